Source: an optimization exercise on an open RTL-to-GDS flow (aim: small area). Production flows keep margins and buffers that such runs may drop.
Function was checked by simulation only, so behaviour that the tests miss may differ from the original.
Order is by start time. A run may have started before the one above it ended, and the first run may already hold edits.
The series may have gaps, and a smaller design here may also do less where the tests do not look.
In runs 9 and 12 to 14 the design's own scripts or RTL, not TritonCTS, make the clock network.
The flow treats the clock pin as an ideal source. Dropping or thinning the clock tree relies on that and would not hold on a real chip.
No activity file was given, so power comes from the tool's default toggle rates.

==> design/flow/design.v <==
`timescale			    1ns/1ns
`default_nettype        none
module EF_PWM32(
    input wire          clk,
    input wire          rst_n,
    output wire         pwmA,
    output wire         pwmB,
    input wire [31:0]   cmpA,
    input wire [31:0]   cmpB,
    input wire [31:0]   top,
    input wire [ 3:0]   clkdiv,
    input wire          cntr_mode,
    input wire          enA,
    input wire          enB,
    input wire          invA,
    input wire          invB,
    input wire          en,
    input wire [1:0]    pwmA_e0a,
    input wire [1:0]    pwmA_e1a,
    input wire [1:0]    pwmA_e2a,
    input wire [1:0]    pwmA_e3a,
    input wire [1:0]    pwmA_e4a,
    input wire [1:0]    pwmA_e5a,
    input wire [1:0]    pwmB_e0a,
    input wire [1:0]    pwmB_e1a,
    input wire [1:0]    pwmB_e2a,
    input wire [1:0]    pwmB_e3a,
    input wire [1:0]    pwmB_e4a,
    input wire [1:0]    pwmB_e5a,
    input wire          cntr_we,
    input wire [31:0]   cntr_wdata,
    output wire [31:0]  cntr_value
);
    reg [ 3:0] clkdiv_ctr;
    always @(posedge clk or negedge rst_n)
        if(!rst_n)
            clkdiv_ctr <= 4'b0;
        else 
            if(en)
                clkdiv_ctr <= clkdiv_ctr + 4'b1;
    wire clkdiv2 = clkdiv[0] & (clkdiv_ctr[0] == 1'b1);
    wire clkdiv4 = clkdiv[1] & (clkdiv_ctr[1:0] == 2'b11);
    wire clkdiv8 = clkdiv[2] & (clkdiv_ctr[2:0] == 3'b111);
    wire clkdiv16 = clkdiv[3] & (clkdiv_ctr[3:0] == 4'b1111);
    reg clken;
    always @(posedge clk or negedge rst_n)
        if(!rst_n)
            clken <= 1'b0;
        else
            clken <= en & (clkdiv2 | clkdiv4 | clkdiv8 | clkdiv16);
    reg [31:0] cntr;
    reg dir;
    wire cmp_top    = (cntr == top);
    wire cmp_zero   = (cntr == 32'd0);
    wire cmp_a      = (cntr == cmpA);
    wire cmp_b      = (cntr == cmpB);
    wire cmp_au     = cmp_a & ~dir;
    wire cmp_ad     = cmp_a & dir;
    wire cmp_bu     = cmp_b & ~dir;
    wire cmp_bd     = cmp_b & dir;
    always @(posedge clk or negedge rst_n)
        if(!rst_n) dir <= 1'b0;
        else if(cmp_zero) dir <= 1'b0;
        else if(cmp_top) dir <= 1'b1;
    always @(posedge clk or negedge rst_n)
        if(!rst_n) cntr <= 32'b0;
        else 
            if (cntr_we)
                cntr <= cntr_wdata;
            else if (clken) 
                if(cntr_mode) cntr <= dir ? cntr - 32'b1 : cntr + 32'b1;
                else 
                    if(cmp_top) cntr <= 32'd0; 
                    else cntr <= cntr + 32'b1;
    reg pwm_a, pwm_b;
    always @(posedge clk or negedge rst_n)
        if(!rst_n) 
            pwm_a <= 1'b0;
        else if(clken & enA) begin
            if(cmp_zero)
                case (pwmA_e0a)
                    2'b01: pwm_a <= 1'b1;
                    2'b10: pwm_a <= 1'b0;
                    2'b11: pwm_a <= ~pwm_a; 
                endcase
            else if(cmp_au)
                case (pwmA_e1a)
                    2'b01: pwm_a <= 1'b1;
                    2'b10: pwm_a <= 1'b0;
                    2'b11: pwm_a <= ~pwm_a; 
                endcase
            else if(cmp_bu)
                case (pwmA_e2a)
                    2'b01: pwm_a <= 1'b1;
                    2'b10: pwm_a <= 1'b0;
                    2'b11: pwm_a <= ~pwm_a; 
                endcase
            else if(cmp_top)
                case (pwmA_e3a)
                    2'b01: pwm_a <= 1'b1;
                    2'b10: pwm_a <= 1'b0;
                    2'b11: pwm_a <= ~pwm_a; 
                endcase
            else if(cmp_bd)
                case (pwmA_e4a)
                    2'b01: pwm_a <= 1'b1;
                    2'b10: pwm_a <= 1'b0;
                    2'b11: pwm_a <= ~pwm_a; 
                endcase
            else if(cmp_ad)
                case (pwmA_e5a)
                    2'b01: pwm_a <= 1'b1;
                    2'b10: pwm_a <= 1'b0;
                    2'b11: pwm_a <= ~pwm_a; 
                endcase
        end
    always @(posedge clk or negedge rst_n)
        if(!rst_n) pwm_b <= 1'b0;
        else if(clken & enB) begin
            if(cmp_zero)
                case (pwmB_e0a)
                    2'b01: pwm_b <= 1'b1;
                    2'b10: pwm_b <= 1'b0;
                    2'b11: pwm_b <= ~pwm_b; 
                endcase
            else if(cmp_au)
                case (pwmB_e1a)
                    2'b01: pwm_b <= 1'b1;
                    2'b10: pwm_b <= 1'b0;
                    2'b11: pwm_b <= ~pwm_b; 
                endcase
            else if(cmp_bu)
                case (pwmB_e2a)
                    2'b01: pwm_b <= 1'b1;
                    2'b10: pwm_b <= 1'b0;
                    2'b11: pwm_b <= ~pwm_b; 
                endcase
            else if(cmp_top)
                case (pwmB_e3a)
                    2'b01: pwm_b <= 1'b1;
                    2'b10: pwm_b <= 1'b0;
                    2'b11: pwm_b <= ~pwm_b; 
                endcase
            else if(cmp_bd)
                case (pwmB_e4a)
                    2'b01: pwm_b <= 1'b1;
                    2'b10: pwm_b <= 1'b0;
                    2'b11: pwm_b <= ~pwm_b; 
                endcase
            else if(cmp_ad)
                case (pwmB_e5a)
                    2'b01: pwm_b <= 1'b1;
                    2'b10: pwm_b <= 1'b0;
                    2'b11: pwm_b <= ~pwm_b; 
                endcase
        end
        assign cntr_value = cntr;
        assign pwmA = invA ? ~pwm_a : pwm_a;
        assign pwmB = invB ? ~pwm_b : pwm_b;
endmodule
`timescale			1ns/1ns
`default_nettype	none
module EF_PWM32_apb (
	output	wire 		pwmA,
	output	wire 		pwmB,
	input	wire 		PCLK,
	input	wire 		PRESETn,
	input	wire [31:0]	PADDR,
	input	wire 		PWRITE,
	input	wire 		PSEL,
	input	wire 		PENABLE,
	input	wire [31:0]	PWDATA,
	output	wire [31:0]	PRDATA,
	output	wire 		PREADY
);
	localparam[15:0] CMPA_REG_ADDR = 16'h0000;
	localparam[15:0] CMPB_REG_ADDR = 16'h0004;
	localparam[15:0] TOP_REG_ADDR = 16'h0008;
	localparam[15:0] CLKDIV_REG_ADDR = 16'h000c;
	localparam[15:0] CONTROL_REG_ADDR = 16'h0010;
	localparam[15:0] GENA_REG_ADDR = 16'h0014;
	localparam[15:0] GENB_REG_ADDR = 16'h0018;
	localparam[15:0] CNTR_REG_ADDR = 16'h001c;
	reg	[31:0]	CMPA_REG;
	reg	[31:0]	CMPB_REG;
	reg	[31:0]	TOP_REG;
	reg	[3:0]	CLKDIV_REG;
	reg	[5:0]	CONTROL_REG;
	reg	[11:0]	GENA_REG;
	reg	[11:0]	GENB_REG;
	wire[31:0]	cmpA	= CMPA_REG[31:0];
	wire[31:0]	cmpB	= CMPB_REG[31:0];
	wire[31:0]	top	= TOP_REG[31:0];
	wire[3:0]	clkdiv	= CLKDIV_REG[3:0];
	wire		en	= CONTROL_REG[0:0];
	wire		enA	= CONTROL_REG[1:1];
	wire		enB	= CONTROL_REG[2:2];
	wire		invA	= CONTROL_REG[3:3];
	wire		invB	= CONTROL_REG[4:4];
	wire		cntr_mode	= CONTROL_REG[5:5];
	wire[1:0]	pwmA_e0a	= GENA_REG[1:0];
	wire[1:0]	pwmA_e1a	= GENA_REG[3:2];
	wire[1:0]	pwmA_e2a	= GENA_REG[5:4];
	wire[1:0]	pwmA_e3a	= GENA_REG[7:6];
	wire[1:0]	pwmA_e4a	= GENA_REG[9:8];
	wire[1:0]	pwmA_e5a	= GENA_REG[11:10];
	wire[1:0]	pwmB_e0a	= GENB_REG[1:0];
	wire[1:0]	pwmB_e1a	= GENB_REG[3:2];
	wire[1:0]	pwmB_e2a	= GENB_REG[5:4];
	wire[1:0]	pwmB_e3a	= GENB_REG[7:6];
	wire[1:0]	pwmB_e4a	= GENB_REG[9:8];
	wire[1:0]	pwmB_e5a	= GENB_REG[11:10];
	wire		apb_valid	= PSEL & PENABLE;
	wire		apb_we	= PWRITE & apb_valid;
	wire		apb_re	= ~PWRITE & apb_valid;
	wire		_clk_	= PCLK;
	wire		_rst_	= ~PRESETn;
	wire		cntr_we	= apb_we & (PADDR[15:0]==CNTR_REG_ADDR);
	wire[31:0]	cntr_value;
	EF_PWM32 inst_to_wrap (
		.clk(_clk_),
		.rst_n(~_rst_),
		.pwmA(pwmA),
		.pwmB(pwmB),
		.cmpA(cmpA),
		.cmpB(cmpB),
		.top(top),
		.clkdiv(clkdiv),
		.cntr_mode(cntr_mode),
		.enA(enA),
		.enB(enB),
		.en(en),
		.invA(invA),
		.invB(invB),
		.pwmA_e0a(pwmA_e0a),
		.pwmA_e1a(pwmA_e1a),
		.pwmA_e2a(pwmA_e2a),
		.pwmA_e3a(pwmA_e3a),
		.pwmA_e4a(pwmA_e4a),
		.pwmA_e5a(pwmA_e5a),
		.pwmB_e0a(pwmB_e0a),
		.pwmB_e1a(pwmB_e1a),
		.pwmB_e2a(pwmB_e2a),
		.pwmB_e3a(pwmB_e3a),
		.pwmB_e4a(pwmB_e4a),
		.pwmB_e5a(pwmB_e5a),
		.cntr_we(cntr_we),
		.cntr_wdata(PWDATA),
		.cntr_value(cntr_value)
	);
	always @(posedge PCLK or negedge PRESETn) if(~PRESETn) CMPA_REG <= 0; else if(apb_we & (PADDR[15:0]==CMPA_REG_ADDR)) CMPA_REG <= PWDATA[32-1:0];
	always @(posedge PCLK or negedge PRESETn) if(~PRESETn) CMPB_REG <= 0; else if(apb_we & (PADDR[15:0]==CMPB_REG_ADDR)) CMPB_REG <= PWDATA[32-1:0];
	always @(posedge PCLK or negedge PRESETn) if(~PRESETn) TOP_REG <= 0; else if(apb_we & (PADDR[15:0]==TOP_REG_ADDR)) TOP_REG <= PWDATA[32-1:0];
	always @(posedge PCLK or negedge PRESETn) if(~PRESETn) CLKDIV_REG <= 0; else if(apb_we & (PADDR[15:0]==CLKDIV_REG_ADDR)) CLKDIV_REG <= PWDATA[4-1:0];
	always @(posedge PCLK or negedge PRESETn) if(~PRESETn) CONTROL_REG <= 0; else if(apb_we & (PADDR[15:0]==CONTROL_REG_ADDR)) CONTROL_REG <= PWDATA[6-1:0];
	always @(posedge PCLK or negedge PRESETn) if(~PRESETn) GENA_REG <= 0; else if(apb_we & (PADDR[15:0]==GENA_REG_ADDR)) GENA_REG <= PWDATA[12-1:0];
	always @(posedge PCLK or negedge PRESETn) if(~PRESETn) GENB_REG <= 0; else if(apb_we & (PADDR[15:0]==GENB_REG_ADDR)) GENB_REG <= PWDATA[12-1:0];
	assign	PRDATA = 
			(PADDR[15:0] == CMPA_REG_ADDR) ? CMPA_REG :
			(PADDR[15:0] == CMPB_REG_ADDR) ? CMPB_REG :
			(PADDR[15:0] == TOP_REG_ADDR) ? TOP_REG :
			(PADDR[15:0] == CLKDIV_REG_ADDR) ? CLKDIV_REG :
			(PADDR[15:0] == CONTROL_REG_ADDR) ? CONTROL_REG :
			(PADDR[15:0] == GENA_REG_ADDR) ? GENA_REG :
			(PADDR[15:0] == GENB_REG_ADDR) ? GENB_REG :
			(PADDR[15:0] == CNTR_REG_ADDR) ? cntr_value :
			32'hDEADBEEF;
	assign PREADY = 1'b1;
endmodule
==> design/flow/run.sh <==
#!/bin/bash
# synth_recipe.tcl (not shown) runs the flow's synth.tcl, then flattens the netlist and writes it again
# the make line also repeats each setting of config.mk as NAME=value (left out here)
make -C /OpenROAD-flow-scripts/flow DESIGN_CONFIG=/design/flow/config.mk WORK_HOME=/design/flow/orfs CLKGATE_MAP_FILE= SYNTH_SCRIPT=/design/flow/synth_recipe.tcl finish
==> design/flow/config.mk <==
export PLATFORM = sky130hd
export DESIGN_NAME = EF_PWM32_apb
export DESIGN_NICKNAME = EF_PWM32_apb
export VERILOG_FILES = /design/flow/design.v
export SDC_FILE = /design/flow/constraint.sdc
export NUM_CORES = 4
export LEC_CHECK = 0
export ABC_AREA = 1
export CAP_MARGIN = 20
export CORE_MARGIN = 2
export CORE_UTILIZATION = 40
export SLEW_MARGIN = 20
==> design/flow/constraint.sdc <==
create_clock -name core_clock -period 10.0 [get_ports {PCLK}]
set_input_delay 2.0000 -clock core_clock [delete_from_list [all_inputs] [get_ports {PCLK}]]
set_output_delay 2.0000 -clock core_clock [all_outputs]
set_load 0.01 [all_outputs]
==> qor.yml, run 1 <==
synthesis:
  seq_area_frac_synth_pct: 34.1
  ys_types: 51
  synth_area_per_cell_um2: 6.57
  synth_flop_cell: "dfrtp_1"
  yosys.area.top_type: "dfrtp_1"
  netlist_area_um2: 12500
  synthTopCellsByCount: "nand2_1, o21ai_0, inv_1"
  yosysMostFrequentCell: "nand2_1"
  synthArstFlopShare_pct: 100
  synth_top_area_share_pct: 34.1
  synth-seq-cells: 170
  ys_top_cells_by_area: "dfrtp_1, nand2_1, o21ai_0"
  netlist_instances: 1902
  syn_nets: 2000
  ys_warn_count: 2
  synth-edff-count: 0
global_route:
  antenna_found_initial: 1
  grt_pass1_vias: 11800
  grt_pass1_wl_um: 69200
  grt_max_degree: 97
  grt.total_usage_pct: 27.1
  grt_overflow_total: 0
route:
  vias: 12800
  drtIter0Drc: 1312
  dr.pass1.iters: 5
  viasPerCell: 5.50
  ant_nets: 0
  drc: 0
  wl_um: 44100
  wl_per_cell_um: 18.9
floorplanning:
  fp-row-count: 64
  die_w_um: 181
  start_util_pct: 40.7
  core_area_um2: 30700
  die-area_um2: 32700
  dieHeight_um: 181
  io_pins: 104
placement:
  place_congestion: 0.980
  io_buffer_count: 86
  dpl_worst_slack_ps: 2330
  dp_hpwl_um: 32600
setup_path:
  crit_fanout: 25
  cp.arrival_ps: 5690
  required_ps: 8000
  crit_type: "in -> out"
  crit_path_end_kind: "output port"
  cp-start-kind: "primary input"
clock_network:
  clk_pin_slew_worst_paths_ps: 70
  insertion_delay_ps: 450
  clockBufferDepth: 2
  post-cts-setup-buffers: 0
  numCtsBuffers: 17
  cts-root-buf: "clkbuf_16"
  clock-sinks: 170
  cts_hold_buf: 0
  cts_tree: "done"
  htree_levels: 4
  cts_resized: 0
sta:
  setup_viol: 0
  relSlewSlack_pct: 22.5
  fin_crit_sh_pct: 76.9
  final.setup.worst_slack_ps: 2310
  max_freq_ghz: 0.130
  final_max_slew_viol_count: 0
  setup_tns_ps: 0
  tightest_slew_ps: 1160
  hold_viol_final: 0
  period_needed_ps: 7690
  rsz0062_at_grt: "no"
  fin_skew_ps: 14.6
status:
  status: "complete, no violations"
power_and_ir_drop:
  pwr_density_cell_nw_per_um2: 101
  p_leak_nw: 6.84
  vdd_ir_drop_max_uv: 119
finish:
  syn2layout_area_growth_pct: 13.0
  nets: 2025
  layout-drive-gt1-share_pct: 5.47
flow_run:
  cap_violations: 0
hold_path:
  hp-class: "reg -> reg"
## final cells by class
class	count	area, µm²
fill	3208	16500
multi-input combinational	1400	6920
sequential	170	4250
timing repair buffer	96	961
inverter	242	913
tap	396	495
clock buffer	19	443
clock inverter	12	138
antenna	1	2.50
## layer usage
layer	share of wire (%)	wire length, µm	GRT usage [%]	up-vias
li1	-	-	-	6201
met1	47	20800	40.2	6063
met2	43	18800	40.5	513
met3	7.7	3380	4.66	71
met4	2.5	1110	7.81	0
met5	0	0	0	-
## registers in the layout (all words and copies together), names as in the netlist
register,flops
CLKDIV_REG,4
CMPA_REG,32
CMPB_REG,32
CONTROL_REG,6
GENA_REG,12
GENB_REG,12
TOP_REG,32
inst_to_wrap.clkdiv_ctr,4
inst_to_wrap.clken,1
inst_to_wrap.cntr,32
inst_to_wrap.dir,1
inst_to_wrap.pwm_a,1
inst_to_wrap.pwm_b,1
## kinds of logic (layout without fill, tap and decap cells)
family,Yosys count,count (layout),share of synthesized area (%)
AO/OA/AOI/OAI,378,378,17.6
XOR/XNOR,32,32,2.24
adder cells (fa/ha/maj),29,29,2.90
buffers and inverters,332,369,10.7
flip-flops,170,170,34.1
multiplexers,1,1,0.0801
other,1,2,0.0300
AND/OR/NAND/NOR,959,959,32.3
## final timing paths
| path | start | depth (start not counted) | to | slack, ps |
|---|---|---|---|---|
| worst max-delay path | PADDR[2] | 8 | PRDATA[2] | 2310 |
| worst min-delay path | inst_to_wrap.clkdiv_ctr[3] | 1 | inst_to_wrap.clkdiv_ctr[3] | 480 |
| worst max register to register | inst_to_wrap.cntr[24] | 13 | inst_to_wrap.cntr[24] | 7040 |
| worst min register to register | inst_to_wrap.clkdiv_ctr[3] | 1 | inst_to_wrap.clkdiv_ctr[3] | 480 |
| max in group asynchronous | PRESETn | 2 | TOP_REG[16] | 7090 |
| min in group asynchronous | PRESETn | 1 | inst_to_wrap.clkdiv_ctr[2] | 1660 |
## placed cells by master, fill, tap and decap left out, types with 29 or more instances in the layout
master and instances:
nand2_1 629, o21ai_0 229, inv_1 221, dfrtp_1 170, nor2_1 153, clkdlybuf4s50_1 85
nand3_1 73, a21oi_1 34, nand4_1 33, ha_1 29
## metrics by stage
step / utilization, % / hold slack [ps] / cell area, µm² / std cells / total power, mW
2_1_floorplan: - / 446 / 12500 / 1902 / 0.713
3_3_place_gp: 44.0 / 475 / 13500 / 2302 / 0.756
3_5_place_dp: 44.1 / 475 / 13500 / 2303 / 0.756
4_1_cts: 46.0 / 490 / 14100 / 2334 / 1.44
5_1_grt: 46.0 / 528 / 14100 / 2335 / 1.47
6_report: 46.0 / 483 / 14100 / 2336 / 1.43
## power breakdown
part / switching [mW] / internal [mW]
Sequential: 0.000114 / 0.687
Clock: 0.309 / 0.377
Combinational: 0.0334 / 0.0209
Total: 0.343 / 1.09
## worst max-delay path, cell delays in order
cell             delay (ps)
clkdlybuf4s50_1         680
inv_2                   180
nor3_1                  400
nand3_2                 660
inv_1                   690
a21oi_1                 140
a22oi_1                 330
clkdlybuf4s50_1         610
==> run 2: changes to the inputs <==
==> design/flow/design.v (replaced) <==
`timescale			    1ns/1ns
`default_nettype        none
module EF_PWM32(
    input wire          clk,
    input wire          rst_n,
    output wire         pwmA,
    output wire         pwmB,
    input wire [31:0]   cmpA,
    input wire [31:0]   cmpB,
    input wire [31:0]   top,
    input wire [ 3:0]   clkdiv,
    input wire          cntr_mode,
    input wire          enA,
    input wire          enB,
    input wire          invA,
    input wire          invB,
    input wire          en,
    input wire [11:0]   genA,
    input wire [11:0]   genB,
    input wire          cntr_we,
    input wire [31:0]   cntr_wdata,
    output wire [31:0]  cntr_value
);
    reg [3:0] pc;
    always @(posedge clk or negedge rst_n)
        if (!rst_n)  pc <= 4'b0;
        else if (en) pc <= pc + 4'b1;
    wire tick_n = pc[0] & (clkdiv[0] | (pc[1] & (clkdiv[1] | (pc[2] & (clkdiv[2] | (pc[3] & clkdiv[3]))))));
    reg clken;
    always @(posedge clk or negedge rst_n)
        if (!rst_n) clken <= 1'b0;
        else        clken <= en & tick_n;
    reg  [31:0] cntr;
    reg         dir;
    wire cmp_top  = (cntr == top);
    wire cmp_zero = ~|cntr;
    wire cmp_a    = (cntr == cmpA);
    wire cmp_b    = (cntr == cmpB);
    always @(posedge clk or negedge rst_n)
        if (!rst_n)        dir <= 1'b0;
        else if (cmp_zero) dir <= 1'b0;
        else if (cmp_top)  dir <= 1'b1;
    wire down = cntr_mode & dir;
    reg [31:0] carry;
    integer i;
    always @* begin
        carry[0] = clken;
        for (i = 1; i < 32; i = i + 1)
            carry[i] = carry[i-1] & (cntr[i-1] ^ down);
    end
    wire clr = clken & ~cntr_mode & cmp_top;
    wire [31:0] cnext = (cntr ^ carry) & {32{~clr}};
    always @(posedge clk or negedge rst_n)
        if (!rst_n)       cntr <= 32'b0;
        else if (cntr_we) cntr <= cntr_wdata;
        else              cntr <= cnext;
    wire e0 = cmp_zero;
    wire e1 = ~e0 & cmp_a & ~dir;
    wire e2 = ~e0 & ~e1 & cmp_b & ~dir;
    wire e3 = ~e0 & ~e1 & ~e2 & cmp_top;
    wire e4 = ~e0 & ~e1 & ~e2 & ~e3 & cmp_b & dir;
    wire e5 = ~e0 & ~e1 & ~e2 & ~e3 & ~e4 & cmp_a & dir;
    wire [1:0] actA = {2{clken & enA}} & (
        ({2{e0}} & genA[1:0]) | ({2{e1}} & genA[3:2]) | ({2{e2}} & genA[5:4]) |
        ({2{e3}} & genA[7:6]) | ({2{e4}} & genA[9:8]) | ({2{e5}} & genA[11:10]));
    wire [1:0] actB = {2{clken & enB}} & (
        ({2{e0}} & genB[1:0]) | ({2{e1}} & genB[3:2]) | ({2{e2}} & genB[5:4]) |
        ({2{e3}} & genB[7:6]) | ({2{e4}} & genB[9:8]) | ({2{e5}} & genB[11:10]));
    reg pwm_a, pwm_b;
    always @(posedge clk or negedge rst_n)
        if (!rst_n) begin
            pwm_a <= 1'b0;
            pwm_b <= 1'b0;
        end else begin
            pwm_a <= actA[0] ? ~(actA[1] & pwm_a) : (~actA[1] & pwm_a);
            pwm_b <= actB[0] ? ~(actB[1] & pwm_b) : (~actB[1] & pwm_b);
        end
    assign cntr_value = cntr;
    assign pwmA = pwm_a ^ invA;
    assign pwmB = pwm_b ^ invB;
endmodule
`timescale			1ns/1ns
`default_nettype	none
module EF_PWM32_apb (
	output	wire 		pwmA,
	output	wire 		pwmB,
	input	wire 		PCLK,
	input	wire 		PRESETn,
	input	wire [31:0]	PADDR,
	input	wire 		PWRITE,
	input	wire 		PSEL,
	input	wire 		PENABLE,
	input	wire [31:0]	PWDATA,
	output	wire [31:0]	PRDATA,
	output	wire 		PREADY
);
	reg	[31:0]	CMPA_REG;
	reg	[31:0]	CMPB_REG;
	reg	[31:0]	TOP_REG;
	reg	[3:0]	CLKDIV_REG;
	reg	[5:0]	CONTROL_REG;
	reg	[11:0]	GENA_REG;
	reg	[11:0]	GENB_REG;
	wire	[31:0]	cntr_value;
	wire		addr_ok	= ~|PADDR[15:5] & ~|PADDR[1:0];
	wire	[7:0]	sel	= {8{addr_ok}} & (8'b1 << PADDR[4:2]);
	wire		apb_we	= PSEL & PENABLE & PWRITE;
	wire	[7:0]	we	= {8{apb_we}} & sel;
	EF_PWM32 inst_to_wrap (
		.clk(PCLK),
		.rst_n(PRESETn),
		.pwmA(pwmA),
		.pwmB(pwmB),
		.cmpA(CMPA_REG),
		.cmpB(CMPB_REG),
		.top(TOP_REG),
		.clkdiv(CLKDIV_REG),
		.cntr_mode(CONTROL_REG[5]),
		.enA(CONTROL_REG[1]),
		.enB(CONTROL_REG[2]),
		.en(CONTROL_REG[0]),
		.invA(CONTROL_REG[3]),
		.invB(CONTROL_REG[4]),
		.genA(GENA_REG),
		.genB(GENB_REG),
		.cntr_we(we[7]),
		.cntr_wdata(PWDATA),
		.cntr_value(cntr_value)
	);
	always @(posedge PCLK or negedge PRESETn) if(~PRESETn) CMPA_REG <= 0; else if(we[0]) CMPA_REG <= PWDATA;
	always @(posedge PCLK or negedge PRESETn) if(~PRESETn) CMPB_REG <= 0; else if(we[1]) CMPB_REG <= PWDATA;
	always @(posedge PCLK or negedge PRESETn) if(~PRESETn) TOP_REG <= 0; else if(we[2]) TOP_REG <= PWDATA;
	always @(posedge PCLK or negedge PRESETn) if(~PRESETn) CLKDIV_REG <= 0; else if(we[3]) CLKDIV_REG <= PWDATA[3:0];
	always @(posedge PCLK or negedge PRESETn) if(~PRESETn) CONTROL_REG <= 0; else if(we[4]) CONTROL_REG <= PWDATA[5:0];
	always @(posedge PCLK or negedge PRESETn) if(~PRESETn) GENA_REG <= 0; else if(we[5]) GENA_REG <= PWDATA[11:0];
	always @(posedge PCLK or negedge PRESETn) if(~PRESETn) GENB_REG <= 0; else if(we[6]) GENB_REG <= PWDATA[11:0];
	assign	PRDATA =
			({32{sel[0]}} & CMPA_REG) |
			({32{sel[1]}} & CMPB_REG) |
			({32{sel[2]}} & TOP_REG) |
			({32{sel[3]}} & {28'd0, CLKDIV_REG}) |
			({32{sel[4]}} & {26'd0, CONTROL_REG}) |
			({32{sel[5]}} & {20'd0, GENA_REG}) |
			({32{sel[6]}} & {20'd0, GENB_REG}) |
			({32{sel[7]}} & cntr_value) |
			({32{~addr_ok}} & 32'hDEADBEEF);
	assign PREADY = 1'b1;
endmodule
==> qor.yml, run 2 <==
floorplanning:
  start_util_pct: 40.6  # was 40.7%
  die-area_um2: 25800  # was 32700 µm²
  io_pins: 104  # unchanged
  core_area_um2: 24200  # was 30700 µm²
  die_w_um: 161  # was 181 µm
  dieHeight_um: 161  # was 181 µm
  fp-row-count: 57  # was 64
clock_network:
  clockBufferDepth: 2  # unchanged
  post-cts-setup-buffers: 0  # unchanged
  clock-sinks: 170  # unchanged
  numCtsBuffers: 17  # unchanged
  cts-root-buf: "clkbuf_16"  # unchanged
  htree_levels: 4  # unchanged
  clk_pin_slew_worst_paths_ps: 70  # about the same
  cts_resized: 0  # unchanged
  cts_hold_buf: 0  # unchanged
  cts_tree: "done"  # unchanged
  insertion_delay_ps: 440  # was 450 ps
power_and_ir_drop:
  vdd_ir_drop_max_uv: 99.0  # was 119 µV
  pwr_density_cell_nw_per_um2: 123  # was 101 nW/µm²
  power_switching_share_pct: 22.3  # was 24.0%
  intPower_mw: 1.10  # was 1.09 mW
  p_switching_uw: 316  # was 343 µW
  pwr-share-comb_pct: 3.6  # was 3.8%
  p_leak_nw: 5.22  # was 6.84 nW
  seqPwrFrac_pct: 48.7  # was 48.1%
  clkPwrFrac_pct: 47.7  # was 48.1%
route:
  drtIter0Drc: 869  # was 1312
  drc: 0  # unchanged
  dr.pass1.iters: 5  # unchanged
  ant_nets: 0  # unchanged
  vias: 9202  # was 12800
  wl_um: 31000  # was 44100 µm
  wl_per_cell_um: 18.5  # was 18.9 µm
  viasPerCell: 5.49  # was 5.50
global_route:
  antenna_found_initial: 0  # was 1
  grt_pass1_wl_um: 48900  # was 69200 µm
  grt_overflow_total: 0  # unchanged
  grt_pass1_vias: 8482  # was 11800
  grt_max_degree: 104  # was 97
  grt.total_usage_pct: 24.6  # was 27.1%
synthesis:
  seq_area_frac_synth_pct: 43.3  # was 34.1%
  synth-seq-cells: 170  # unchanged
  synth-edff-count: 0  # unchanged
  synth_top_area_share_pct: 43.3  # was 34.1%
  synthTopCellsByCount: "nand2_1, o21ai_0, dfrtp_1"  # was nand2_1, o21ai_0, inv_1
  ys_warn_count: 2  # unchanged
  synth_flop_cell: "dfrtp_1"  # unchanged
  netlist_area_um2: 9820  # was 12500 µm²
  yosys.area.top_type: "dfrtp_1"  # unchanged
  ys_types: 47  # was 51
  yosysMostFrequentCell: "nand2_1"  # unchanged
  syn_nets: 1360  # was 2000
  netlist_instances: 1290  # was 1902
  ys_top_cells_by_area: "dfrtp_1, nand2_1, o21ai_0"  # unchanged
  synthArstFlopShare_pct: 100  # unchanged
  synth_area_per_cell_um2: 7.61  # was 6.57 µm²
finish:
  layout-drive-gt1-share_pct: 6.36  # was 5.47%
  antennaDiodeCount: 0  # was 1
  mostFrequentLayoutCells: "nand2_1, o21ai_0, dfrtp_1"  # was nand2_1, o21ai_0, inv_1
  nFillCells: 2442  # was 3208
  nets: 1409  # was 2025
  final_common_cell: "nand2_1"  # unchanged
  syn2layout_area_growth_pct: 17.2  # was 13.0%
status:
  status: "complete, no violations"  # unchanged
sta:
  whs_ps: 484  # was 483 ps
  fin_skew_ps: 13.1  # was 14.6 ps
  fin_crit_sh_pct: 76.1  # was 76.9%
  period_needed_ps: 7610  # was 7690 ps
  final_max_slew_viol_count: 0  # unchanged
  tightest_slew_ps: 1140  # was 1160 ps
  setup_tns_ps: 0  # unchanged
  hold_viol_final: 0  # unchanged
  setup_viol: 0  # unchanged
  rsz0062_at_grt: "no"  # unchanged
  relSlewSlack_pct: 24.2  # was 22.5%
  max_freq_ghz: 0.131  # was 0.130 GHz
hold_path:
  hold_path_depth: 1  # unchanged
  hp-class: "reg -> reg"  # unchanged
placement:
  place_congestion: 0.904  # was 0.980
  dp_hpwl_um: 21100  # was 32600 µm
  io_buffer_count: 86  # unchanged
setup_path:
  required_ps: 8000  # about the same
  rr_worst_depth: 15  # was 13
  crit_path_end_kind: "output port"  # unchanged
  crit_type: "in -> out"  # unchanged
  cp-start-kind: "primary input"  # unchanged
  reg2reg_slack_ps: 6520  # was 7040 ps
  crit_fanout: 26  # was 25
  cp.arrival_ps: 5610  # was 5690 ps
flow_run:
  cap_violations: 0  # unchanged
==> run 2: layer usage <==
layer  up-vias  global-route usage [%]  part of all wire (%)
li1       4397                       -                     -
met1      4393                    35.0                    44
met2       359                    38.2                    46
met3        53                    3.87                   7.0
met4         0                    8.19                   2.6
met5         -                       0                     0
==> run 2: stage by stage <==
step | power, mW | util, % | instances | setup slack (ps) | instance area [µm²]
3_3_place_gp | 0.751 | 45.0 | 1643 | 2440 | 10900
3_5_place_dp | 0.751 | 45.0 | 1643 | 2440 | 10900
4_1_cts | 1.42 | 47.5 | 1675 | 2430 | 11500
6_report | 1.41 | 47.6 | 1676 | 2390 | 11500
5_1_grt | 1.45 | 47.6 | 1676 | 2160 | 11500
2_1_floorplan | 0.710 | - | 1290 | 4430 | 9820
==> run 2: final timing paths <==
path,endpoint,from
worst min-delay path,inst_to_wrap.pc[3],inst_to_wrap.pc[3]
worst max-delay path,PRDATA[10],PADDR[12]
min in group asynchronous,inst_to_wrap.cntr[26],PRESETn
max in group asynchronous,inst_to_wrap.cntr[3],PRESETn
worst min register to register,inst_to_wrap.pc[3],inst_to_wrap.pc[3]
worst max register to register,inst_to_wrap.cntr[29],CONTROL_REG[5]
==> run 2: area by class of cell <==
cell class	count	area [µm²]	share of cell area [%]
multi-input cells	918	4790	41.6
flip-flops and latches	170	4250	37.0
repair buffers	97	965	8.38
inverters	135	507	4.40
clock buffers	22	474	4.12
well taps	324	405	3.52
clock inverters	10	118	1.02
==> run 2: logic make-up after synthesis <==
logic type,Yosys count,synth area share (%)
and+or+nand+nor,524,23.4
AOI/OAI and AO/OA,323,18.9
buffers and inverters,202,8.05
DFF,170,43.3
xor gates and xnor gates,68,6.07
adders and majority gates,1,0.127
other,1,0.0382
muxes,1,0.115
==> run 2: power by group through the flow <==
stage | logic [mW] | clock network [mW] | registers [mW]
after floorplan | 0.00878 | 0 | 0.701
after global placement | 0.0503 | 0 | 0.701
after detailed placement | 0.0504 | 0 | 0.701
after CTS | 0.0507 | 0.681 | 0.688
after global routing | 0.0569 | 0.708 | 0.687
final | 0.0505 | 0.674 | 0.688
==> run 2: critical path, cell delays in order <==
cell and delay (ps):
clkdlybuf4s50_1 390, nor2_1 100, nand2_1 60, nor4_1 180
nand2_1 80, buf_4 270, nor2_1 250, nand2_1 70
buf_4 210, inv_1 840, a22oi_1 300, o2111ai_1 230
clkdlybuf4s50_1 590
==> run 3: changes to the inputs <==
==> design/flow/flow/run.sh (new file) <==
#!/bin/bash
# Standard ORFS layout with three changes to how it is made:
#  - an area-oriented ABC script for the combinational logic (registers are
#    mapped by the standard synthesis unchanged),
#  - port buffers of the smallest buffer cell,
#  - clock tree without dummy loads, built from small clock buffers.
set -euo pipefail
W=$PWD
rm -rf "$W/scripts_copy"
cp -r "$FLOW_HOME/scripts" "$W/scripts_copy"
cp "$W/flow/abc_area.script" "$W/scripts_copy/abc_area.script"
export SCRIPTS_DIR="$W/scripts_copy"
export BUFFER_PORTS_ARGS="-buffer_cell sky130_fd_sc_hd__buf_1"
export CTS_ARGS="-sink_clustering_enable -repair_clock_nets -dont_use_dummy_load -buf_list {sky130_fd_sc_hd__clkbuf_2 sky130_fd_sc_hd__clkbuf_4 sky130_fd_sc_hd__clkbuf_8}"
bash standard.sh > "$W/flow.log" 2>&1
==> design/flow/flow/abc_area.script (new file) <==
strash
dch
map -a
mfs2
strash
dch
map -a
mfs2
strash
dch
map -a
topo
==> design/flow/standard.sh (new file) <==
#!/bin/bash
# synth_recipe.tcl (not shown) runs the flow's synth.tcl, then flattens the netlist and writes it again
# the make line also repeats each setting of config.mk as NAME=value (left out here)
make -C /OpenROAD-flow-scripts/flow DESIGN_CONFIG=/design/flow/config.mk WORK_HOME=/design/flow/orfs CLKGATE_MAP_FILE= SYNTH_SCRIPT=/design/flow/synth_recipe.tcl "${@:-finish}"
removed: design/flow/run.sh
==> qor.yml, run 3 <==
synthesis:
  synthArstFlopShare_pct: 100  # unchanged
  netlist_instances: 1076  # was 1290
  synth_area_per_cell_um2: 8.35  # was 7.61 µm²
  synth_flop_cell: "dfrtp_1"  # unchanged
  ys_types: 31  # was 47
  ys_top_cells_by_area: "dfrtp_1, o21ai_0, nand2_1"  # was dfrtp_1, nand2_1, o21ai_0
  seq_area_frac_synth_pct: 47.4  # was 43.3%
  yosys.area.top_type: "dfrtp_1"  # unchanged
  ys_warn_count: 2  # unchanged
  synthTopCellsByCount: "nand2_1, o21ai_0, dfrtp_1"  # unchanged
  syn_nets: 1146  # was 1360
  yosysMostFrequentCell: "nand2_1"  # unchanged
  synth-edff-count: 0  # unchanged
  synth_top_area_share_pct: 47.4  # was 43.3%
  netlist_area_um2: 8980  # was 9820 µm²
  synth-seq-cells: 170  # unchanged
floorplanning:
  die-area_um2: 23700  # was 25800 µm²
  fp-row-count: 54  # was 57
  core_area_um2: 22000  # was 24200 µm²
  dieHeight_um: 154  # was 161 µm
  start_util_pct: 40.9  # was 40.6%
  die_w_um: 154  # was 161 µm
  io_pins: 104  # unchanged
global_route:
  grt_max_degree: 69  # was 104
  grt.total_usage_pct: 27.4  # was 24.6%
  grt_overflow_total: 0  # unchanged
  grt_pass1_wl_um: 49300  # was 48900 µm
  grt_pass1_vias: 8208  # was 8482
  antenna_found_initial: 0  # unchanged
sta:
  period_needed_ps: 7070  # was 7610 ps
  setup_tns_ps: 0  # unchanged
  max_freq_ghz: 0.142  # was 0.131 GHz
  tightest_slew_ps: 1120  # was 1140 ps
  relSlewSlack_pct: 24.8  # was 24.2%
  final_max_slew_viol_count: 0  # unchanged
  rsz0062_at_grt: "no"  # unchanged
  fin_skew_ps: 54.5  # was 13.1 ps
  whs_ps: 488  # was 484 ps
  fin_crit_sh_pct: 70.7  # was 76.1%
  hold_viol_final: 0  # unchanged
  setup_viol: 0  # unchanged
route:
  drc: 0  # unchanged
  viasPerCell: 5.91  # was 5.49
  drtIter0Drc: 838  # was 869
  wl_um: 31700  # was 31000 µm
  vias: 8692  # was 9202
  ant_nets: 0  # unchanged
  dr.pass1.iters: 5  # unchanged
  wl_per_cell_um: 21.5  # was 18.5 µm
setup_path:
  reg2reg_slack_ps: 5250  # was 6520 ps
  rr_worst_depth: 34  # was 15
  r2r_end: "inst_to_wrap.cntr[31]"  # was inst_to_wrap.cntr[29]
  cp-start-kind: "primary input"  # unchanged
  crit_path_end_kind: "output port"  # unchanged
  crit_fanout: 22  # was 26
  required_ps: 8000  # about the same
  crit_type: "in -> out"  # unchanged
  timing.rr.start: "inst_to_wrap.dir"  # was CONTROL_REG[5]
  cp.arrival_ps: 5070  # was 5610 ps
clock_network:
  clk_pin_slew_worst_paths_ps: 120  # was 70 ps
  clockBufferDepth: 2  # unchanged
  post-cts-setup-buffers: 0  # unchanged
  cts_resized: 0  # unchanged
  cts-root-buf: "clkbuf_8"  # was clkbuf_16
  cts_tree: "done"  # unchanged
  htree_levels: 4  # unchanged
  clock-sinks: 170  # unchanged
  insertion_delay_ps: 490  # was 440 ps
  numCtsBuffers: 17  # unchanged
  cts_hold_buf: 0  # unchanged
hold_path:
  worstHoldStart: "inst_to_wrap.pc[2]"  # was inst_to_wrap.pc[3]
  hold_path_depth: 1  # unchanged
  hp-class: "reg -> reg"  # unchanged
  min_to: "inst_to_wrap.pc[2]"  # was inst_to_wrap.pc[3]
flow_run:
  cap_violations: 0  # unchanged
finish:
  syn2layout_area_growth_pct: 11.3  # was 17.2%
  final_util_pct: 45.5  # was 47.6%
  antennaDiodeCount: 0  # unchanged
  layout-drive-gt1-share_pct: 3.36  # was 6.36%
  mostFrequentLayoutCells: "nand2_1, o21ai_0, dfrtp_1"  # unchanged
  nFillCells: 2236  # was 2442
  nets: 1263  # was 1409
  final_common_cell: "nand2_1"  # unchanged
placement:
  place_congestion: 0.988  # was 0.904
  io_buffer_count: 86  # unchanged
  dp_hpwl_um: 22400  # was 21100 µm
power_and_ir_drop:
  vdd_ir_drop_max_uv: 56.5  # was 99.0 µV
  pwr_density_cell_nw_per_um2: 111  # was 123 nW/µm²
  fin_total_pwr_mw: 1.11  # was 1.41 mW
  p_leak_nw: 4.03  # was 5.22 nW
status:
  status: "complete, no violations"  # unchanged
## run 3: cell count changes in the layout (fill, tap and decap cells not counted), moves of 15 or more
| cell | change |
|---|---|
| o22ai_1 | +26 |
| clkinv_1 | +112 |
| a22oi_1 | +27 |
| nand3_1 | -42 |
| inv_1 | -129 |
| nand2_1 | -79 |
| clkbuf_16 | -17 |
| or2_2 | -15 |
| buf_1 | +85 |
| nor2_1 | -24 |
| clkdlybuf4s50_1 | -85 |
## run 3: cells by family after synthesis
kind of cell / synth area share [%]
and+or+nand+nor: 15.9
adders and majority gates: 0.139
buffers and inverters: 4.89
DFF: 47.4
other: 0.0418
AOI/OAI and AO/OA: 25.8
xor gates and xnor gates: 5.85
## run 3: layout make-up
cell class | count | area (µm²) | share of cell area, %
clock buffers | 17 | 234 | 2.34
flip-flops and latches | 170 | 4250 | 42.6
inverters | 115 | 432 | 4.32
repair buffers | 99 | 424 | 4.24
well taps | 280 | 350 | 3.51
multi-input cells | 790 | 4300 | 43.0
## run 3: worst max-delay path: stages
cell	delay (ps)
buf_1	80
nor3_1	50
nand4_1	80
buf_4	350
nor2_1	230
nand2_1	390
clkinv_1	690
buf_4	480
a221oi_1	300
o2111ai_1	210
buf_1	180
## run 3: metrics by stage
step / cells / cell area, µm² / setup slack, ps
after detailed placement: 1454 / 9750 / 3050
after global placement: 1454 / 9750 / 3060
after floorplan: 1076 / 8980 / 3860
after global routing: 1471 / 9990 / 2760
final: 1471 / 9990 / 2930
after CTS: 1471 / 9990 / 3050
## run 3: metal layers
| layer | global-route usage [%] | up-vias | routed length [µm] |
|---|---|---|---|
| met5 | 0 | - | 0 |
| met4 | 8.86 | 0 | 814 |
| met3 | 5.02 | 61 | 2520 |
| met2 | 41.7 | 392 | 14300 |
| met1 | 39.7 | 4174 | 14100 |
| li1 | - | 4065 | - |
## run 3: how the worst max path moves through the flow
| stage | from | cells past startpoint | end |
|---|---|---|---|
| final | PADDR[1] | 11 | PRDATA[3] |
| after global routing | PADDR[12] | 11 | PRDATA[3] |
| after CTS | PADDR[12] | 11 | PRDATA[5] |
| after detailed placement | PADDR[8] | 11 | PRDATA[5] |
| after global placement | PADDR[8] | 11 | PRDATA[3] |
| after floorplan | PADDR[12] | 7 | PRDATA[12] |
## run 3: where the power goes
group          leakage (nW)  total (mW)  internal (mW)  switching, mW
Clock                 0.122       0.383          0.151          0.233
Combinational          1.53      0.0365        0.00711         0.0294
Sequential             2.38       0.687          0.687       0.000111
Total                  4.03        1.11          0.845          0.262
==> run 4: changes to the inputs <==
--- a/design/flow/config.mk
+++ b/design/flow/config.mk
@@ -8,5 +8,5 @@
 export ABC_AREA = 1
 export CAP_MARGIN = 20
 export CORE_MARGIN = 2
-export CORE_UTILIZATION = 40
+export CORE_UTILIZATION = 75
 export SLEW_MARGIN = 20
==> qor.yml, run 4 <==
clock_network:
  numCtsBuffers: 17  # unchanged
  clk_pin_slew_worst_paths_ps: 70  # was 120 ps
  cts-root-buf: "clkbuf_8"  # unchanged
  post-cts-setup-buffers: 0  # unchanged
  cts_resized: 0  # unchanged
  htree_levels: 4  # unchanged
  insertion_delay_ps: 490  # about the same
  cts_tree: "done"  # unchanged
  clock-sinks: 170  # unchanged
  clockBufferDepth: 2  # unchanged
  cts_hold_buf: 0  # unchanged
sta:
  period_needed_ps: 7400  # was 7070 ps
  tightest_slew_ps: 1160  # was 1120 ps
  hold_viol_final: 0  # unchanged
  fin_skew_ps: 34.7  # was 54.5 ps
  rsz0062_at_grt: "no"  # unchanged
  relSlewSlack_pct: 22.1  # was 24.8%
  final_max_slew_viol_count: 0  # unchanged
  max_freq_ghz: 0.135  # was 0.142 GHz
  setup_tns_ps: 0  # unchanged
  setup_viol: 0  # unchanged
  fin_crit_sh_pct: 74.0  # was 70.7%
setup_path:
  crit_type: "in -> out"  # unchanged
  cp.arrival_ps: 5400  # was 5070 ps
  cp-start-kind: "primary input"  # unchanged
  crit_path_end_kind: "output port"  # unchanged
  crit_fanout: 25  # was 22
  required_ps: 8000  # about the same
  reg2reg_slack_ps: 4290  # was 5250 ps
synthesis:
  synth-edff-count: 0  # unchanged
  seq_area_frac_synth_pct: 47.4  # unchanged
  synth_top_area_share_pct: 47.4  # unchanged
  synthTopCellsByCount: "nand2_1, o21ai_0, dfrtp_1"  # unchanged
  ys_top_cells_by_area: "dfrtp_1, o21ai_0, nand2_1"  # unchanged
  yosys.area.top_type: "dfrtp_1"  # unchanged
  synth_area_per_cell_um2: 8.35  # unchanged
  synth_flop_cell: "dfrtp_1"  # unchanged
  yosysMostFrequentCell: "nand2_1"  # unchanged
  netlist_area_um2: 8980  # unchanged
  syn_nets: 1146  # unchanged
  ys_types: 31  # unchanged
  synthArstFlopShare_pct: 100  # unchanged
  synth-seq-cells: 170  # unchanged
  netlist_instances: 1076  # unchanged
  ys_warn_count: 2  # unchanged
finish:
  final_util_pct: 84.8  # was 45.5%
  mostFrequentLayoutCells: "nand2_1, o21ai_0, dfrtp_1"  # unchanged
  nets: 1259  # was 1263
  syn2layout_area_growth_pct: 9.15  # was 11.3%
  antennaDiodeCount: 0  # unchanged
  layout-drive-gt1-share_pct: 3.03  # was 3.36%
  final_common_cell: "nand2_1"  # unchanged
  nFillCells: 659  # was 2236
global_route:
  grt_pass1_vias: 9125  # was 8208
  grt_overflow_total: 0  # unchanged
  grt_pass1_wl_um: 48800  # was 49300 µm
  grt_max_degree: 75  # was 69
  grt.total_usage_pct: 49.8  # was 27.4%
  antenna_found_initial: 0  # unchanged
power_and_ir_drop:
  pwr_density_cell_nw_per_um2: 112  # was 111 nW/µm²
  p_leak_nw: 4.04  # was 4.03 nW
  fin_total_pwr_mw: 1.10  # was 1.11 mW
  vdd_ir_drop_max_uv: 105  # was 56.5 µV
placement:
  place_congestion: 1.02  # was 0.988
  dp_hpwl_um: 20800  # was 22400 µm
  io_buffer_count: 86  # unchanged
floorplanning:
  die_w_um: 113  # was 154 µm
  die-area_um2: 12900  # was 23700 µm²
  fp-row-count: 39  # was 54
  dieHeight_um: 113  # was 154 µm
  start_util_pct: 77.6  # was 40.9%
  io_pins: 104  # unchanged
  core_area_um2: 11600  # was 22000 µm²
route:
  vias: 9802  # was 8692
  wl_um: 31600  # was 31700 µm
  drtIter0Drc: 2254  # was 838
  ant_nets: 0  # unchanged
  drc: 0  # unchanged
  wl_per_cell_um: 23.8  # was 21.5 µm
  viasPerCell: 7.37  # was 5.91
  dr.pass1.iters: 11  # was 5
flow_run:
  cap_violations: 0  # unchanged
status:
  status: "complete, no violations"  # unchanged
hold_path:
  hp-class: "reg -> reg"  # unchanged
-- run 4: layer usage --
metal	up-vias	global-route usage (%)	part of all wire, %
li1	4064	-	-
met1	4415	65.6	33
met4	0	25.0	7.3
met3	298	15.9	17
met2	1025	75.4	43
met5	-	0	0
-- run 4: worst paths after layout --
path,from,to,cells after the start
worst min-delay path,GENA_REG[5],GENA_REG[5],2
max in group asynchronous,PRESETn,inst_to_wrap.cntr[20],2
worst max register to register,inst_to_wrap.dir,inst_to_wrap.cntr[30],31
min in group asynchronous,PRESETn,CMPA_REG[23],1
worst min register to register,GENA_REG[5],GENA_REG[5],2
worst max-delay path,PADDR[12],PRDATA[0],10
-- run 4: power by group --
part	internal (mW)	switching (mW)	total, mW
Clock	0.150	0.225	0.375
Combinational	0.00711	0.0296	0.0367
Sequential	0.687	0.000116	0.687
Total	0.844	0.255	1.10
-- run 4: layout make-up --
type	instances	area [µm²]	area share, %
timing repair buffer	95	394	4.02
inverter	115	432	4.40
sequential	170	4250	43.4
clock buffer	17	234	2.39
multi-input combinational	790	4310	44.0
tap	143	179	1.83
-- run 4: kinds of logic after synthesis --
family / Yosys count / share of synthesized area, %
and+or+nand+nor: 341 / 15.9
xor gates and xnor gates: 60 / 5.85
AOI/OAI and AO/OA: 387 / 25.8
adders and majority gates: 1 / 0.139
other: 1 / 0.0418
buffers and inverters: 116 / 4.89
DFF: 170 / 47.4
-- run 4: through the flow --
step	instance area [µm²]	cells	hold WS, ps	worst slack, ps
after floorplan	8980	1076	444	3860
after global routing	9800	1330	529	2640
final	9800	1330	500	2600
after CTS	9790	1330	499	2990
after global placement	9550	1313	464	3120
after detailed placement	9550	1313	481	3120
-- run 4: critical path: stages --
cell and delay (ps):
buf_1 80, nor4_1 50, nand4_1 80, buf_4 360
nor2_1 250, nand2_1 460, clkinv_1 1060, a32oi_1 650
nand4_1 210, buf_1 190
==> run 5: changes to the inputs <==
--- a/design/flow/config.mk
+++ b/design/flow/config.mk
@@ -8,5 +8,5 @@
 export ABC_AREA = 1
 export CAP_MARGIN = 20
 export CORE_MARGIN = 2
-export CORE_UTILIZATION = 75
+export CORE_UTILIZATION = 60
 export SLEW_MARGIN = 20
==> qor.yml, run 5 <==
clock_network:
  post-cts-setup-buffers: 0  # unchanged
  cts_resized: 0  # unchanged
  clockBufferDepth: 2  # unchanged
  insertion_delay_ps: 480  # was 490 ps
  cts_tree: "done"  # unchanged
  numCtsBuffers: 17  # unchanged
  clock-sinks: 170  # unchanged
  htree_levels: 4  # unchanged
  cts-root-buf: "clkbuf_8"  # unchanged
  clk_pin_slew_worst_paths_ps: 100  # was 70 ps
  cts_hold_buf: 0  # unchanged
global_route:
  grt_pass1_wl_um: 46700  # was 48800 µm
  grt_overflow_total: 0  # unchanged
  top_usage_layer: "met1"  # was met2
  grt_use_met1_pct: 55.8  # was 65.6%
  grt_pass1_vias: 8126  # was 9125
  grt.met3_usage_pct: 12.3  # was 15.9%
  gr-usage-met2_pct: 54.5  # was 75.4%
  antenna_found_initial: 0  # unchanged
  grt_max_degree: 80  # was 75
  grt.total_usage_pct: 38.3  # was 49.8%
setup_path:
  r2r_end: "inst_to_wrap.cntr[31]"  # was inst_to_wrap.cntr[30]
  required_ps: 8000  # about the same
  crit_fanout: 29  # was 25
  crit_type: "in -> out"  # unchanged
  startpoint: "PADDR[12]"  # unchanged
  cp.arrival_ps: 4980  # was 5400 ps
  cp-start-kind: "primary input"  # unchanged
  rr_worst_depth: 31  # unchanged
  timing.rr.start: "inst_to_wrap.dir"  # unchanged
  reg2reg_slack_ps: 4540  # was 4290 ps
  crit_path_end_kind: "output port"  # unchanged
synthesis:
  synth-edff-count: 0  # unchanged
  netlist_instances: 1076  # unchanged
  syn_nets: 1146  # unchanged
  synth_top_family_by_area: "compound AO/OA/AOI/OAI gates"  # unchanged
  synth-seq-cells: 170  # unchanged
  synthArstFlopShare_pct: 100  # unchanged
  synth_compound_area_share_pct: 25.8  # unchanged
  ys_warn_count: 2  # unchanged
  yosysMostFrequentCell: "nand2_1"  # unchanged
  ys_top_cells_by_area: "dfrtp_1, o21ai_0, nand2_1"  # unchanged
  synth_flop_cell: "dfrtp_1"  # unchanged
  yosys.area_share.simple_pct: 15.9  # unchanged
  synthXorXnorAreaFrac_pct: 5.85  # unchanged
  ys_types: 31  # unchanged
  netlist_area_um2: 8980  # unchanged
  synth_top_area_share_pct: 47.4  # unchanged
  synthAdderAreaFrac_pct: 0.139  # unchanged
  synthMuxAreaShare_pct: 0  # unchanged
  synthTopCellsByCount: "nand2_1, o21ai_0, dfrtp_1"  # unchanged
  synth_area_per_cell_um2: 8.35  # unchanged
  seq_area_frac_synth_pct: 47.4  # unchanged
  yosys.area.top_type: "dfrtp_1"  # unchanged
route:
  wl_per_cell_um: 22.0  # was 23.8 µm
  viasPerCell: 6.53  # was 7.37
  ant_nets: 0  # unchanged
  wl_um: 30200  # was 31600 µm
  drtIter0Drc: 1296  # was 2254
  dr.pass1.iters: 6  # was 11
  drc: 0  # unchanged
  vias: 8961  # was 9802
finish:
  syn2layout_area_growth_pct: 10.3  # was 9.15%
  layout-drive-gt1-share_pct: 3.28  # was 3.03%
  mostFrequentLayoutCells: "nand2_1, o21ai_0, dfrtp_1"  # unchanged
  final_common_cell: "nand2_1"  # unchanged
  antennaDiodeCount: 0  # unchanged
  nets: 1261  # was 1259
power_and_ir_drop:
  p_leak_nw: 4.05  # was 4.04 nW
  intPower_uw: 845  # was 844 µW
  pwr_density_cell_nw_per_um2: 111  # was 112 nW/µm²
  power_switching_share_pct: 23.0  # was 23.2%
  seqPwrFrac_pct: 62.6  # was 62.5%
  pwr-share-comb_pct: 3.4  # was 3.3%
  clkPwrFrac_pct: 34.0  # was 34.1%
  vdd_ir_drop_max_uv: 108  # was 105 µV
  p_switching_uw: 253  # was 255 µW
sta:
  period_needed_ps: 6980  # was 7400 ps
  tightest_slew_ps: 849  # was 1160 ps
  fin_crit_sh_pct: 69.8  # was 74.0%
  rsz0062_at_grt: "no"  # unchanged
  hold_viol_final: 0  # unchanged
  final.setup.worst_slack_ps: 3020  # was 2600 ps
  final_max_slew_viol_count: 0  # unchanged
  setup_viol: 0  # unchanged
  fin_skew_ps: 31.1  # was 34.7 ps
  setup_tns_ps: 0  # unchanged
  relSlewSlack_pct: 43.4  # was 22.1%
  max_freq_ghz: 0.143  # was 0.135 GHz
status:
  status: "complete, no violations"  # unchanged
floorplanning:
  die-area_um2: 16000  # was 12900 µm²
  io_pins: 104  # unchanged
  start_util_pct: 61.6  # was 77.6%
  die_w_um: 126  # was 113 µm
  fp-row-count: 44  # was 39
  dieHeight_um: 126  # was 113 µm
  core_area_um2: 14600  # was 11600 µm²
hold_path:
  min_to: "inst_to_wrap.pc[3]"  # was GENA_REG[5]
  worstHoldStart: "inst_to_wrap.pc[3]"  # was GENA_REG[5]
  hp-class: "reg -> reg"  # unchanged
  hold_path_depth: 1  # was 2
placement:
  dp_hpwl_um: 20700  # was 20800 µm
  dpl_worst_slack_ps: 2880  # was 3120 ps
  place_congestion: 0.976  # was 1.02
  io_buffer_count: 86  # unchanged
flow_run:
  cap_violations: 0  # unchanged
[run 5: cell counts after synthesis]
Identical to the previous run, type by type.
[run 5: layout make-up]
cell class                      count  area, µm²
Sequential cell                   170       4250
Tap cell                          184        230
Fill cell                        1257       4690
Inverter                          115        432
Timing Repair Buffer               97        449
Clock buffer                       17        234
Multi-Input combinational cell    790       4300
[run 5: worst max path at each step]
stage | endpoint | slack, ps | depth (start not counted)
after floorplan | PRDATA[12] | 3860 | 7
after global placement | PRDATA[20] | 2870 | 10
after detailed placement | PRDATA[20] | 2880 | 10
after CTS | PRDATA[20] | 2860 | 10
after global routing | PRDATA[3] | 2870 | 10
final | PRDATA[3] | 3020 | 10
[run 5: logic make-up (layout without fill, tap and decap cells)]
logic type	Yosys count	count (layout)
flops	170	170
compound gates	387	387
buf+inv	116	229
other cells	1	1
fa+ha+maj	1	1
xor+xnor	60	60
simple gates	341	341
[run 5: worst max-delay path, stage by stage]
cell and delay [ps]:
buf_1 70, nor4_1 260, nand4_1 120, buf_4 280
nor2_1 500, nand2_1 460, inv_2 680, a221oi_1 230
o2111ai_1 180, buf_1 190
[run 5: through the flow]
step | instances | util (%) | instance area [µm²] | power, mW | hold slack (ps)
floorplan | 1076 | - | 8980 | 0.710 | 444
global placement | 1354 | 65.8 | 9600 | 0.736 | 463
detailed placement | 1354 | 65.9 | 9610 | 0.737 | 472
CTS | 1371 | 67.5 | 9840 | 1.10 | 491
global route | 1373 | 67.9 | 9900 | 1.13 | 518
finish | 1373 | 67.9 | 9900 | 1.10 | 490
[run 5: routing by layer]
layer	up-vias	routed length [µm]	share of wire, %
li1	4066	-	-
met1	4175	12300	41
met2	615	12900	43
met3	105	3910	13
met4	0	1110	3.7
met5	-	0	0
[run 5: power by group through the flow]
stage | clock (mW) | sequential, mW | combinational (mW)
after floorplan | 0 | 0.701 | 0.00885
after global placement | 0 | 0.701 | 0.0357
after detailed placement | 0 | 0.701 | 0.0360
after CTS | 0.374 | 0.687 | 0.0361
after global routing | 0.402 | 0.687 | 0.0419
final | 0.374 | 0.687 | 0.0369
==> run 6: changes to the inputs <==
==> design/flow/flow/abc_area.script (replaced) <==
strash
dch
amap
mfs2
strash
dch
amap
mfs2
strash
dch
amap
mfs2
strash
dch
amap
topo
--- a/design/flow/config.mk
+++ b/design/flow/config.mk
@@ -8,5 +8,6 @@
 export ABC_AREA = 1
 export CAP_MARGIN = 20
 export CORE_MARGIN = 2
-export CORE_UTILIZATION = 60
+export CORE_UTILIZATION = 50
+export GPL_TIMING_DRIVEN = 0
 export SLEW_MARGIN = 20
==> qor.yml, run 6 <==
sta:
  whs_ps: 504  # was 490 ps
  rsz0062_at_grt: "no"  # unchanged
  setup_tns_ps: 0  # unchanged
  final_max_slew_viol_count: 0  # unchanged
  relSlewSlack_pct: 32.4  # was 43.4%
  final.setup.worst_slack_ps: 601  # was 3020 ps
  hold_viol_final: 0  # unchanged
  setup_viol: 0  # unchanged
  fin_skew_ps: 36.2  # was 31.1 ps
  max_freq_ghz: 0.106  # was 0.143 GHz
  period_needed_ps: 9400  # was 6980 ps
  fin_crit_sh_pct: 94.0  # was 69.8%
  tightest_slew_ps: 1010  # was 849 ps
floorplanning:
  dieHeight_um: 136  # was 126 µm
  start_util_pct: 50.9  # was 61.6%
  fp-row-count: 48  # was 44
  io_pins: 104  # unchanged
  die_w_um: 136  # was 126 µm
  die-area_um2: 18600  # was 16000 µm²
  core_area_um2: 17200  # was 14600 µm²
synthesis:
  synthArstFlopShare_pct: 100  # unchanged
  netlist_instances: 998  # was 1076
  synth-edff-count: 0  # unchanged
  yosys.area.top_type: "dfrtp_1"  # unchanged
  synth_top_family_by_area: "compound AO/OA/AOI/OAI gates"  # unchanged
  synth_compound_area_share_pct: 33.0  # was 25.8%
  syn_nets: 1068  # was 1146
  ys_warn_count: 2  # unchanged
  ys_top_cells_by_area: "dfrtp_1, o22ai_1, clkinv_1"  # was dfrtp_1, o21ai_0, nand2_1
  yosysMostFrequentCell: "o22ai_1"  # was nand2_1
  synth_area_per_cell_um2: 8.79  # was 8.35 µm²
  ys_types: 37  # was 31
  netlist_area_um2: 8770  # was 8980 µm²
  synth-seq-cells: 170  # unchanged
  synthTopCellsByCount: "o22ai_1, clkinv_1, dfrtp_1"  # was nand2_1, o21ai_0, dfrtp_1
  seq_area_frac_synth_pct: 48.5  # was 47.4%
  synthAdderAreaFrac_pct: 0.143  # was 0.139%
  synth_flop_cell: "dfrtp_1"  # unchanged
  yosys.area_share.simple_pct: 9.23  # was 15.9%
  synthMuxAreaShare_pct: 0  # unchanged
  synthXorXnorAreaFrac_pct: 0  # was 5.85%
  synth_top_area_share_pct: 48.5  # was 47.4%
finish:
  final_common_cell: "o22ai_1"  # was nand2_1
  layout-drive-gt1-share_pct: 4.91  # was 3.28%
  mostFrequentLayoutCells: "o22ai_1, clkinv_1, dfrtp_1"  # was nand2_1, o21ai_0, dfrtp_1
  syn2layout_area_growth_pct: 14.2  # was 10.3%
  final_cells: 1346  # was 1373
  antennaDiodeCount: 0  # unchanged
  nets: 1193  # was 1261
power_and_ir_drop:
  pwr-share-comb_pct: 9.0  # was 3.4%
  p_leak_nw: 3.41  # was 4.05 nW
  intPower_uw: 885  # was 845 µW
  vdd_ir_drop_max_uv: 97.9  # was 108 µV
  seqPwrFrac_pct: 59.7  # was 62.6%
  fin_total_pwr_mw: 1.23  # was 1.10 mW
  p_switching_uw: 340  # was 253 µW
  pwr_density_cell_nw_per_um2: 122  # was 111 nW/µm²
  power_switching_share_pct: 27.8  # was 23.0%
  clkPwrFrac_pct: 31.3  # was 34.0%
placement:
  io_buffer_count: 86  # unchanged
  placed_cells: 1329  # was 1354
  dpl_worst_slack_ps: 516  # was 2880 ps
  place_congestion: 1.01  # was 0.976
  dp_hpwl_um: 26600  # was 20700 µm
hold_path:
  hp-class: "reg -> reg"  # unchanged
global_route:
  grt.total_usage_pct: 40.7  # was 38.3%
  grt_max_degree: 38  # was 80
  grt_pass1_wl_um: 55000  # was 46700 µm
  antenna_found_initial: 0  # unchanged
  grt_pass1_vias: 8785  # was 8126
  grt_overflow_total: 0  # unchanged
clock_network:
  cts-root-buf: "clkbuf_8"  # unchanged
  post-cts-setup-buffers: 0  # unchanged
  clk_pin_slew_worst_paths_ps: 80  # was 100 ps
  htree_levels: 4  # unchanged
  cts_tree: "done"  # unchanged
  cts_hold_buf: 0  # unchanged
  numCtsBuffers: 17  # unchanged
  cts_resized: 0  # unchanged
  clock-sinks: 170  # unchanged
  insertion_delay_ps: 490  # was 480 ps
  clockBufferDepth: 2  # unchanged
setup_path:
  path_cells: "buf_1, nor4_1, nand3_1, nor3_2, clkinv_1, or2_0, nor3_2, buf_4, clkinv_1, o22ai_1, a2111oi_0, o2111ai_1, buf_1"  # was buf_1, nor4_1, nand4_1, buf_4, nor2_1, nand2_1, inv_2, a221oi_1, o2111ai_1, buf_1
  cp-start-kind: "primary input"  # unchanged
  crit_type: "in -> out"  # unchanged
  crit_path_end_kind: "output port"  # unchanged
  critPathSlowestCell: "clkinv_1"  # was inv_2
  cp.arrival_ps: 7400  # was 4980 ps
  path_buf_inv: 5  # was 4
  required_ps: 8000  # about the same
  crit_fanout: 20  # was 29
  cp_slowest_stage_delay_ps: 1020  # was 680 ps
  cp_top_family: "buffers and inverters"  # was simple AND/OR/NAND/NOR gates
route:
  drc: 0  # unchanged
  dr.pass1.iters: 6  # unchanged
  dr.max_layer_used: "met4"  # unchanged
  vias: 9470  # was 8961
  dr_wl_met2_um: 16000  # was 12900 µm
  viasPerCell: 7.04  # was 6.53
  ant_nets: 0  # unchanged
  wl_per_cell_um: 27.4  # was 22.0 µm
  wl_met1_um: 14800  # was 12300 µm
  wl_met3_um: 4720  # was 3910 µm
  drtIter0Drc: 1374  # was 1296
  wl_um: 36800  # was 30200 µm
flow_run:
  cap_violations: 0  # unchanged
status:
  status: "complete, no violations"  # unchanged
[run 6: changes by cell type in the layout (fill, tap and decap cells not counted), sizes merged, moves of 15 or more]
cell	before	now
a21oi	48	18
xnor2	35	0
nor2	51	72
nor3	4	20
o21ai	183	74
nand2	226	36
a22oi	61	21
o221ai	11	31
clkinv	114	210
o211ai	15	0
xor2	25	0
o22ai	41	232
[run 6: layout make-up]
cell class,instances,area (µm²)
Fill cell,1626,7220
Sequential cell,170,4250
Multi-Input combinational cell,617,3800
Inverter,210,792
Timing Repair Buffer,106,653
Tap cell,225,282
Clock buffer,17,234
Buffer,1,7.51
[run 6: power groups by stage]
| stage | Combinational [mW] | Sequential (mW) | Clock, mW |
|---|---|---|---|
| global route | 0.117 | 0.732 | 0.410 |
| floorplan | 0.0522 | 0.731 | 0 |
| CTS | 0.108 | 0.729 | 0.382 |
| finish | 0.110 | 0.731 | 0.384 |
| detailed placement | 0.108 | 0.742 | 0 |
| global placement | 0.0978 | 0.742 | 0 |
[run 6: routing by layer]
metal	GRT usage [%]	up-vias
met5	0	-
met4	15.6	0
met3	11.7	102
met2	58.4	708
met1	58.2	4561
li1	-	4099
[run 6: through the flow]
step           utilization (%)  instance area, µm²
2_1_floorplan                -                8770
3_3_place_gp              54.4                9380
3_5_place_dp              56.7                9780
4_1_cts                   58.1               10000
5_1_grt                   58.1               10000
6_report                  58.1               10000
[run 6: logic make-up (layout without fill, tap and decap cells)]
group           count (synthesis)  after routing
fa+ha+maj                       1              1
simple gates                  177            177
compound gates                438            438
flops                         170            170
other cells                     1              1
buf+inv                       211            334
[run 6: final timing paths]
check                                        endpoint  slack (ps)  cells past startpoint               start
worst min-delay path               inst_to_wrap.pc[2]         500                      1  inst_to_wrap.pc[2]
worst max-delay path                        PRDATA[0]         600                     13           PADDR[10]
worst min register to register     inst_to_wrap.pc[2]         500                      1  inst_to_wrap.pc[2]
min in group asynchronous                CMPB_REG[24]        1340                      1             PRESETn
worst max register to register  inst_to_wrap.cntr[31]        2630                     36      CONTROL_REG[5]
max in group asynchronous                 CMPB_REG[6]        7790                      4             PRESETn
[run 6: worst reg2reg max path: cells and delay by family (launching register included)]
family	cells	cell delay [ps]
AOI/OAI and AO/OA	13	2110
buffers and inverters	14	2160
DFF	1	430
and+or+nand+nor	9	2560
==> run 7: changes to the inputs <==
--- a/design/flow/config.mk
+++ b/design/flow/config.mk
@@ -6,8 +6,7 @@
 export NUM_CORES = 4
 export LEC_CHECK = 0
 export ABC_AREA = 1
-export CAP_MARGIN = 20
+export CAP_MARGIN = 5
 export CORE_MARGIN = 2
 export CORE_UTILIZATION = 50
-export GPL_TIMING_DRIVEN = 0
-export SLEW_MARGIN = 20
+export SLEW_MARGIN = 5
==> qor.yml, run 7 <==
status:
  status: "complete, no violations"  # unchanged
finish:
  final_common_cell: "o22ai_1"  # unchanged
  nets: 1195  # was 1193
  final_util_pct: 56.9  # was 58.1%
  layout-drive-gt1-share_pct: 4.27  # was 4.91%
  antennaDiodeCount: 0  # unchanged
  nFillCells: 1673  # was 1626
  syn2layout_area_growth_pct: 11.9  # was 14.2%
  mostFrequentLayoutCells: "o22ai_1, clkinv_1, dfrtp_1"  # unchanged
route:
  dr.pass1.iters: 7  # was 6
  viasPerCell: 6.99  # was 7.04
  drtIter0Drc: 1273  # was 1374
  vias: 9428  # was 9470
  wl_per_cell_um: 27.0  # was 27.4 µm
  wl_um: 36400  # was 36800 µm
  drc: 0  # unchanged
  ant_nets: 0  # unchanged
sta:
  setup_tns_ps: 0  # unchanged
  rsz0062_at_grt: "no"  # unchanged
  tightest_slew_ps: 972  # was 1010 ps
  fin_skew_ps: 30.8  # was 36.2 ps
  final_max_slew_viol_count: 0  # unchanged
  hold_viol_final: 0  # unchanged
  setup_viol: 0  # unchanged
  relSlewSlack_pct: 35.2  # was 32.4%
  fin_crit_sh_pct: 77.8  # was 94.0%
  max_freq_ghz: 0.129  # was 0.106 GHz
  period_needed_ps: 7780  # was 9400 ps
flow_run:
  cap_violations: 0  # unchanged
synthesis:
  synthArstFlopShare_pct: 100  # unchanged
  netlist_area_um2: 8770  # unchanged
  syn_nets: 1068  # unchanged
  synth-edff-count: 0  # unchanged
  synthTopCellsByCount: "o22ai_1, clkinv_1, dfrtp_1"  # unchanged
  synth_area_per_cell_um2: 8.79  # unchanged
  ys_top_cells_by_area: "dfrtp_1, o22ai_1, clkinv_1"  # unchanged
  ys_warn_count: 2  # unchanged
  synth_top_area_share_pct: 48.5  # unchanged
  synth_flop_cell: "dfrtp_1"  # unchanged
  synth-seq-cells: 170  # unchanged
  yosys.area.top_type: "dfrtp_1"  # unchanged
  seq_area_frac_synth_pct: 48.5  # unchanged
  yosysMostFrequentCell: "o22ai_1"  # unchanged
  netlist_instances: 998  # unchanged
  ys_types: 37  # unchanged
power_and_ir_drop:
  p_leak_nw: 3.35  # was 3.41 nW
  vdd_ir_drop_max_uv: 98.2  # was 97.9 µV
  pwr_density_cell_nw_per_um2: 124  # was 122 nW/µm²
floorplanning:
  core_area_um2: 17200  # unchanged
  die-area_um2: 18600  # unchanged
  die_w_um: 136  # unchanged
  io_pins: 104  # unchanged
  fp-row-count: 48  # unchanged
  dieHeight_um: 136  # unchanged
  start_util_pct: 50.9  # unchanged
clock_network:
  clock-sinks: 170  # unchanged
  post-cts-setup-buffers: 0  # unchanged
  clk_pin_slew_worst_paths_ps: 90  # was 80 ps
  insertion_delay_ps: 480  # was 490 ps
  numCtsBuffers: 17  # unchanged
  cts_resized: 0  # unchanged
  cts-root-buf: "clkbuf_8"  # unchanged
  clockBufferDepth: 2  # unchanged
  cts_hold_buf: 0  # unchanged
  cts_tree: "done"  # unchanged
  htree_levels: 4  # unchanged
placement:
  io_buffer_count: 86  # unchanged
  dp_hpwl_um: 25400  # was 26600 µm
  place_congestion: 1.01  # about the same
global_route:
  grt_pass1_vias: 8408  # was 8785
  grt_max_degree: 71  # was 38
  antenna_found_initial: 0  # unchanged
  grt_pass1_wl_um: 53300  # was 55000 µm
  grt.total_usage_pct: 39.6  # was 40.7%
  grt_overflow_total: 0  # unchanged
hold_path:
  hp-class: "reg -> reg"  # unchanged
setup_path:
  crit_fanout: 20  # unchanged
  required_ps: 8000  # about the same
  crit_path_end_kind: "output port"  # unchanged
  crit_type: "in -> out"  # unchanged
  cp.arrival_ps: 5780  # was 7400 ps
  cp-start-kind: "primary input"  # unchanged
-- run 7: report_power, final --
group / leakage [nW] / internal (mW) / switching (mW)
Clock: 0.122 / 0.150 / 0.230
Combinational: 1.45 / 0.0307 / 0.0728
Sequential: 1.78 / 0.700 / 0.0309
Total: 3.35 / 0.881 / 0.334
-- run 7: worst max-delay path, stage by stage --
cell and delay, ps:
buf_1 70, nor4_1 280, nand3_1 110, nor3_1 150, buf_4 210, clkinv_1 70, buf_4 230, or2_0 370
nor3_2 150, buf_4 370, clkinv_1 810, o22ai_1 510, a2111oi_0 120, o2111ai_1 120, buf_1 190
-- run 7: path summary, 6_finish.rpt --
kind	startpoint	endpoint	slack, ps	depth (start not counted)
worst min register to register	inst_to_wrap.pc[2]	inst_to_wrap.pc[2]	510	1
worst min-delay path	inst_to_wrap.pc[2]	inst_to_wrap.pc[2]	510	1
max in group asynchronous	PRESETn	GENB_REG[0]	6930	2
min in group asynchronous	PRESETn	inst_to_wrap.cntr[24]	1610	1
worst max register to register	CONTROL_REG[5]	inst_to_wrap.cntr[31]	2940	37
worst max-delay path	PADDR[10]	PRDATA[0]	2220	15
-- run 7: final cells by class --
class                           count  area [µm²]  share of cell area, %
Inverter                          210         788                   8.03
Multi-Input combinational cell    617        3760                   38.3
Timing Repair Buffer              109         499                   5.09
Clock buffer                       17         234                   2.38
Sequential cell                   170        4250                   43.3
Tap cell                          225         282                   2.87
-- run 7: per-layer routing --
| metal | track usage, % | wire length, µm | share of wire, % | vias up |
|---|---|---|---|---|
| li1 | - | - | - | 4112 |
| met1 | 58.1 | 15100 | 42 | 4503 |
| met2 | 57.5 | 15500 | 43 | 703 |
| met3 | 9.73 | 4490 | 12 | 110 |
| met4 | 12.8 | 1270 | 3.5 | 0 |
| met5 | 0 | 0 | 0 | - |
-- run 7: logic make-up after synthesis --
group,after synthesis,share of synthesized area (%)
flops,170,48.5
compound gates,438,33.0
buf+inv,211,9.07
simple gates,177,9.23
other cells,1,0.0428
fa+ha+maj,1,0.143
-- run 7: per-stage QoR --
stage / hold WS [ps] / instance area (µm²) / std cells / setup WS, ps / power [mW]
4_1_cts: 512 / 9810 / 1348 / 2400 / 1.21
3_3_place_gp: 484 / 9580 / 1331 / 2430 / 0.844
3_5_place_dp: 496 / 9580 / 1331 / 2410 / 0.843
6_report: 514 / 9810 / 1348 / 2220 / 1.22
5_1_grt: 519 / 9810 / 1348 / 2040 / 1.25
2_1_floorplan: 457 / 8770 / 998 / 2190 / 0.783
==> run 8: changes to the inputs <==
--- a/design/flow/config.mk
+++ b/design/flow/config.mk
@@ -6,7 +6,7 @@
 export NUM_CORES = 4
 export LEC_CHECK = 0
 export ABC_AREA = 1
-export CAP_MARGIN = 5
+export CAP_MARGIN = 20
 export CORE_MARGIN = 2
 export CORE_UTILIZATION = 50
-export SLEW_MARGIN = 5
+export SLEW_MARGIN = 20
==> qor.yml, run 8 <==
power_and_ir_drop:
  fin_total_pwr_mw: 1.22  # unchanged
  p_leak_nw: 3.35  # unchanged
  vdd_ir_drop_max_uv: 98.2  # unchanged
  pwr_density_cell_nw_per_um2: 124  # unchanged
clock_network:
  post-cts-setup-buffers: 0  # unchanged
  clk_pin_slew_worst_paths_ps: 90  # about the same
  clock-sinks: 170  # unchanged
  cts_hold_buf: 0  # unchanged
  clockBufferDepth: 2  # unchanged
  cts_resized: 0  # unchanged
  numCtsBuffers: 17  # unchanged
  cts-root-buf: "clkbuf_8"  # unchanged
  htree_levels: 4  # unchanged
  cts_tree: "done"  # unchanged
  insertion_delay_ps: 480  # about the same
global_route:
  grt_pass1_wl_um: 53300  # unchanged
  grt_overflow_total: 0  # unchanged
  grt_pass1_vias: 8408  # unchanged
  grt_use_met1_pct: 58.1  # unchanged
  antenna_found_initial: 0  # unchanged
  grt.total_usage_pct: 39.6  # unchanged
  gr-usage-met2_pct: 57.5  # unchanged
  top_usage_layer: "met1"  # unchanged
  grt.met3_usage_pct: 9.73  # unchanged
  grt_max_degree: 71  # unchanged
setup_path:
  endpoint: "PRDATA[0]"  # unchanged
  cp_slowest_stage_delay_ps: 810  # about the same
  r2r_end: "inst_to_wrap.cntr[31]"  # unchanged
  cp-start-kind: "primary input"  # unchanged
  reg2reg_slack_ps: 2940  # about the same
  rr_worst_depth: 37  # unchanged
  critPathSlowestCell: "clkinv_1"  # unchanged
  crit_top_cell: "buf_4"  # unchanged
  timing.rr.start: "CONTROL_REG[5]"  # unchanged
  crit_type: "in -> out"  # unchanged
  crit_path_end_kind: "output port"  # unchanged
  cp.arrival_ps: 5780  # about the same
  cp_top_family: "buffers and inverters"  # unchanged
  crit_fanout: 20  # unchanged
  path_cells: "buf_1, nor4_1, nand3_1, nor3_1, buf_4, clkinv_1, buf_4, or2_0, nor3_2, buf_4, clkinv_1, o22ai_1, a2111oi_0, o2111ai_1, buf_1"  # unchanged
  startpoint: "PADDR[10]"  # unchanged
  path_buf_inv: 7  # unchanged
  cp.depth: 15  # unchanged
  required_ps: 8000  # about the same
finish:
  antennaDiodeCount: 0  # unchanged
  mostFrequentLayoutCells: "o22ai_1, clkinv_1, dfrtp_1"  # unchanged
  layout-drive-gt1-share_pct: 4.27  # unchanged
  syn2layout_area_growth_pct: 11.9  # unchanged
  stdcell_area_um2: 9810  # unchanged
  final_cells: 1348  # unchanged
  nets: 1195  # unchanged
  final_common_cell: "o22ai_1"  # unchanged
  final_util_pct: 56.9  # unchanged
route:
  wl_um: 36400  # unchanged
  dr.pass1.iters: 7  # unchanged
  wl_per_cell_um: 27.0  # unchanged
  drc: 0  # unchanged
  viasPerCell: 6.99  # unchanged
  vias: 9428  # unchanged
  ant_nets: 0  # unchanged
  drtIter0Drc: 1273  # unchanged
sta:
  relSlewSlack_pct: 35.2  # unchanged
  whs_ps: 514  # unchanged
  fin_crit_sh_pct: 77.8  # unchanged
  final_max_slew_viol_count: 0  # unchanged
  setup_viol: 0  # unchanged
  fin_skew_ps: 30.8  # unchanged
  rsz0062_at_grt: "no"  # unchanged
  final.setup.worst_slack_ps: 2220  # unchanged
  period_needed_ps: 7780  # unchanged
  setup_tns_ps: 0  # unchanged
  tightest_slew_ps: 972  # unchanged
  max_freq_ghz: 0.129  # unchanged
  hold_viol_final: 0  # unchanged
synthesis:
  yosysMostFrequentCell: "o22ai_1"  # unchanged
  netlist_area_um2: 8770  # unchanged
  yosys.area.top_type: "dfrtp_1"  # unchanged
  netlist_instances: 998  # unchanged
  synth-edff-count: 0  # unchanged
  ys_top_cells_by_area: "dfrtp_1, o22ai_1, clkinv_1"  # unchanged
  ys_types: 37  # unchanged
  synthTopCellsByCount: "o22ai_1, clkinv_1, dfrtp_1"  # unchanged
  synth-seq-cells: 170  # unchanged
  syn_nets: 1068  # unchanged
  synth_top_area_share_pct: 48.5  # unchanged
  synthArstFlopShare_pct: 100  # unchanged
  seq_area_frac_synth_pct: 48.5  # unchanged
  synth_area_per_cell_um2: 8.79  # unchanged
  synth_flop_cell: "dfrtp_1"  # unchanged
  ys_warn_count: 2  # unchanged
status:
  status: "complete, no violations"  # unchanged
floorplanning:
  fp-row-count: 48  # unchanged
  start_util_pct: 50.9  # unchanged
  die_w_um: 136  # unchanged
  core_area_um2: 17200  # unchanged
  die-area_um2: 18600  # unchanged
  dieHeight_um: 136  # unchanged
  io_pins: 104  # unchanged
hold_path:
  hold_path_depth: 1  # unchanged
  hp-class: "reg -> reg"  # unchanged
placement:
  place_congestion: 1.01  # unchanged
  dp_hpwl_um: 25400  # unchanged
  dpl_worst_slack_ps: 2410  # unchanged
  io_buffer_count: 86  # unchanged
  placed_cells: 1331  # unchanged
  place_area_um2: 9580  # unchanged
flow_run:
  cap_violations: 0  # unchanged
run 8: cell counts after synthesis:
No cell type changed its count.
run 8: worst min-delay path by stage:
stage | startpoint | endpoint | slack, ps
4_1_cts | inst_to_wrap.pwm_b | inst_to_wrap.pwm_b | 510
2_1_floorplan | inst_to_wrap.pc[2] | inst_to_wrap.pc[2] | 460
3_5_place_dp | inst_to_wrap.pc[3] | inst_to_wrap.pc[3] | 500
6_report | inst_to_wrap.pc[2] | inst_to_wrap.pc[2] | 510
5_1_grt | inst_to_wrap.pc[2] | inst_to_wrap.pc[2] | 520
3_3_place_gp | inst_to_wrap.pc[2] | inst_to_wrap.pc[2] | 480
run 8: where the power goes:
part	internal, mW	total [mW]	switching (mW)
sequential	0.700	0.731	0.0309
clock	0.150	0.381	0.230
combinational	0.0307	0.104	0.0728
total	0.881	1.22	0.334
run 8: per-layer routing:
metal / up-vias / wire [µm]
met5: - / 0
met4: 0 / 1270
met3: 110 / 4490
met2: 703 / 15500
met1: 4503 / 15100
li1: 4112 / -
run 8: area by class of cell:
class                   instances  area (µm²)
fillers                      1673        7420
flip-flops and latches        170        4250
multi-input cells             617        3760
inverters                     210         788
repair buffers                109         499
well taps                     225         282
clock buffers                  17         234
run 8: cell families after synthesis:
kind of cell / count (synthesis) / synth area share (%)
buffers and inverters: 211 / 9.07
adder cells (fa/ha/maj): 1 / 0.143
flip-flops: 170 / 48.5
AND/OR/NAND/NOR: 177 / 9.23
AO/OA/AOI/OAI: 438 / 33.0
other: 1 / 0.0428
==> run 9: changes to the inputs <==
==> design/flow/flow/run.sh (replaced) <==
#!/bin/bash
# Standard ORFS layout with these changes to how it is made:
#  - an area-oriented ABC script for the combinational logic (registers are
#    mapped by the standard synthesis unchanged),
#  - port buffers of the smallest buffer cell,
#  - a two-level clock tree built by flow/mycts.tcl (one root buffer, a grid
#    of equal-size register groups each driven by one leaf buffer) in place
#    of TritonCTS; the rest of the CTS step (legalisation, repair) is kept.
set -euo pipefail
W=$PWD
rm -rf "$W/scripts_copy"
cp -r "$FLOW_HOME/scripts" "$W/scripts_copy"
cp "$W/flow/abc_area.script" "$W/scripts_copy/abc_area.script"
sed -i 's|^log_cmd clock_tree_synthesis {\*}$cts_args|source $::env(MYCTS_TCL)|' "$W/scripts_copy/cts.tcl"
grep -q 'MYCTS_TCL' "$W/scripts_copy/cts.tcl"
export SCRIPTS_DIR="$W/scripts_copy"
export BUFFER_PORTS_ARGS="-buffer_cell sky130_fd_sc_hd__buf_1"
export MYCTS_TCL="$W/flow/mycts.tcl"
export MYCTS_CLK=PCLK
export MYCTS_ROWS=5
export MYCTS_COLS=4
export MYCTS_LEAF=sky130_fd_sc_hd__clkbuf_4
export MYCTS_ROOT=sky130_fd_sc_hd__clkbuf_16
bash standard.sh > "$W/flow.log" 2>&1
==> design/flow/flow/mycts.tcl (new file) <==
# Two-level clock tree built by hand: the clock port drives one root buffer,
# which drives MYCTS_ROWS x MYCTS_COLS leaf buffers; each leaf drives a
# compact, equal-size group of the registers (grid partition by location).
proc mycts_build {} {
  set rows $::env(MYCTS_ROWS)
  set cols $::env(MYCTS_COLS)
  set leaf_cell $::env(MYCTS_LEAF)
  set root_cell $::env(MYCTS_ROOT)
  set db [ord::get_db]
  set block [ord::get_db_block]
  set clk [$block findNet $::env(MYCTS_CLK)]
  set sinks {}
  foreach it [$clk getITerms] {
    set inst [$it getInst]
    set loc [$inst getLocation]
    lappend sinks [list $it [lindex $loc 0] [lindex $loc 1]]
  }
  set n [llength $sinks]
  puts "mycts: $n sinks, $rows x $cols leaves of $leaf_cell, root $root_cell"
  set lm [$db findMaster $leaf_cell]
  set rm [$db findMaster $root_cell]
  # root buffer and net
  set rootnet [odb::dbNet_create $block clknet_root]
  $rootnet setSigType CLOCK
  set root [odb::dbInst_create $block $rm clkbuf_root]
  # split by y into rows, then each row by x
  set byy [lsort -integer -index 2 $sinks]
  set k 0
  set lx {}; set ly {}
  for {set r 0} {$r < $rows} {incr r} {
    set a [expr {($r * $n) / $rows}]
    set b [expr {(($r + 1) * $n) / $rows - 1}]
    set row [lsort -integer -index 1 [lrange $byy $a $b]]
    set m [llength $row]
    for {set c 0} {$c < $cols} {incr c} {
      set a2 [expr {($c * $m) / $cols}]
      set b2 [expr {(($c + 1) * $m) / $cols - 1}]
      set grp [lrange $row $a2 $b2]
      if {[llength $grp] == 0} continue
      set sx 0; set sy 0
      foreach s $grp { incr sx [lindex $s 1]; incr sy [lindex $s 2] }
      set cx [expr {$sx / [llength $grp]}]
      set cy [expr {$sy / [llength $grp]}]
      set net [odb::dbNet_create $block clknet_leaf_$k]
      $net setSigType CLOCK
      set buf [odb::dbInst_create $block $lm clkbuf_leaf_$k]
      $buf setLocation $cx $cy
      $buf setPlacementStatus PLACED
      [$buf findITerm A] connect $rootnet
      [$buf findITerm X] connect $net
      foreach s $grp {
        set it [lindex $s 0]
        $it disconnect
        $it connect $net
      }
      lappend lx $cx; lappend ly $cy
      incr k
    }
  }
  set sx 0; set sy 0
  foreach x $lx { incr sx $x }
  foreach y $ly { incr sy $y }
  $root setLocation [expr {$sx / $k}] [expr {$sy / $k}]
  $root setPlacementStatus PLACED
  [$root findITerm A] connect $clk
  [$root findITerm X] connect $rootnet
  puts "mycts: built $k leaf buffers"
}
mycts_build
set_propagated_clock [all_clocks]
==> qor.yml, run 9 <==
synthesis:
  ys_warn_count: 2  # unchanged
  ys_types: 37  # unchanged
  seq_area_frac_synth_pct: 48.5  # unchanged
  netlist_instances: 998  # unchanged
  yosysMostFrequentCell: "o22ai_1"  # unchanged
  synth_area_per_cell_um2: 8.79  # unchanged
  synth_flop_cell: "dfrtp_1"  # unchanged
  syn_nets: 1068  # unchanged
  netlist_area_um2: 8770  # unchanged
  synth-edff-count: 0  # unchanged
  synth_top_area_share_pct: 48.5  # unchanged
  synthArstFlopShare_pct: 100  # unchanged
  ys_top_cells_by_area: "dfrtp_1, o22ai_1, clkinv_1"  # unchanged
  synth-seq-cells: 170  # unchanged
  synthTopCellsByCount: "o22ai_1, clkinv_1, dfrtp_1"  # unchanged
  yosys.area.top_type: "dfrtp_1"  # unchanged
clock_network:
  cts_hold_buf: 0  # unchanged
  cts_resized: 0  # unchanged
  post-cts-setup-buffers: 0  # unchanged
  insertion_delay_ps: 440  # was 480 ps
  clk_pin_slew_worst_paths_ps: 80  # was 90 ps
route:
  ant_nets: 0  # unchanged
  wl_per_cell_um: 26.9  # was 27.0 µm
  dr.pass1.iters: 6  # was 7
  drc: 0  # unchanged
  vias: 9388  # was 9428
  viasPerCell: 6.94  # was 6.99
  drtIter0Drc: 1208  # was 1273
  wl_um: 36300  # was 36400 µm
global_route:
  grt.total_usage_pct: 38.9  # was 39.6%
  antenna_found_initial: 0  # unchanged
  grt_use_met1_pct: 58.3  # was 58.1%
  grt.met3_usage_pct: 6.97  # was 9.73%
  gr-usage-met2_pct: 57.1  # was 57.5%
  top_usage_layer: "met1"  # unchanged
  grt_pass1_vias: 8460  # was 8408
  grt_pass1_wl_um: 53500  # was 53300 µm
  grt_max_degree: 71  # unchanged
  grt_overflow_total: 0  # unchanged
status:
  status: "complete, no violations"  # unchanged
finish:
  final_util_pct: 56.6  # was 56.9%
  multi_input_area_um2: 3760  # unchanged
  layout-drive-gt1-share_pct: 4.61  # was 4.27%
  mostFrequentLayoutCells: "o22ai_1, clkinv_1, dfrtp_1"  # unchanged
  nets: 1199  # was 1195
  nFillCells: 1682  # was 1673
  ff_latch_area_um2: 4250  # unchanged
  antennaDiodeCount: 0  # unchanged
  syn2layout_area_growth_pct: 11.2  # was 11.9%
  final_common_cell: "o22ai_1"  # unchanged
sta:
  period_needed_ps: 7770  # was 7780 ps
  relSlewSlack_pct: 32.5  # was 35.2%
  whs_ps: 512  # was 514 ps
  final_max_slew_viol_count: 0  # unchanged
  fin_skew_ps: 24.6  # was 30.8 ps
  tightest_slew_ps: 1010  # was 972 ps
  setup_viol: 0  # unchanged
  setup_tns_ps: 0  # unchanged
  hold_viol_final: 0  # unchanged
  fin_crit_sh_pct: 77.7  # was 77.8%
  max_freq_ghz: 0.129  # about the same
  rsz0062_at_grt: "no"  # unchanged
power_and_ir_drop:
  fin_total_pwr_mw: 1.18  # was 1.22 mW
  p_leak_nw: 3.33  # was 3.35 nW
  pwr_density_cell_nw_per_um2: 121  # was 124 nW/µm²
  vdd_ir_drop_max_uv: 122  # was 98.2 µV
floorplanning:
  core_area_um2: 17200  # unchanged
  fp-row-count: 48  # unchanged
  io_pins: 104  # unchanged
  die_w_um: 136  # unchanged
  start_util_pct: 50.9  # unchanged
  dieHeight_um: 136  # unchanged
  die-area_um2: 18600  # unchanged
placement:
  place_congestion: 1.01  # unchanged
  io_buffer_count: 86  # unchanged
  dp_hpwl_um: 25400  # unchanged
setup_path:
  cp-start-kind: "primary input"  # unchanged
  crit_type: "in -> out"  # unchanged
  startpoint: "PADDR[10]"  # unchanged
  required_ps: 8000  # about the same
  timing.rr.start: "CONTROL_REG[5]"  # unchanged
  crit_path_end_kind: "output port"  # unchanged
  cp.arrival_ps: 5770  # was 5780 ps
  crit_fanout: 20  # unchanged
hold_path:
  hp-class: "reg -> reg"  # unchanged
  worstHoldStart: "inst_to_wrap.pc[2]"  # unchanged
flow_run:
  cap_violations: 0  # unchanged
## run 9: cell counts after synthesis
No cell type changed its count.
## run 9: per-layer routing
| metal | up-vias | part of all wire (%) |
|---|---|---|
| li1 | 4120 | - |
| met1 | 4448 | 41 |
| met2 | 710 | 42 |
| met5 | - | 0 |
| met3 | 110 | 13 |
| met4 | 0 | 4.1 |
## run 9: per-stage QoR
| stage | setup WS [ps] | instances | instance area (µm²) |
|---|---|---|---|
| floorplan | 2190 | 998 | 8770 |
| global placement | 2430 | 1331 | 9580 |
| detailed placement | 2410 | 1331 | 9580 |
| CTS | 2400 | 1352 | 9760 |
| global route | 2050 | 1352 | 9760 |
| finish | 2230 | 1352 | 9760 |
## run 9: cell families (layout without fill, tap and decap cells)
| logic type | Yosys count | after routing | share of synthesized area, % |
|---|---|---|---|
| compound gates | 438 | 438 | 33.0 |
| fa+ha+maj | 1 | 1 | 0.143 |
| buf+inv | 211 | 340 | 9.07 |
| flops | 170 | 170 | 48.5 |
| other cells | 1 | 1 | 0.0428 |
| simple gates | 177 | 177 | 9.23 |
## run 9: area by class of cell
class,instances,area share (%)
well taps,225,2.89
repair buffers,109,5.12
multi-input cells,617,38.5
flip-flops and latches,170,43.6
plain buffers,21,1.80
inverters,210,8.08
## run 9: report_power, final
part / internal (mW) / switching [mW] / total, mW / leakage [nW]
registers: 0.700 / 0.0313 / 0.731 / 1.78
clock network: 0.111 / 0.237 / 0.348 / 0.104
logic: 0.0307 / 0.0732 / 0.104 / 1.45
## run 9: worst paths after layout
| path | slack [ps] | depth (start not counted) | to |
|---|---|---|---|
| setup / recovery | 2230 | 15 | PRDATA[0] |
| hold / removal | 510 | 1 | inst_to_wrap.pc[2] |
| setup reg to reg | 2940 | 37 | inst_to_wrap.cntr[31] |
| hold reg to reg | 510 | 1 | inst_to_wrap.pc[2] |
| max in group asynchronous | 6890 | 2 | inst_to_wrap.pc[2] |
| min in group asynchronous | 1650 | 1 | CMPB_REG[24] |
## run 9: worst max-delay path: stages
cell and delay, ps:
buf_1 70, nor4_1 280, nand3_1 110, nor3_1 150, buf_4 210, clkinv_1 70
buf_4 230, or2_0 370, nor3_2 150, buf_4 370, clkinv_1 790, o22ai_1 510
a2111oi_0 120, o2111ai_1 120, buf_1 190
==> run 10: changes to the inputs <==
==> design/flow/flow/run.sh (replaced) <==
#!/bin/bash
# Standard ORFS layout with three changes to how it is made:
#  - an area-oriented ABC script for the combinational logic (registers are
#    mapped by the standard synthesis unchanged),
#  - port buffers of the smallest buffer cell,
#  - clock tree without dummy loads, built from small clock buffers.
set -euo pipefail
W=$PWD
rm -rf "$W/scripts_copy"
cp -r "$FLOW_HOME/scripts" "$W/scripts_copy"
cp "$W/flow/abc_area.script" "$W/scripts_copy/abc_area.script"
export SCRIPTS_DIR="$W/scripts_copy"
export BUFFER_PORTS_ARGS="-buffer_cell sky130_fd_sc_hd__buf_1"
export CTS_ARGS="-sink_clustering_enable -repair_clock_nets -dont_use_dummy_load -buf_list {sky130_fd_sc_hd__clkbuf_2 sky130_fd_sc_hd__clkbuf_4 sky130_fd_sc_hd__clkbuf_8}"
bash standard.sh > "$W/flow.log" 2>&1
==> design/flow/flow/abc_area.script (replaced) <==
strash
dch
map -a
mfs2
strash
dch
map -a
mfs2
strash
dch
map -a
mfs2
strash
dch
map -a
mfs2
strash
dch
map -a
mfs2
strash
dch
amap
topo
removed: design/flow/flow/mycts.tcl
==> qor.yml, run 10 <==
setup_path:
  crit_type: "in -> out"  # unchanged
  cp.arrival_ps: 5410  # was 5770 ps
  required_ps: 8000  # about the same
  cp-start-kind: "primary input"  # unchanged
  crit_path_end_kind: "output port"  # unchanged
  crit_fanout: 17  # was 20
  rr_worst_depth: 28  # was 37
clock_network:
  clk_pin_slew_worst_paths_ps: 90  # was 80 ps
  cts_tree: "done"
  htree_levels: 4
  cts_hold_buf: 0  # unchanged
  clockBufferDepth: 2
  clock-sinks: 170
  cts-root-buf: "clkbuf_8"
  insertion_delay_ps: 490  # was 440 ps
  post-cts-setup-buffers: 0  # unchanged
  cts_resized: 0  # unchanged
  numCtsBuffers: 17
synthesis:
  synth_top_area_share_pct: 48.4  # was 48.5%
  ys_types: 35  # was 37
  synth_area_per_cell_um2: 8.74  # was 8.79 µm²
  seq_area_frac_synth_pct: 48.4  # was 48.5%
  yosys.area.top_type: "dfrtp_1"  # unchanged
  ys_top_cells_by_area: "dfrtp_1, o22ai_1, clkinv_1"  # unchanged
  netlist_instances: 1005  # was 998
  synth-seq-cells: 170  # unchanged
  netlist_area_um2: 8790  # was 8770 µm²
  synth_flop_cell: "dfrtp_1"  # unchanged
  syn_nets: 1075  # was 1068
  synthArstFlopShare_pct: 100  # unchanged
  synthTopCellsByCount: "o22ai_1, clkinv_1, dfrtp_1"  # unchanged
  synth-edff-count: 0  # unchanged
  ys_warn_count: 2  # unchanged
  yosysMostFrequentCell: "o22ai_1"  # unchanged
flow_run:
  cap_violations: 0  # unchanged
sta:
  fin_crit_sh_pct: 74.1  # was 77.7%
  relSlewSlack_pct: 31.2  # was 32.5%
  period_needed_ps: 7410  # was 7770 ps
  max_freq_ghz: 0.135  # was 0.129 GHz
  setup_viol: 0  # unchanged
  rsz0062_at_grt: "no"  # unchanged
  fin_skew_ps: 33.6  # was 24.6 ps
  whs_ps: 509  # was 512 ps
  tightest_slew_ps: 1030  # was 1010 ps
  setup_tns_ps: 0  # unchanged
  hold_viol_final: 0  # unchanged
  final_max_slew_viol_count: 0  # unchanged
placement:
  place_congestion: 0.983  # was 1.01
  dp_hpwl_um: 24700  # was 25400 µm
  io_buffer_count: 86  # unchanged
power_and_ir_drop:
  p_leak_nw: 3.33  # about the same
  vdd_ir_drop_max_uv: 105  # was 122 µV
  pwr_density_cell_nw_per_um2: 127  # was 121 nW/µm²
finish:
  layout-drive-gt1-share_pct: 3.90  # was 4.61%
  nets: 1200  # was 1199
  syn2layout_area_growth_pct: 11.5  # was 11.2%
  antennaDiodeCount: 0  # unchanged
  mostFrequentLayoutCells: "o22ai_1, clkinv_1, dfrtp_1"  # unchanged
  final_util_pct: 56.8  # was 56.6%
  final_common_cell: "o22ai_1"  # unchanged
  nFillCells: 1648  # was 1682
global_route:
  grt.total_usage_pct: 40.1  # was 38.9%
  grt_pass1_wl_um: 54200  # was 53500 µm
  grt_overflow_total: 0  # unchanged
  grt_pass1_vias: 8829  # was 8460
  antenna_found_initial: 0  # unchanged
  grt_max_degree: 77  # was 71
floorplanning:
  dieHeight_um: 137  # was 136 µm
  fp-row-count: 48  # unchanged
  die-area_um2: 18700  # was 18600 µm²
  start_util_pct: 51.0  # was 50.9%
  io_pins: 104  # unchanged
  core_area_um2: 17200  # unchanged
  die_w_um: 137  # was 136 µm
route:
  dr.pass1.iters: 6  # unchanged
  wl_per_cell_um: 27.0  # was 26.9 µm
  viasPerCell: 7.00  # was 6.94
  drtIter0Drc: 1209  # was 1208
  drc: 0  # unchanged
  ant_nets: 0  # unchanged
  vias: 9468  # was 9388
  wl_um: 36500  # was 36300 µm
hold_path:
  hp-class: "reg -> reg"  # unchanged
  hold_path_depth: 1  # unchanged
status:
  status: "complete, no violations"  # unchanged
run 10: changes by cell type in the layout (fill, tap and decap cells not counted), moves of 6 or more:
cell and change:
o22ai_1 -6, o211ai_1 +9, clkbuf_8 +17, nand2_1 -10
clkbuf_4 -20, a21oi_1 +23
run 10: area by class of cell:
cell class | count | area (µm²) | area share (%)
clock buffers | 17 | 234 | 2.39
inverters | 214 | 803 | 8.20
multi-input cells | 620 | 3740 | 38.2
flip-flops and latches | 170 | 4250 | 43.4
well taps | 225 | 282 | 2.87
repair buffers | 107 | 484 | 4.94
run 10: per-layer routing:
metal / track usage, % / wire [µm]
met5: 0 / 0
met4: 12.7 / 1360
met3: 11.1 / 4640
met2: 59.6 / 15700
met1: 57.0 / 14800
run 10: final timing paths:
path                                          from                    end  slack, ps
worst min-delay path            inst_to_wrap.pc[2]     inst_to_wrap.pc[2]        510
min in group asynchronous                  PRESETn            GENA_REG[9]       1520
worst max-delay path                     PADDR[12]              PRDATA[2]       2590
worst min register to register  inst_to_wrap.pc[2]     inst_to_wrap.pc[2]        510
max in group asynchronous                  PRESETn           CMPA_REG[21]       7020
worst max register to register      CONTROL_REG[5]  inst_to_wrap.cntr[31]       2760
run 10: kinds of logic (layout without fill, tap and decap cells):
group / after synthesis / in the layout / share of synthesized area (%)
compound gates: 453 / 453 / 33.7
other cells: 1 / 1 / 0.0427
flops: 170 / 170 / 48.4
buf+inv: 215 / 338 / 9.23
fa+ha+maj: 1 / 1 / 0.142
simple gates: 165 / 165 / 8.51
run 10: stage by stage:
step                      area [µm²]  worst slack (ps)  total power, mW  std cells
final                           9800              2590             1.24       1353
after global routing            9800              2270             1.28       1353
after CTS                       9800              2770             1.23       1353
after detailed placement        9560              2790            0.864       1336
after global placement          9560              2800            0.861       1336
after floorplan                 8790              2870            0.798       1005
run 10: power by group:
group	internal, mW	switching, mW
Sequential	0.701	0.0323
Combinational	0.0379	0.0838
Clock	0.150	0.235
run 10: worst max-delay path, cell delays in order:
cell and delay, ps:
buf_1 70, nor4_1 280, nand4_1 120, buf_4 250
clkinv_1 70, buf_4 290, nand2_1 130, nor2_1 120
buf_4 340, clkinv_1 790, o22ai_1 510, nor4_1 110
o221ai_1 110, buf_1 190
==> run 11: changes to the inputs <==
==> design/flow/flow/abc_area.script (replaced) <==
strash
dch
map -a
mfs2
strash
dch
map -a
mfs2
strash
dch
map -a
mfs2
strash
dch
amap
topo
==> qor.yml, run 11 <==
status:
  status: "complete, no violations"  # unchanged
synthesis:
  synth_top_area_share_pct: 48.1  # was 48.4%
  synthArstFlopShare_pct: 100  # unchanged
  yosys.area.top_type: "dfrtp_1"  # unchanged
  netlist_area_um2: 8840  # was 8790 µm²
  netlist_instances: 1014  # was 1005
  syn_nets: 1084  # was 1075
  ys_top_cells_by_area: "dfrtp_1, o22ai_1, clkinv_1"  # unchanged
  synth_flop_cell: "dfrtp_1"  # unchanged
  synth-edff-count: 0  # unchanged
  synth_area_per_cell_um2: 8.72  # was 8.74 µm²
  seq_area_frac_synth_pct: 48.1  # was 48.4%
  ys_types: 36  # was 35
  synth-seq-cells: 170  # unchanged
  synthTopCellsByCount: "o22ai_1, clkinv_1, dfrtp_1"  # unchanged
  yosysMostFrequentCell: "o22ai_1"  # unchanged
  ys_warn_count: 2  # unchanged
hold_path:
  hp-class: "reg -> reg"  # unchanged
  min_to: "inst_to_wrap.pc[2]"  # unchanged
  hold_path_depth: 1  # unchanged
  worstHoldStart: "inst_to_wrap.pc[2]"  # unchanged
power_and_ir_drop:
  pwr_density_cell_nw_per_um2: 125  # was 127 nW/µm²
  p_leak_nw: 3.28  # was 3.33 nW
  vdd_ir_drop_max_uv: 94.3  # was 105 µV
sta:
  setup_tns_ps: 0  # unchanged
  hold_viol_final: 0  # unchanged
  rsz0062_at_grt: "no"  # unchanged
  final_max_slew_viol_count: 0  # unchanged
  fin_skew_ps: 37.2  # was 33.6 ps
  setup_viol: 0  # unchanged
  max_freq_ghz: 0.125  # was 0.135 GHz
  relSlewSlack_pct: 34.0  # was 31.2%
  tightest_slew_ps: 990  # was 1030 ps
  period_needed_ps: 8010  # was 7410 ps
  fin_crit_sh_pct: 80.1  # was 74.1%
setup_path:
  timing.rr.start: "CONTROL_REG[5]"  # unchanged
  cp-start-kind: "flop"  # was primary input
  crit_fanout: 19  # was 17
  cp_slowest_stage_delay_ps: 730  # was 790 ps
  crit_top_cell: "nor2_1"  # was buf_4
  rr_worst_depth: 33  # was 28
  r2r_end: "inst_to_wrap.cntr[31]"  # unchanged
  required_ps: 10380  # was 8000 ps
  crit_path_end_kind: "flop"  # was output port
  cp.arrival_ps: 8390  # was 5410 ps
  critPathSlowestCell: "clkinv_1"  # unchanged
  reg2reg_slack_ps: 1990  # was 2760 ps
  crit_type: "reg -> reg"  # was in -> out
global_route:
  grt.total_usage_pct: 40.0  # was 40.1%
  antenna_found_initial: 0  # unchanged
  grt_max_degree: 74  # was 77
  grt_overflow_total: 0  # unchanged
  grt_pass1_wl_um: 54600  # was 54200 µm
  grt_pass1_vias: 8696  # was 8829
placement:
  place_congestion: 0.977  # was 0.983
  io_buffer_count: 86  # unchanged
  dp_hpwl_um: 25200  # was 24700 µm
clock_network:
  clock-sinks: 170  # unchanged
  cts_resized: 0  # unchanged
  numCtsBuffers: 17  # unchanged
  clockBufferDepth: 2  # unchanged
  clk_pin_slew_worst_paths_ps: 100  # was 90 ps
  cts_tree: "done"  # unchanged
  cts_hold_buf: 0  # unchanged
  post-cts-setup-buffers: 0  # unchanged
  cts-root-buf: "clkbuf_8"  # unchanged
  htree_levels: 4  # unchanged
  insertion_delay_ps: 470  # was 490 ps
finish:
  mostFrequentLayoutCells: "o22ai_1, clkinv_1, dfrtp_1"  # unchanged
  multi_input_area_um2: 3800  # was 3740 µm²
  final_common_cell: "o22ai_1"  # unchanged
  antennaDiodeCount: 0  # unchanged
  ff_latch_area_um2: 4250  # unchanged
  final_util_pct: 57.0  # was 56.8%
  nets: 1208  # was 1200
  nFillCells: 1622  # was 1648
  syn2layout_area_growth_pct: 11.5  # about the same
  layout-drive-gt1-share_pct: 3.87  # was 3.90%
route:
  viasPerCell: 7.00  # about the same
  wl_per_cell_um: 27.0  # about the same
  vias: 9525  # was 9468
  drtIter0Drc: 1349  # was 1209
  wl_um: 36700  # was 36500 µm
  drc: 0  # unchanged
  dr.pass1.iters: 9  # was 6
  ant_nets: 0  # unchanged
floorplanning:
  die_w_um: 137  # about the same
  start_util_pct: 51.1  # was 51.0%
  die-area_um2: 18800  # was 18700 µm²
  io_pins: 104  # unchanged
  core_area_um2: 17300  # was 17200 µm²
  fp-row-count: 48  # unchanged
  dieHeight_um: 137  # about the same
flow_run:
  cap_violations: 0  # unchanged
## run 11: changes by cell type in the layout (fill, tap and decap cells not counted), moves of 7 or more
cell,previous run,this run
a21oi_1,41,24
a221oi_1,22,12
a22oi_1,17,25
nor2_1,70,93
nor2b_1,0,9
o21ai_0,70,42
o221ai_1,32,25
o22ai_1,226,237
o32ai_1,4,16
## run 11: worst max path at each step
stage                    from                     to  slack, ps  cells past startpoint
3_5_place_dp   CONTROL_REG[5]  inst_to_wrap.cntr[31]       2380                     33
5_1_grt        CONTROL_REG[5]  inst_to_wrap.cntr[31]       1560                     33
3_3_place_gp   CONTROL_REG[5]  inst_to_wrap.cntr[31]       2500                     33
2_1_floorplan       PADDR[12]              PRDATA[3]       3010                      9
6_report       CONTROL_REG[5]  inst_to_wrap.cntr[31]       1990                     33
4_1_cts        CONTROL_REG[5]  inst_to_wrap.cntr[31]       2390                     33
## run 11: critical path, delay by kind of cell, from the launching register on
family                 cells  cell delay [ps]
AOI/OAI and AO/OA          8             1620
DFF                        1              400
buffers and inverters     12             2460
and+or+nand+nor           13             3440
## run 11: final cells by class
type	instances	area share (%)
clock buffer	17	2.37
inverter	216	8.22
multi-input combinational	627	38.6
sequential	170	43.2
tap	225	2.86
timing repair buffer	106	4.84
## run 11: report_power, final
part           leakage (nW)  internal [mW]  total (mW)  switching (mW)
combinational          1.42         0.0350       0.119          0.0840
clock                 0.122          0.151       0.385           0.234
sequential             1.74          0.701       0.731          0.0294
total                  3.28          0.887        1.23           0.348
## run 11: per-layer routing
layer	GRT usage [%]	part of all wire, %
met1	58.7	42
met2	56.6	43
met3	11.1	12
met4	13.6	3.5
met5	0	0
## run 11: metrics by stage
stage / instance area (µm²) / cells / hold slack [ps] / power, mW / worst slack [ps]
2_1_floorplan: 8840 / 1014 / 456 / 0.794 / 3010
3_3_place_gp: 9620 / 1344 / 479 / 0.858 / 2500
3_5_place_dp: 9620 / 1344 / 487 / 0.859 / 2380
4_1_cts: 9850 / 1361 / 502 / 1.23 / 2390
5_1_grt: 9860 / 1361 / 527 / 1.27 / 1560
6_report: 9860 / 1361 / 501 / 1.23 / 1990
## run 11: logic make-up after synthesis
kind of cell             after synthesis  synth area share, %
AND/OR/NAND/NOR                      200                 10.3
other                                  1               0.0424
adder cells (fa/ha/maj)                1                0.141
AO/OA/AOI/OAI                        425                 32.1
buffers and inverters                217                 9.25
flip-flops                           170                 48.1
==> run 12: changes to the inputs <==
==> design/flow/flow/run.sh (replaced) <==
#!/bin/bash
# Standard ORFS layout with these changes to how it is made:
#  - an area-oriented ABC script for the combinational logic (registers are
#    mapped by the standard synthesis unchanged),
#  - port buffers of the smallest buffer cell,
#  - a two-level clock tree built by flow/mycts.tcl (one root buffer, a grid
#    of equal-size register groups each driven by one leaf buffer) in place
#    of TritonCTS; the rest of the CTS step (legalisation, repair) is kept.
set -euo pipefail
W=$PWD
rm -rf "$W/scripts_copy"
cp -r "$FLOW_HOME/scripts" "$W/scripts_copy"
cp "$W/flow/abc_area.script" "$W/scripts_copy/abc_area.script"
sed -i 's|^log_cmd clock_tree_synthesis {\*}$cts_args|source $::env(MYCTS_TCL)|' "$W/scripts_copy/cts.tcl"
grep -q 'MYCTS_TCL' "$W/scripts_copy/cts.tcl"
export SCRIPTS_DIR="$W/scripts_copy"
export BUFFER_PORTS_ARGS="-buffer_cell sky130_fd_sc_hd__buf_1"
export MYCTS_TCL="$W/flow/mycts.tcl"
export MYCTS_CLK=PCLK
export MYCTS_ROWS=6
export MYCTS_COLS=4
export MYCTS_LEAF=sky130_fd_sc_hd__clkbuf_4
export MYCTS_ROOT=sky130_fd_sc_hd__clkbuf_8
bash standard.sh > "$W/flow.log" 2>&1
==> design/flow/flow/abc_area.script (replaced) <==
strash
dch
map -a
mfs2
strash
dch
map -a
mfs2
strash
dch
map -a
mfs2
strash
dch
map -a
mfs2
strash
dch
map -a
mfs2
strash
dch
amap
topo
==> design/flow/flow/mycts.tcl: back to that of run 9 <==
==> qor.yml, run 12 <==
setup_path:
  cp-start-kind: "primary input"  # was flop
  crit_path_end_kind: "output port"  # was flop
  reg2reg_slack_ps: 2760  # was 1990 ps
  cp.arrival_ps: 5410  # was 8390 ps
  crit_fanout: 18  # was 19
  critPathSlowestCell: "clkinv_1"  # unchanged
  required_ps: 8000  # was 10380 ps
  crit_type: "in -> out"  # was reg -> reg
  path_cells: "buf_1, nor4_1, nand4_1, buf_4, nor2_1, clkinv_1, nor3_2, buf_4, clkinv_1, o22ai_1, a211oi_1, o211ai_1, buf_1"
  cp_slowest_stage_delay_ps: 860  # was 730 ps
finish:
  multi_input_area_um2: 3740  # was 3800 µm²
  stdcell_area_um2: 9760  # was 9860 µm²
  nFillCells: 1670  # was 1622
  final_common_cell: "o22ai_1"  # unchanged
  nets: 1208  # unchanged
  ff_latch_area_um2: 4250  # unchanged
  layout-drive-gt1-share_pct: 4.58  # was 3.87%
  mostFrequentLayoutCells: "o22ai_1, clkinv_1, dfrtp_1"  # unchanged
  antennaDiodeCount: 0  # unchanged
  syn2layout_area_growth_pct: 11.0  # was 11.5%
power_and_ir_drop:
  pwr_density_cell_nw_per_um2: 125  # about the same
  vdd_ir_drop_max_uv: 118  # was 94.3 µV
  p_leak_nw: 3.33  # was 3.28 nW
clock_network:
  cts_hold_buf: 0  # unchanged
  insertion_delay_ps: 570  # was 470 ps
  post-cts-setup-buffers: 0  # unchanged
  cts_resized: 0  # unchanged
  clk_pin_slew_worst_paths_ps: 80  # was 100 ps
synthesis:
  synthAdderAreaFrac_pct: 0.142  # about the same
  synth_top_family_by_area: "compound AO/OA/AOI/OAI gates"  # unchanged
  synth_compound_area_share_pct: 33.7  # was 32.1%
  synth_flop_cell: "dfrtp_1"  # unchanged
  synth_area_per_cell_um2: 8.74  # was 8.72 µm²
  synthArstFlopShare_pct: 100  # unchanged
  yosysMostFrequentCell: "o22ai_1"  # unchanged
  syn_nets: 1075  # was 1084
  ys_warn_count: 2  # unchanged
  yosys.area_share.simple_pct: 8.51  # was 10.3%
  synthXorXnorAreaFrac_pct: 0  # unchanged
  synth-edff-count: 0  # unchanged
  ys_types: 35  # was 36
  synthMuxAreaShare_pct: 0  # unchanged
  netlist_instances: 1005  # was 1014
  synth_top_area_share_pct: 48.4  # was 48.1%
  synthTopCellsByCount: "o22ai_1, clkinv_1, dfrtp_1"  # unchanged
  yosys.area.top_type: "dfrtp_1"  # unchanged
  synth-seq-cells: 170  # unchanged
  seq_area_frac_synth_pct: 48.4  # was 48.1%
  netlist_area_um2: 8790  # was 8840 µm²
  ys_top_cells_by_area: "dfrtp_1, o22ai_1, clkinv_1"  # unchanged
global_route:
  grt_pass1_wl_um: 54600  # about the same
  antenna_found_initial: 0  # unchanged
  grt_max_degree: 77  # was 74
  grt.total_usage_pct: 39.5  # was 40.0%
  grt_overflow_total: 0  # unchanged
  grt_pass1_vias: 8928  # was 8696
route:
  viasPerCell: 6.98  # was 7.00
  wl_per_cell_um: 27.0  # about the same
  vias: 9494  # was 9525
  wl_um: 36700  # about the same
  drtIter0Drc: 1156  # was 1349
  drc: 0  # unchanged
  ant_nets: 0  # unchanged
  dr.pass1.iters: 6  # was 9
hold_path:
  hp-class: "reg -> reg"  # unchanged
status:
  status: "complete, no violations"  # unchanged
floorplanning:
  core_area_um2: 17200  # was 17300 µm²
  dieHeight_um: 137  # about the same
  fp-row-count: 48  # unchanged
  start_util_pct: 51.0  # was 51.1%
  die_w_um: 137  # about the same
  io_pins: 104  # unchanged
  die-area_um2: 18700  # was 18800 µm²
sta:
  setup_tns_ps: 0  # unchanged
  max_freq_ghz: 0.135  # was 0.125 GHz
  hold_viol_final: 0  # unchanged
  final_max_slew_viol_count: 0  # unchanged
  period_needed_ps: 7410  # was 8010 ps
  fin_crit_sh_pct: 74.1  # was 80.1%
  fin_skew_ps: 21.8  # was 37.2 ps
  tightest_slew_ps: 1020  # was 990 ps
  setup_viol: 0  # unchanged
  rsz0062_at_grt: "no"  # unchanged
  relSlewSlack_pct: 32.1  # was 34.0%
placement:
  place_congestion: 0.983  # was 0.977
  dp_hpwl_um: 24700  # was 25200 µm
  io_buffer_count: 86  # unchanged
  place_area_um2: 9560  # was 9620 µm²
flow_run:
  cap_violations: 0  # unchanged
## run 12: changes by cell type after synthesis, moves of 3 or more
cell,previous run,this run
o21ai_0,42,70
nor2_1,96,73
a21oi_1,24,41
o32ai_1,16,4
o22ai_1,237,226
a221oi_1,12,22
nor2b_1,9,0
a22oi_1,25,17
o221ai_1,25,32
a222oi_1,4,8
o211ai_1,13,9
o22a_1,4,1
## run 12: layout make-up
type	count	area share [%]
inverter	214	8.23
tap	225	2.88
timing repair buffer	107	4.96
sequential	170	43.6
multi-input combinational	620	38.3
buffer	25	1.99
## run 12: kinds of logic after synthesis
logic type                 after synthesis
AOI/OAI and AO/OA                      453
adders and majority gates                1
buffers and inverters                  215
DFF                                    170
other                                    1
and+or+nand+nor                        165
## run 12: worst paths after layout
check,cells past startpoint,end,startpoint
setup / recovery,13,PRDATA[11],PADDR[12]
hold / removal,1,inst_to_wrap.pc[2],inst_to_wrap.pc[2]
setup reg to reg,28,inst_to_wrap.cntr[31],CONTROL_REG[5]
hold reg to reg,1,inst_to_wrap.pc[2],inst_to_wrap.pc[2]
max in group asynchronous,2,CMPA_REG[20],PRESETn
min in group asynchronous,1,GENB_REG[11],PRESETn
## run 12: critical path: cells and delay by family
family,cells,cell delay [ps]
buf+inv,6,1890
simple gates,4,810
compound gates,3,700
## run 12: through the flow
| step | utilization [%] | hold WS [ps] | power (mW) | instances | worst slack [ps] |
|---|---|---|---|---|---|
| after global routing | 56.6 | 544 | 1.26 | 1361 | 2270 |
| after detailed placement | 55.5 | 493 | 0.864 | 1336 | 2790 |
| after floorplan | - | 456 | 0.798 | 1005 | 2870 |
| after global placement | 55.5 | 491 | 0.861 | 1336 | 2800 |
| after CTS | 56.6 | 506 | 1.21 | 1361 | 2780 |
| final | 56.6 | 506 | 1.22 | 1361 | 2590 |
## run 12: metal layers
metal	share of wire [%]	wire length, µm	vias up	track usage [%]
met3	12	4480	120	9.81
li1	-	-	4162	-
met2	43	15700	676	58.5
met5	0	0	-	0
met4	4.2	1520	0	12.7
met1	41	15000	4536	57.0
## run 12: power by group
part,internal [mW],switching [mW],total [mW]
combinational,0.0379,0.0838,0.122
sequential,0.701,0.0321,0.733
clock,0.118,0.248,0.366
==> run 13: changes to the inputs <==
--- a/design/flow/config.mk
+++ b/design/flow/config.mk
@@ -8,5 +8,6 @@
 export ABC_AREA = 1
 export CAP_MARGIN = 20
 export CORE_MARGIN = 2
-export CORE_UTILIZATION = 50
+export CORE_UTILIZATION = 60
+export PLACE_DENSITY = 0.7
 export SLEW_MARGIN = 20
==> qor.yml, run 13 <==
synthesis:
  ys_top_cells_by_area: "dfrtp_1, o22ai_1, clkinv_1"  # unchanged
  synth_flop_cell: "dfrtp_1"  # unchanged
  yosys.area_share.simple_pct: 8.51  # unchanged
  yosys.area.top_type: "dfrtp_1"  # unchanged
  synthArstFlopShare_pct: 100  # unchanged
  netlist_area_um2: 8790  # unchanged
  synth_top_family_by_area: "compound AO/OA/AOI/OAI gates"  # unchanged
  ys_warn_count: 2  # unchanged
  synth-seq-cells: 170  # unchanged
  synthXorXnorAreaFrac_pct: 0  # unchanged
  netlist_instances: 1005  # unchanged
  yosysMostFrequentCell: "o22ai_1"  # unchanged
  synth-edff-count: 0  # unchanged
  ys_types: 35  # unchanged
  seq_area_frac_synth_pct: 48.4  # unchanged
  synthMuxAreaShare_pct: 0  # unchanged
  synth_compound_area_share_pct: 33.7  # unchanged
  synth_top_area_share_pct: 48.4  # unchanged
  synthAdderAreaFrac_pct: 0.142  # unchanged
  syn_nets: 1075  # unchanged
  synth_area_per_cell_um2: 8.74  # unchanged
  synthTopCellsByCount: "o22ai_1, clkinv_1, dfrtp_1"  # unchanged
floorplanning:
  start_util_pct: 60.9  # was 51.0%
  die-area_um2: 15600  # was 18700 µm²
  io_pins: 104  # unchanged
  fp-row-count: 44  # was 48
  core_area_um2: 14400  # was 17200 µm²
  dieHeight_um: 125  # was 137 µm
  die_w_um: 125  # was 137 µm
placement:
  place_area_um2: 9510  # was 9560 µm²
  placed_cells: 1295  # was 1336
  dpl_worst_slack_ps: 2070  # was 2790 ps
  place_congestion: 1.02  # was 0.983
  dp_hpwl_um: 23400  # was 24700 µm
  io_buffer_count: 86  # unchanged
sta:
  setup_viol: 0  # unchanged
  rsz0062_at_grt: "no"  # unchanged
  hold_viol_final: 0  # unchanged
  fin_skew_ps: 21.6  # was 21.8 ps
  max_freq_ghz: 0.121  # was 0.135 GHz
  final_max_slew_viol_count: 0  # unchanged
  period_needed_ps: 8240  # was 7410 ps
  whs_ps: 502  # was 506 ps
  final.setup.worst_slack_ps: 1760  # was 2590 ps
  setup_tns_ps: 0  # unchanged
  tightest_slew_ps: 1100  # was 1020 ps
  relSlewSlack_pct: 26.2  # was 32.1%
  fin_crit_sh_pct: 82.4  # was 74.1%
clock_network:
  cts_resized: 0  # unchanged
  post-cts-setup-buffers: 0  # unchanged
  insertion_delay_ps: 560  # was 570 ps
  cts_hold_buf: 0  # unchanged
  clk_pin_slew_worst_paths_ps: 90  # was 80 ps
global_route:
  grt_pass1_vias: 9341  # was 8928
  antenna_found_initial: 2  # was 0
  grt_overflow_total: 0  # unchanged
  grt_pass1_wl_um: 54000  # was 54600 µm
  grt_max_degree: 76  # was 77
  grt.total_usage_pct: 44.3  # was 39.5%
finish:
  final_util_pct: 67.3  # was 56.6%
  stdcell_area_um2: 9700  # was 9760 µm²
  layout-drive-gt1-share_pct: 4.49  # was 4.58%
  multi_input_area_um2: 3740  # about the same
  final_cells: 1320  # was 1361
  syn2layout_area_growth_pct: 10.4  # was 11.0%
  ff_latch_area_um2: 4250  # unchanged
  mostFrequentLayoutCells: "o22ai_1, clkinv_1, dfrtp_1"  # unchanged
  nets: 1208  # unchanged
  final_common_cell: "o22ai_1"  # unchanged
  antennaDiodeCount: 0  # unchanged
  nFillCells: 1275  # was 1670
route:
  wl_per_cell_um: 26.4  # was 27.0 µm
  viasPerCell: 7.26  # was 6.98
  wl_met1_um: 13200  # was 15000 µm
  vias: 9588  # was 9494
  drc: 0  # unchanged
  dr.max_layer_used: "met5"  # was met4
  drtIter0Drc: 1512  # was 1156
  dr.pass1.iters: 10  # was 6
  wl_um: 34800  # was 36700 µm
  ant_nets: 0  # unchanged
  wl_met3_um: 5070  # was 4480 µm
  dr_wl_met2_um: 14400  # was 15700 µm
hold_path:
  hp-class: "reg -> reg"  # unchanged
  worstHoldStart: "inst_to_wrap.pc[3]"  # was inst_to_wrap.pc[2]
setup_path:
  reg2reg_slack_ps: 3530  # was 2760 ps
  crit_fanout: 18  # unchanged
  cp-start-kind: "primary input"  # unchanged
  crit_type: "in -> out"  # unchanged
  cp.arrival_ps: 6240  # was 5410 ps
  crit_path_end_kind: "output port"  # unchanged
  startpoint: "PADDR[12]"  # unchanged
  required_ps: 8000  # about the same
  timing.rr.start: "CONTROL_REG[5]"  # unchanged
power_and_ir_drop:
  vdd_ir_drop_max_uv: 97.9  # was 118 µV
  power_switching_share_pct: 29.0  # was 29.8%
  seqPwrFrac_pct: 60.5  # was 60.1%
  intPower_uw: 857  # about the same
  p_switching_uw: 350  # was 364 µW
  pwr-share-comb_pct: 10.0  # about the same
  p_leak_nw: 3.32  # was 3.33 nW
  pwr_density_cell_nw_per_um2: 124  # was 125 nW/µm²
  clkPwrFrac_pct: 29.5  # was 30.0%
  fin_total_pwr_mw: 1.21  # was 1.22 mW
status:
  status: "complete, no violations"  # unchanged
flow_run:
  cap_violations: 0  # unchanged
[run 13: cell types whose count changed in the layout (fill, tap and decap cells not counted)]
cell	change
nand3_2	-1
nand3_1	+1
[run 13: cell type report]
| cell class | instances | area share (%) |
|---|---|---|
| flip-flops and latches | 170 | 43.8 |
| multi-input cells | 620 | 38.5 |
| inverters | 214 | 8.28 |
| repair buffers | 107 | 4.99 |
| well taps | 184 | 2.37 |
| plain buffers | 25 | 2.00 |
[run 13: worst paths after layout]
check,to,cells past startpoint
worst max-delay path,PRDATA[0],12
worst min-delay path,inst_to_wrap.pc[3],1
worst max register to register,inst_to_wrap.cntr[31],29
worst min register to register,inst_to_wrap.pc[3],1
max in group asynchronous,CMPB_REG[30],2
min in group asynchronous,GENB_REG[11],1
[run 13: kinds of logic after synthesis]
logic type / after synthesis
buffers and inverters: 215
AOI/OAI and AO/OA: 453
adders and majority gates: 1
other: 1
DFF: 170
and+or+nand+nor: 165
[run 13: per-layer routing]
metal	global-route usage [%]	vias up
met1	62.6	4482
met4	20.0	2
met3	12.8	177
met2	63.7	797
li1	-	4130
met5	0	-
[run 13: worst max-delay path, stage by stage]
cell and delay [ps]:
buf_1 70, nor4_1 270, nand4_1 900, nor2_1 560
clkinv_1 210, nor3_2 140, buf_4 360, clkinv_1 820
o22ai_1 480, nor4_1 110, o221ai_1 130, buf_1 180
[run 13: power by group through the flow]
stage / logic (mW) / registers (mW) / clock network [mW]
5_1_grt: 0.133 / 0.733 / 0.379
3_5_place_dp: 0.116 / 0.743 / 0
4_1_cts: 0.117 / 0.729 / 0.348
3_3_place_gp: 0.115 / 0.742 / 0
2_1_floorplan: 0.0647 / 0.733 / 0
6_report: 0.120 / 0.731 / 0.356
==> run 14: changes to the inputs <==
--- a/design/flow/flow/run.sh
+++ b/design/flow/flow/run.sh
@@ -6,6 +6,8 @@
 #  - a two-level clock tree built by flow/mycts.tcl (one root buffer, a grid
 #    of equal-size register groups each driven by one leaf buffer) in place
 #    of TritonCTS; the rest of the CTS step (legalisation, repair) is kept.
+#  - power recovery (downsizing of gates off the critical paths) after
+#    global routing, through ORFS's RECOVER_POWER.
 set -euo pipefail
 W=$PWD
 rm -rf "$W/scripts_copy"
@@ -15,6 +17,7 @@
 grep -q 'MYCTS_TCL' "$W/scripts_copy/cts.tcl"
 export SCRIPTS_DIR="$W/scripts_copy"
 export BUFFER_PORTS_ARGS="-buffer_cell sky130_fd_sc_hd__buf_1"
+export RECOVER_POWER=100
 export MYCTS_TCL="$W/flow/mycts.tcl"
 export MYCTS_CLK=PCLK
 export MYCTS_ROWS=6
==> qor.yml, run 14 <==
power_and_ir_drop:
  p_switching_uw: 352  # was 350 µW
  intPower_uw: 857  # about the same
  vdd_ir_drop_max_uv: 98.0  # was 97.9 µV
  p_leak_nw: 3.27  # was 3.32 nW
  fin_total_pwr_mw: 1.21  # about the same
  clkPwrFrac_pct: 29.6  # was 29.5%
  power_switching_share_pct: 29.1  # was 29.0%
  pwr_density_cell_nw_per_um2: 125  # was 124 nW/µm²
  pwr-share-comb_pct: 9.9  # was 10.0%
  seqPwrFrac_pct: 60.6  # was 60.5%
synthesis:
  synth-seq-cells: 170  # unchanged
  synthArstFlopShare_pct: 100  # unchanged
  yosysMostFrequentCell: "o22ai_1"  # unchanged
  netlist_area_um2: 8790  # unchanged
  syn_nets: 1075  # unchanged
  ys_top_cells_by_area: "dfrtp_1, o22ai_1, clkinv_1"  # unchanged
  ys_warn_count: 2  # unchanged
  synth_top_area_share_pct: 48.4  # unchanged
  netlist_instances: 1005  # unchanged
  seq_area_frac_synth_pct: 48.4  # unchanged
  synthTopCellsByCount: "o22ai_1, clkinv_1, dfrtp_1"  # unchanged
  synth-edff-count: 0  # unchanged
  synth_area_per_cell_um2: 8.74  # unchanged
  synth_flop_cell: "dfrtp_1"  # unchanged
  ys_types: 35  # unchanged
  yosys.area.top_type: "dfrtp_1"  # unchanged
placement:
  io_buffer_count: 86  # unchanged
  place_congestion: 1.02  # unchanged
  dpl_worst_slack_ps: 2070  # unchanged
  placed_cells: 1295  # unchanged
  dp_hpwl_um: 23400  # unchanged
route:
  drtIter0Drc: 1475  # was 1512
  wl_um: 34900  # was 34800 µm
  vias: 9601  # was 9588
  viasPerCell: 7.27  # was 7.26
  dr.pass1.iters: 6  # was 10
  wl_per_cell_um: 26.4  # about the same
  ant_nets: 0  # unchanged
  drc: 0  # unchanged
floorplanning:
  fp-row-count: 44  # unchanged
  die_w_um: 125  # unchanged
  core_area_um2: 14400  # unchanged
  io_pins: 104  # unchanged
  start_util_pct: 60.9  # unchanged
  die-area_um2: 15600  # unchanged
  dieHeight_um: 125  # unchanged
setup_path:
  crit_path_end_kind: "output port"  # unchanged
  required_ps: 8000  # about the same
  cp.arrival_ps: 6860  # was 6240 ps
  crit_fanout: 17  # was 18
  cp-start-kind: "primary input"  # unchanged
  crit_type: "in -> out"  # unchanged
clock_network:
  post-cts-setup-buffers: 0  # unchanged
  insertion_delay_ps: 560  # about the same
  clk_pin_slew_worst_paths_ps: 80  # was 90 ps
  cts_resized: 0  # unchanged
  cts_hold_buf: 0  # unchanged
sta:
  tightest_slew_ps: 4190  # was 1100 ps
  relSlewSlack_pct: -179  # was 26.2%
  hold_viol_final: 0  # unchanged
  max_freq_ghz: 0.113  # was 0.121 GHz
  final.setup.worst_slack_ps: 1140  # was 1760 ps
  whs_ps: 501  # was 502 ps
  fin_crit_sh_pct: 88.6  # was 82.4%
  setup_tns_ps: 0  # unchanged
  period_needed_ps: 8860  # was 8240 ps
  setup_viol: 0  # unchanged
  fin_skew_ps: 25.4  # was 21.6 ps
  rsz0062_at_grt: "no"  # unchanged
  final_max_slew_viol_count: 409  # was 0
global_route:
  antenna_found_initial: 2  # unchanged
  grt_pass1_vias: 9341  # unchanged
  grt_overflow_total: 0  # unchanged
  grt_pass1_wl_um: 54000  # unchanged
  grt_max_degree: 76  # unchanged
  grt.total_usage_pct: 44.3  # unchanged
status:
  so.violations: "max-capacitance violations, max-slew violations"
  status: "finished with violations"  # was complete, no violations
finish:
  mostFrequentLayoutCells: "o22ai_1, clkinv_1, dfrtp_1"  # unchanged
  final_cells: 1320  # unchanged
  nFillCells: 1296  # was 1275
  antennaDiodeCount: 0  # unchanged
  syn2layout_area_growth_pct: 9.64  # was 10.4%
  final_common_cell: "o22ai_1"  # unchanged
  nets: 1208  # unchanged
  layout-drive-gt1-share_pct: 2.90  # was 4.49%
flow_run:
  cap_violations: 10  # was 0
hold_path:
  hp-class: "reg -> reg"  # unchanged
## run 14: path summary, 6_finish.rpt
kind,start,endpoint,slack (ps),cells past startpoint
min reg2reg,inst_to_wrap.pc[3],inst_to_wrap.pc[3],500,1
max reg2reg,inst_to_wrap.dir,inst_to_wrap.cntr[31],3540,28
min in group asynchronous,PRESETn,GENB_REG[11],2110,1
max,PADDR[8],PRDATA[2],1140,13
max in group asynchronous,PRESETn,CMPB_REG[8],2990,2
min,inst_to_wrap.pc[3],inst_to_wrap.pc[3],500,1
## run 14: power groups by stage
stage | Sequential, mW | Clock (mW) | Combinational [mW]
after global placement | 0.742 | 0 | 0.115
after detailed placement | 0.743 | 0 | 0.116
after global routing | 0.733 | 0.379 | 0.132
after CTS | 0.729 | 0.348 | 0.117
after floorplan | 0.733 | 0 | 0.0647
final | 0.732 | 0.357 | 0.119
## run 14: critical path, stage by stage
cell,delay (ps)
buf_1,70
nor4_1,280
nand4_1,890
clkinv_1,190
clkbuf_1,940
nand2_1,210
nor2_1,150
buf_4,320
clkinv_1,800
o22ai_1,560
nor4_1,100
o221ai_1,140
buf_1,190
## run 14: area by class of cell
type                       count  area (µm²)  share of cell area (%)
tap                          184         230                    2.39
inverter                     214         803                    8.34
multi-input combinational    620        3730                    38.7
timing repair buffer         107         428                    4.44
buffer                        25         194                    2.01
sequential                   170        4250                    44.2
## run 14: through the flow
stage / instance area, µm² / util [%]
after CTS: 9700 / 67.3
after global routing: 9640 / 66.8
after detailed placement: 9510 / 65.9
after global placement: 9510 / 65.9
after floorplan: 8790 / -
final: 9640 / 66.8
## run 14: kinds of logic after synthesis
kind of cell | count (synthesis) | share of synthesized area (%)
other | 1 | 0.0427
and+or+nand+nor | 165 | 8.51
buffers and inverters | 215 | 9.23
adders and majority gates | 1 | 0.142
AOI/OAI and AO/OA | 453 | 33.7
DFF | 170 | 48.4
## run 14: per-layer routing
metal / up-vias / global-route usage [%] / part of all wire, %
met5: - / 0 / 0.043
met4: 2 / 20.0 / 5.8
met3: 165 / 12.8 / 15
met2: 827 / 63.7 / 41
met1: 4462 / 62.6 / 38
li1: 4145 / - / -

separate check: timing with driven ports:
In the flow no input, the clock included, has a driving cell. The finished layouts below were timed again as built, in two steps. Step 1 assumes that a clkbuf_16 drives the clock port and a buf_2 every other input. Step 2 adds t to the input delays and takes it off the output delays; t is the mean of the earliest and latest rising clock arrival at the registers after step 1. Input paths then give back, and output paths get back, about the clock's delay inside the block. a / b / c = ideal / step 1 / step 2; a / b = the first two.
| run | shift t [ns] | setup slack, ns | slew at the worst register clock pin (ns) | worst data-port slew with drivers (ns) |
|---|---|---|---|---|
| run 1 | 0.494 | 2.313 / 2.283 / 2.283 | 0.08 / 0.08 | 0.04 |
| run 2 | 0.483 | 2.393 / 2.366 / 2.366 | 0.07 / 0.07 | 0.04 |
| run 3 | 0.504 | 2.935 / 2.909 / 2.909 | 0.12 / 0.12 | 0.03 |
| run 4 | 0.514 | 2.605 / 2.583 / 2.583 | 0.10 / 0.10 | 0.05 |
| run 5 | 0.504 | 3.016 / 2.995 / 2.995 | 0.10 / 0.10 | 0.03 |
| run 6 | 0.508 | 0.601 / 0.578 / 0.578 | 0.09 / 0.09 | 0.03 |
| run 7 | 0.504 | 2.224 / 2.205 / 2.205 | 0.09 / 0.09 | 0.03 |
| run 8 | 0.504 | 2.224 / 2.205 / 2.205 | 0.09 / 0.09 | 0.03 |
| run 9 | 0.476 | 2.229 / 2.209 / 2.209 | 0.11 / 0.11 | 0.03 |
| run 10 | 0.512 | 2.595 / 2.573 / 2.573 | 0.10 / 0.10 | 0.03 |
| run 11 | 0.500 | 1.986 / 1.986 / 1.986 | 0.10 / 0.10 | 0.03 |
| run 12 | 0.603 | 2.588 / 2.567 / 2.567 | 0.10 / 0.10 | 0.03 |
| run 13 | 0.592 | 1.763 / 1.739 / 1.739 | 0.10 / 0.10 | 0.03 |
| run 14 | 0.590 | 1.144 / 1.120 / 1.120 | 0.11 / 0.11 | 0.03 |
The setup slack of run 1, which loses most, moves by -0.030 ns with the drivers and by -0.030 ns with both steps.
